Source: an optimization exercise on an open RTL-to-GDS flow (aim: small area and a short achievable clock period). Production flows keep margins and buffers that such runs may drop. Where RTL was checked, it was by simulation tests only, not by an equivalence proof against the original. Order is by start time. A run may have started before the one above it ended, and the first run may already hold edits. Some runs may be left out. An edit can pass the tests and still lose a function that they never use. The RTL of runs 4 to 6 and 10 was laid out without a check of its function. The clock cells of runs 8 and 10 come from the design's own scripts or RTL, not from TritonCTS. The flow treats the clock pin as an ideal source. Dropping or thinning the clock tree relies on that and would not hold on a real chip.

==> design.v <==
`default_nettype	none
module rxuart(i_clk, i_reset, i_uart_rx, o_wr, o_data);
	parameter  [15:0]	CLOCKS_PER_BAUD = 868;
	localparam	[3:0]	IDLE      = 4'h0;
	localparam	[3:0]	BIT_ZERO  = 4'h1;
	localparam	[3:0]	STOP_BIT  = 4'h9;
	input	wire		i_clk;
	input	wire		i_reset;
	input	wire		i_uart_rx;
	output	reg		o_wr;
	output	reg	[7:0]	o_data;
	reg	[3:0]		state;
	reg	[15:0]		baud_counter;
	reg			zero_baud_counter;
	reg		ck_uart;
	reg		q_uart;
	always @(posedge i_clk)
	if (i_reset)
		{ ck_uart, q_uart } <= -1;
	else
		{ ck_uart, q_uart } <= { q_uart, i_uart_rx };
	always @(posedge i_clk)
	if (i_reset)
	begin
		state <= IDLE;
		baud_counter <= 0;
	end else if (state == IDLE)
	begin
		state <= IDLE;
		baud_counter <= 0;
		if (!ck_uart)
		begin
			state <= BIT_ZERO;
			baud_counter <= CLOCKS_PER_BAUD+CLOCKS_PER_BAUD/2-1'b1;
		end
	end else if (zero_baud_counter)
	begin
		state <= state + 1;
		baud_counter <= CLOCKS_PER_BAUD-1'b1;
		if (state == STOP_BIT)
		begin
			state <= IDLE;
			baud_counter <= 0;
		end
	end else
		baud_counter <= baud_counter - 1'b1;
	always @(*)
		zero_baud_counter = (baud_counter == 0);
	always @(posedge i_clk)
	if ((zero_baud_counter)&&(state != STOP_BIT))
		o_data <= { ck_uart, o_data[7:1] };
	always @(posedge i_clk)
	if (i_reset)
		o_wr <= 1'b0;
	else
		o_wr <= ((zero_baud_counter)&&(state == STOP_BIT));
endmodule
`default_nettype	none
module sfifo(i_clk, i_reset, i_wr, i_data, o_full, o_fill, i_rd, o_data, o_empty);
	parameter	BW=8;	 
	parameter 	LGFLEN=4;
	input	wire			i_clk;
	input	wire			i_reset;
	input	wire			i_wr;
	input	wire [(BW-1):0]	i_data;
	output	reg 			o_full;
	output	reg [LGFLEN:0]	o_fill;
	input	wire			i_rd;
	output	reg [(BW-1):0]	o_data;
	output	reg				o_empty;	 
	reg	[(BW-1):0]		fifo_mem[0:(1<<LGFLEN)-1];
	reg	[LGFLEN:0]		wr_addr, rd_addr;
	reg	[LGFLEN-1:0]	rd_next;
	wire	w_wr = (i_wr && !o_full);
	wire	w_rd = (i_rd && !o_empty);
	always @(posedge i_clk)
	if (i_reset)
		wr_addr <= 0;
	else if (w_wr)
		wr_addr <= wr_addr + 1'b1;
	always @(posedge i_clk)
	if (w_wr)
		fifo_mem[wr_addr[(LGFLEN-1):0]] <= i_data;
	always @(posedge i_clk)
	if (i_reset)
		rd_addr <= 0;
	else if (w_rd)
		rd_addr <= rd_addr + 1;
	always @(*)
		o_data = fifo_mem[rd_addr[LGFLEN-1:0]];
	always @(*)
		o_fill = wr_addr - rd_addr;	 
	always @(*)
		o_full = o_fill == { 1'b1, {(LGFLEN){1'b0}} };	 
	always @(*)
		o_empty = (o_fill  == 0);	 
	always @(*)
		rd_next = rd_addr[LGFLEN-1:0] + 1;
	/*verilator lint_off UNUSED*/
	wire	[LGFLEN-1:0]	unused;
	assign	unused = rd_next;
	/*verilator lint_on UNUSED*/
endmodule
`default_nettype	none
module txuart(i_clk, i_reset, i_wr, i_data, o_uart_tx, o_busy);
	parameter	[15:0]	CLOCKS_PER_BAUD = 16'd868;
	input	wire		i_clk;
	input	wire		i_reset;
	input	wire		i_wr;
	input	wire	[7:0]	i_data;
	output	wire		o_uart_tx;
	output	reg		o_busy;
	localparam [3:0] START	= 4'h0,
		BIT_ZERO	= 4'h1,
		BIT_ONE		= 4'h2,
		BIT_TWO		= 4'h3,
		BIT_THREE	= 4'h4,
		BIT_FOUR	= 4'h5,
		BIT_FIVE	= 4'h6,
		BIT_SIX		= 4'h7,
		BIT_SEVEN	= 4'h8,
		LAST		= 4'h8,
		IDLE		= 4'hf;
	reg	[15:0]	counter;
	reg	[3:0]	state;
	reg	[8:0]	lcl_data;
	reg		baud_stb;
	always @(posedge i_clk)
	if (i_reset)
		{ o_busy, state } <= { 1'b0, IDLE };
	else if ((i_wr)&&(!o_busy))
		{ o_busy, state } <= { 1'b1, START };
	else if (baud_stb)
	begin
		if (state == IDLE)  
			{ o_busy, state } <= { 1'b0, IDLE };
		else if (state < LAST) begin
			o_busy <= 1'b1;
			state <= state + 1'b1;
		end else  
			{ o_busy, state } <= { 1'b1, IDLE };
	end
	always @(posedge i_clk)
	if (i_reset)
		lcl_data <= 9'h1ff;
	else if ((i_wr)&&(!o_busy))
		lcl_data <= { i_data, 1'b0 };
	else if (baud_stb)
		lcl_data <= { 1'b1, lcl_data[8:1] };
	assign	o_uart_tx = lcl_data[0];
	always @(posedge i_clk)
	if (i_reset)
	begin
		counter  <= 0;
		baud_stb <= 1'b1;
	end else if ((i_wr)&&(!o_busy))
	begin
		counter  <= CLOCKS_PER_BAUD - 1'b1;
		baud_stb <= 1'b0;
	end else if (!baud_stb)
	begin
		baud_stb <= (counter == 1);
		counter  <= counter - 1'b1;
	end else if (state != IDLE)
	begin
		counter <= CLOCKS_PER_BAUD - 1;
		baud_stb <= 1'b0;
	end
endmodule
`default_nettype	none
module	linetest(i_clk, i_reset, i_uart_rx, o_uart_tx);
	parameter 		CLOCKS_PER_BAUD = 24;
	input	wire		i_clk;
	input	wire		i_reset;
	input	wire		i_uart_rx;
	output	wire		o_uart_tx;
	wire		rx_stb, tx_busy, fifo_empty, fifo_valid,
			fifo_full;
	wire	[7:0]	rx_data, tx_data;
	wire	[8:0]	fifo_fill;
	reg	[7:0]	line_count;
	reg		run_tx, tx_stb, fifo_rd;
	rxuart	#(.CLOCKS_PER_BAUD(CLOCKS_PER_BAUD))
		receiver(i_clk, i_reset, i_uart_rx, rx_stb, rx_data);
	sfifo	#(.BW(8), .LGFLEN(8))
		fifo(i_clk, i_reset, rx_stb, rx_data, fifo_full, fifo_fill,
			fifo_rd, tx_data, fifo_empty);
	assign	fifo_valid = !fifo_empty;
	always @(posedge i_clk)
	if (i_reset)
	begin
		run_tx <= 1'b0;
		line_count <= 0;
	end else if (rx_stb && (rx_data == 8'ha || rx_data == 8'hd))
	begin
		run_tx <= 1'b1;
		line_count <= fifo_fill[7:0];
	end else if (!run_tx)
	begin
		if (fifo_fill >= 9'd80)
		begin
			run_tx <= 1'b1;
			line_count <= 80;
		end else if (fifo_valid && (tx_data == 8'ha || tx_data == 8'hd))
		begin
			run_tx <= 1'b1;
			line_count <= 1;
		end
	end else if (!fifo_empty && !tx_busy) begin  
		line_count <= line_count - 1;
		if (line_count == 1)
			run_tx <= 0;
	end
	always @(*)
		fifo_rd = (tx_stb && !tx_busy);
	always @(*)
		tx_stb = (run_tx && fifo_valid);
	txuart	#(.CLOCKS_PER_BAUD(CLOCKS_PER_BAUD))
		transmitter(i_clk, i_reset, tx_stb, tx_data, o_uart_tx, tx_busy);
	/*verilator lint_off UNUSED*/
	wire	unused;
	assign	unused = fifo_full;
	/*verilator lint_on UNUSED*/
endmodule
==> run.sh <==
#!/bin/bash
# synth_recipe.tcl (not shown) runs the flow's synth.tcl, then flattens the netlist and writes it again
# the make line also repeats each setting of config.mk as NAME=value (left out here)
make -C /OpenROAD-flow-scripts/flow DESIGN_CONFIG=/design/flow/config.mk WORK_HOME=/design/flow/orfs CLKGATE_MAP_FILE= SYNTH_SCRIPT=/design/flow/synth_recipe.tcl finish
==> config.mk <==
export PLATFORM = sky130hd
export DESIGN_NAME = linetest
export DESIGN_NICKNAME = linetest
export VERILOG_FILES = /design/flow/design.v
export SDC_FILE = /design/flow/constraint.sdc
export NUM_CORES = 4
export LEC_CHECK = 0
export CAP_MARGIN = 20
export CORE_MARGIN = 2
export CORE_UTILIZATION = 40
export SLEW_MARGIN = 20
==> constraint.sdc <==
create_clock -name core_clock -period 5.0 [get_ports {i_clk}]
set_input_delay 1.0000 -clock core_clock [delete_from_list [all_inputs] [get_ports {i_clk}]]
set_output_delay 1.0000 -clock core_clock [all_outputs]
set_load 0.01 [all_outputs]
==> flow_metrics.env, run 1 <==
export IMPL_cts_root_buf="clkbuf_16"
export IMPL_cts_tree="done"
export IMPL_start_kind="flop"
export IMPL_rows=168
export IMPL_num_vias=43900
export IMPL_ant_nets=0
export IMPL_syn_num_nets=4350
export IMPL_critPathArrivalTime_ns=5.42
export IMPL_synth_top_area_share_pct=72.9
export IMPL_setup_slack_ns=0.315
export IMPL_drive_above_1_share_pct=23.9
export IMPL_wl_per_cell_um=28.7
export IMPL_dp_slack_ns=0.410
export IMPL_yosys_most_used_dff="edfxtp_1"
export IMPL_netlist_area_sq_um=84700
export IMPL_tns_ns=0
export IMPL_cpMaxStageDelayCell="nor3_1"
export IMPL_dieArea_sq_um=215000
export IMPL_hold_viol_final=0
export IMPL_dr_first_iter_drc_count=5610
export IMPL_insertion_delay_ns=0.86
export IMPL_cp_cell_sequence="buf_12 -> buf_4 -> buf_4 -> mux4_2 -> a221oi_1 -> o22ai_1 -> nor3_1 -> nor3_1 -> and3_1 -> o2111ai_2 -> a221oi_2 -> a31o_1"
export IMPL_clockBufferDepth=3
export IMPL_portBuffers=3
export IMPL_period_minus_slack_ns=4.68
export IMPL_outcome="finished clean"
export IMPL_setup_viol=0
export IMPL_die_w_um=464
export IMPL_nFillCells=17500
export IMPL_netlist_instances=4323
export IMPL_fp_dieH_um=464
export IMPL_holdPathStages=1
export IMPL_criticalPathCategory="reg -> reg"
export IMPL_drt_total_wl_um=218000
export IMPL_final_min_period_over_clock_period_pct=93.7
export IMPL_io_pins=4
export IMPL_cts_sinks=2145
export IMPL_place_area_sq_um=89700
export IMPL_fin_area_sq_um=96400
export IMPL_worstMarginPinSlew_ns=1.21
export IMPL_htree_levels=4
export IMPL_drc=0
export IMPL_r2r_slack_ns=0.32
export IMPL_clk_pin_slew_ns=0.07
export IMPL_relSlewSlack_pct=19.2
export IMPL_avgViaCountPerCell=5.78
export IMPL_drt_pass1_iter_count=5
export IMPL_async_flop_share_pct=0
export IMPL_clock_skew_ns=0.0519
export IMPL_yosys_top_cells_area="edfxtp_1 73%, mux4_2 12%, mux2i_1 2.4%"
export IMPL_syn2layout_area_growth_pct=13.9
export IMPL_hold_class="reg -> reg"
export IMPL_clock_fmax_ghz=0.213
export IMPL_synth_edf_count=2056
export IMPL_crit_fanout=28
export IMPL_max_stage_delay_ns=0.65
export IMPL_ctsResizeCount=0
export IMPL_cap_viol_max_count=0
export IMPL_dpl_hpwl_um=137000
export IMPL_initial_core_util_pct=40.3
export IMPL_place_congestion=0.866
export IMPL_yosys_warnings=4
export IMPL_antenna_found_initial=2
export IMPL_grt_pass1_vias=43200
export IMPL_worst_ep_required_time_ns=5.74
export IMPL_syn_area_per_cell_sq_um=19.6
export IMPL_cp_end_kind="flop"
export IMPL_r2r_cells=12
export IMPL_track_usage_pct=20.1
export IMPL_rsz0062_at_grt="no"
export IMPL_core_area_sq_um=210000
export IMPL_synth_largest_area_cell="edfxtp_1"
export IMPL_ys_seq_area_share_pct=75.0
export IMPL_ys_types=91
export IMPL_nets=4645
export IMPL_finalMaxSlewViolations=0
export IMPL_cts_hold_buffers=0
export IMPL_whs_ns=0.422
export IMPL_grt_max_degree=206
export IMPL_synth_seq_cells=2145
export IMPL_cts_buffers=209
export IMPL_grt_pass1_wl_um=315000
export IMPL_overflow=0
export IMPL_cts_setup_buffers=0
## cell families after synthesis
| group | Yosys count | share of synthesized area [%] |
|---|---|---|
| AOI/OAI and AO/OA | 419 | 3.44 |
| xor gates and xnor gates | 34 | 0.352 |
| adders and majority gates | 24 | 0.363 |
| buffers and inverters | 273 | 1.95 |
| DFF | 2145 | 75.0 |
| muxes | 677 | 14.7 |
| and+or+nand+nor | 751 | 4.21 |
## synthesized netlist by cell type (19+ instances only)
cell and instances:
edfxtp_1 2056, mux4_2 439, nor2_1 349, mux2i_1 207, nand2_1 115, a22oi_1 105, dfxtp_1 89, clkbuf_1 88
a21oi_1 80, nand3_1 78, buf_2 73, o22ai_1 45, o21ai_0 38, buf_6 32, buf_4 31, nor2b_1 30
nor3_1 30, inv_1 29, ha_1 23, nand4_1 23, mux2_2 22, a221oi_1 19
## worst max-delay path, delay by kind of cell (launching register included)
kind,cells,cell delay (ns)
AOI/OAI and AO/OA,5,1.54
and+or+nand+nor,3,1.11
buffers and inverters,3,0.94
muxes,1,0.51
DFF,1,0.42
## state kept, by name (all words and copies together) (netlist names), 4 cells and up, named ones only
signal,count
receiver.state,4
transmitter.state,4
transmitter.lcl_data,9
line_count,8
fifo.wr_addr,9
receiver.baud_counter,16
transmitter.counter,16
receiver.o_data,8
fifo.fifo_mem,2048
fifo.rd_addr,9
## area by class of cell
class,instances,area [sq um],share of cell area [%]
repair buffers,327,2870,2.98
clock inverters,135,1380,1.43
inverters,30,115,0.119
diodes,1,2.50,0.00259
well taps,2805,3510,3.64
flip-flops and latches,2145,63500,65.9
multi-input cells,1905,19600,20.4
clock buffers,249,5390,5.59
## metal layers
metal  global-route usage, %  wire length [um]  up-vias
li1                        -                 -    18300
met1                    29.6             93600    23300
met2                    30.6            100000     1956
met3                    3.56             18200      317
met4                    5.83              6040        0
met5                       0                 0        -
## metrics by stage
stage | cells | util (%)
final | 7597 | 45.9
after global routing | 7596 | 45.9
after CTS | 7595 | 45.9
after detailed placement | 7211 | 42.7
after global placement | 7211 | 42.7
after floorplan | 4323 | -
## worst paths after layout
kind,from,end
setup / recovery,flop,line_count[3]
hold / removal,receiver.q_uart,receiver.ck_uart
setup reg to reg,flop,line_count[3]
hold reg to reg,receiver.q_uart,receiver.ck_uart
## placed cells by master, fill, tap and decap left out, types with 30 or more instances in the layout
cell type     n
o22ai_1      45
edfxtp_1   2056
mux4_2      439
nand2_1     115
clkbuf_16   209
nor3_1       30
clkinv_1     43
a21oi_1      80
buf_12       33
nand3_1      63
nor2_1      348
a22oi_1     105
mux2i_1     207
dfxtp_1      83
buf_4       291
clkbuf_1     39
clkinv_2     40
o21ai_0      38
Power of run 1 is not shown: the default activity estimate is doubtful for this run.
==> run 2: changes to the inputs <==
==> design.v (replaced) <==
`default_nettype	none
module rxuart(i_clk, i_reset, i_uart_rx, o_wr, o_data);
	parameter	CLOCKS_PER_BAUD = 24;
	localparam	CW = 6;	 
	localparam	[3:0]	IDLE      = 4'h0;
	localparam	[3:0]	BIT_ZERO  = 4'h1;
	localparam	[3:0]	STOP_BIT  = 4'h9;
	input	wire		i_clk;
	input	wire		i_reset;
	input	wire		i_uart_rx;
	output	reg		o_wr;
	output	reg	[7:0]	o_data;
	reg	[3:0]		state;
	reg	[CW-1:0]	baud_counter;
	wire			zero_baud_counter = (baud_counter == 0);
	reg		ck_uart, q_uart;
	always @(posedge i_clk)
	if (i_reset)
		{ ck_uart, q_uart } <= 2'b11;
	else
		{ ck_uart, q_uart } <= { q_uart, i_uart_rx };
	always @(posedge i_clk)
	if (i_reset)
	begin
		state <= IDLE;
		baud_counter <= 0;
	end else if (state == IDLE)
	begin
		if (!ck_uart)
		begin
			state <= BIT_ZERO;
			baud_counter <= CLOCKS_PER_BAUD+CLOCKS_PER_BAUD/2-1;
		end
	end else if (zero_baud_counter)
	begin
		if (state == STOP_BIT)
			state <= IDLE;
		else begin
			state <= state + 1'b1;
			baud_counter <= CLOCKS_PER_BAUD-1;
		end
	end else
		baud_counter <= baud_counter - 1'b1;
	always @(posedge i_clk)
	if (zero_baud_counter && state != STOP_BIT)
		o_data <= { ck_uart, o_data[7:1] };
	always @(posedge i_clk)
	if (i_reset)
		o_wr <= 1'b0;
	else
		o_wr <= (zero_baud_counter && state == STOP_BIT);
endmodule
`default_nettype	none
module sfifo(i_clk, i_reset, i_wr, i_data, o_fill, i_rd, o_data, o_empty);
	input	wire		i_clk;
	input	wire		i_reset;
	input	wire		i_wr;
	input	wire	[7:0]	i_data;
	output	wire	[8:0]	o_fill;
	input	wire		i_rd;
	output	wire	[7:0]	o_data;
	output	wire		o_empty;
	reg	[8:0]	wr_addr, rd_addr;
	assign	o_fill  = wr_addr - rd_addr;
	assign	o_empty = (o_fill == 0);
	wire	full = o_fill[8];
	wire	w_wr = i_wr && !full;
	wire	w_rd = i_rd && !o_empty;
	always @(posedge i_clk)
	if (i_reset)
		wr_addr <= 0;
	else if (w_wr)
		wr_addr <= wr_addr + 1'b1;
	always @(posedge i_clk)
	if (i_reset)
		rd_addr <= 0;
	else if (w_rd)
		rd_addr <= rd_addr + 1'b1;
	reg	[6:0]	pos;
	always @(posedge i_clk)
		pos <= pos + 1'b1;
	reg		pend_v;
	reg	[7:0]	pend_d;
	wire		commit = pend_v && (pos == wr_addr[7:1]);
	wire		commit0 = commit &&  wr_addr[0];
	wire		commit1 = commit && !wr_addr[0];
	always @(posedge i_clk)
	if (i_reset)
		pend_v <= 1'b0;
	else if (w_wr)
		pend_v <= 1'b1;
	else if (commit)
		pend_v <= 1'b0;
	always @(posedge i_clk)
	if (w_wr)
		pend_d <= i_data;
	reg	[1023:0]	ring0, ring1;
	wire	[7:0]	port0 = commit0 ? pend_d : ring0[1023:1016];
	wire	[7:0]	port1 = commit1 ? pend_d : ring1[1023:1016];
	always @(posedge i_clk)
	begin
		ring0 <= { ring0[1015:0], port0 };
		ring1 <= { ring1[1015:0], port1 };
	end
	reg	[7:0]	head, nxt;
	reg		nxt_v;
	wire	[8:0]	rd_plus = { 1'b0, rd_addr[7:1] } + 1'b1;
	wire		fetch = !nxt_v && (pos == rd_plus[6:0]);
	wire	[7:0]	fetch_d = rd_addr[0] ? port0 : port1;
	wire		wr_head = w_wr && (w_rd ? (o_fill == 1) : (o_fill == 0));
	wire		wr_nxt  = w_wr && (w_rd ? (o_fill == 2) : (o_fill == 1));
	always @(posedge i_clk)
	if (wr_head)
		head <= i_data;
	else if (w_rd)
		head <= nxt;
	always @(posedge i_clk)
	if (wr_nxt)
		nxt <= i_data;
	else if (fetch)
		nxt <= fetch_d;
	always @(posedge i_clk)
	if (i_reset)
		nxt_v <= 1'b0;
	else if (wr_nxt)
		nxt_v <= 1'b1;
	else if (w_rd)
		nxt_v <= 1'b0;
	else if (fetch)
		nxt_v <= 1'b1;
	assign	o_data = head;
endmodule
`default_nettype	none
module txuart(i_clk, i_reset, i_wr, i_data, o_uart_tx, o_busy);
	parameter	CLOCKS_PER_BAUD = 24;
	localparam	CW = 5;	 
	input	wire		i_clk;
	input	wire		i_reset;
	input	wire		i_wr;
	input	wire	[7:0]	i_data;
	output	wire		o_uart_tx;
	output	reg		o_busy;
	localparam [3:0] START	= 4'h0,
		LAST		= 4'h8,
		IDLE		= 4'hf;
	reg	[CW-1:0]	counter;
	reg	[3:0]	state;
	reg	[8:0]	lcl_data;
	reg		baud_stb;
	wire	start = i_wr && !o_busy;
	always @(posedge i_clk)
	if (i_reset)
		{ o_busy, state } <= { 1'b0, IDLE };
	else if (start)
		{ o_busy, state } <= { 1'b1, START };
	else if (baud_stb)
	begin
		if (state == IDLE)
			o_busy <= 1'b0;
		else if (state < LAST)
			state <= state + 1'b1;
		else
			state <= IDLE;
	end
	always @(posedge i_clk)
	if (i_reset)
		lcl_data <= 9'h1ff;
	else if (start)
		lcl_data <= { i_data, 1'b0 };
	else if (baud_stb)
		lcl_data <= { 1'b1, lcl_data[8:1] };
	assign	o_uart_tx = lcl_data[0];
	always @(posedge i_clk)
	if (i_reset)
	begin
		counter  <= 0;
		baud_stb <= 1'b1;
	end else if (start)
	begin
		counter  <= CLOCKS_PER_BAUD - 1;
		baud_stb <= 1'b0;
	end else if (!baud_stb)
	begin
		baud_stb <= (counter == 1);
		counter  <= counter - 1'b1;
	end else if (state != IDLE)
	begin
		counter <= CLOCKS_PER_BAUD - 1;
		baud_stb <= 1'b0;
	end
endmodule
`default_nettype	none
module	linetest(i_clk, i_reset, i_uart_rx, o_uart_tx);
	parameter 		CLOCKS_PER_BAUD = 24;
	input	wire		i_clk;
	input	wire		i_reset;
	input	wire		i_uart_rx;
	output	wire		o_uart_tx;
	wire		rx_stb, tx_busy, fifo_empty;
	wire	[7:0]	rx_data, tx_data;
	wire	[8:0]	fifo_fill;
	reg	[7:0]	line_count;
	reg		run_tx;
	rxuart	#(.CLOCKS_PER_BAUD(CLOCKS_PER_BAUD))
		receiver(i_clk, i_reset, i_uart_rx, rx_stb, rx_data);
	wire	tx_stb  = run_tx && !fifo_empty;
	wire	fifo_rd = tx_stb && !tx_busy;
	sfifo	fifo(i_clk, i_reset, rx_stb, rx_data, fifo_fill,
			fifo_rd, tx_data, fifo_empty);
	always @(posedge i_clk)
	if (i_reset)
	begin
		run_tx <= 1'b0;
		line_count <= 0;
	end else if (rx_stb && (rx_data == 8'ha || rx_data == 8'hd))
	begin
		run_tx <= 1'b1;
		line_count <= fifo_fill[7:0];
	end else if (!run_tx)
	begin
		if (fifo_fill >= 9'd80)
		begin
			run_tx <= 1'b1;
			line_count <= 80;
		end else if (!fifo_empty && (tx_data == 8'ha || tx_data == 8'hd))
		begin
			run_tx <= 1'b1;
			line_count <= 1;
		end
	end else if (!fifo_empty && !tx_busy) begin
		line_count <= line_count - 1'b1;
		if (line_count == 1)
			run_tx <= 0;
	end
	txuart	#(.CLOCKS_PER_BAUD(CLOCKS_PER_BAUD))
		transmitter(i_clk, i_reset, tx_stb, tx_data, o_uart_tx, tx_busy);
endmodule
==> run 2 against run 1 <==
- global-route usage fell by 11 points
- cell area shrank 43%
- setup slack better by 0.58 ns
- fmax grew 14%
- critical endpoint is now fifo.nxt[7]
- largest cell class unchanged
==> flow_metrics.env, run 2 <==
export IMPL_max_stage_delay_ns=0.49
export IMPL_avgViaCountPerCell=3.85
export IMPL_worstMarginPinSlew_ns=0.841
export IMPL_initial_core_util_pct=40.3
export IMPL_r2r_end="fifo.nxt[7]"
export IMPL_synth_edf_count=32
export IMPL_synth_top_area_share_pct=90.6
export IMPL_dieArea_sq_um=120000
export IMPL_dr_first_iter_drc_count=821
export IMPL_netlist_area_sq_um=46800
export IMPL_clock_fmax_ghz=0.244
export IMPL_drt_total_wl_um=52400
export IMPL_synth_most_common_cell="dfxtp_1"
export IMPL_clock_skew_ns=0.0391
export IMPL_drt_pass1_iter_count=4
export IMPL_portBuffers=3
export IMPL_hold_start="fifo.ring1[680]"
export IMPL_r2r_start="fifo.wr_addr[0]"
export IMPL_worst_path_buf_inv=2
export IMPL_rows=125
export IMPL_ys_types=73
export IMPL_critPathArrivalTime_ns=4.49
export IMPL_cts_buffers=187
export IMPL_hold_path_end="fifo.ring1[688]"
export IMPL_cp_cell_sequence="inv_1 -> ha_1 -> fa_1 -> nand2b_1 -> a211oi_1 -> o21ai_0 -> nand2_1 -> nand2_1 -> inv_2 -> nand4_2 -> or2_1 -> o21ai_1"
export IMPL_cp_end_kind="flop"
export IMPL_dpl_hpwl_um=26000
export IMPL_grt_pass1_vias=17600
export IMPL_place_congestion=0.759
export IMPL_yosys_top_cells_area="dfxtp_1 91%, edfxtp_1 2.1%, mux2_2 0.63%"
export IMPL_dp_slack_ns=0.858
export IMPL_ctsResizeCount=0
export IMPL_cap_viol_max_count=0
export IMPL_grt_pass1_wl_um=89400
export IMPL_cts_root_buf="clkbuf_16"
export IMPL_relSlewSlack_pct=43.8
export IMPL_synth_seq_cells=2149
export IMPL_clockBufferDepth=3
export IMPL_final_common_cell="dfxtp_1"
export IMPL_rsz0062_at_grt="no"
export IMPL_syn2layout_area_growth_pct=18.0
export IMPL_whs_ns=0.293
export IMPL_yosys_warnings=4
export IMPL_overflow=0
export IMPL_grt_max_degree=38
export IMPL_drc=0
export IMPL_finalMaxSlewViolations=0
export IMPL_antenna_found_initial=3
export IMPL_cts_sinks=2149
export IMPL_synthTopCellsByCount="2,117 x dfxtp_1, 68 x nor2_1, 37 x nand2_1, 36 x inv_1, 32 x edfxtp_1"
export IMPL_r2r_cells=12
export IMPL_nets=2858
export IMPL_drive_above_1_share_pct=12.1
export IMPL_fin_util_pct=47.5
export IMPL_hold_viol_final=0
export IMPL_ys_seq_area_share_pct=92.7
export IMPL_cts_hold_buffers=0
export IMPL_insertion_delay_ns=0.75
export IMPL_clk_pin_slew_ns=0.06
export IMPL_crit_fanout=16
export IMPL_core_area_sq_um=116000
export IMPL_outcome="finished clean"
export IMPL_syn_area_per_cell_sq_um=17.6
export IMPL_num_vias=17400
export IMPL_fp_dieH_um=346
export IMPL_mostFrequentLayoutCells="2,117 x dfxtp_1, 189 x clkbuf_16, 68 x nor2_1, 48 x clkbuf_8"
export IMPL_period_minus_slack_ns=4.11
export IMPL_worst_ep_required_time_ns=5.38
export IMPL_start_kind="flop"
export IMPL_hold_class="reg -> reg"
export IMPL_worst_path_most_repeated_cell="nand2_1"
export IMPL_yosys_most_used_dff="dfxtp_1"
export IMPL_async_flop_share_pct=0
export IMPL_wl_per_cell_um=11.6
export IMPL_cts_tree="done"
export IMPL_holdPathStages=0
export IMPL_syn_num_nets=2685
export IMPL_cpMaxStageDelayCell="o21ai_1"
export IMPL_setup_viol=0
export IMPL_criticalPathCategory="reg -> reg"
export IMPL_cts_setup_buffers=0
export IMPL_r2r_slack_ns=0.89
export IMPL_synth_largest_area_cell="dfxtp_1"
export IMPL_crit_family="simple AND/OR/NAND/NOR gates"
export IMPL_netlist_instances=2658
export IMPL_htree_levels=4
export IMPL_track_usage_pct=9.08
export IMPL_setup_slack_ns=0.893
export IMPL_io_pins=4
export IMPL_tns_ns=0
export IMPL_ant_nets=0
export IMPL_die_w_um=346
export IMPL_final_min_period_over_clock_period_pct=82.1
==> run 2: worst max path at each step <==
stage	startpoint	endpoint	slack (ns)	cells after the start
final	fifo.wr_addr[0]	fifo.nxt[7]	0.89	12
after global routing	fifo.wr_addr[0]	fifo.nxt[1]	0.55	12
after CTS	fifo.wr_addr[0]	fifo.nxt[4]	0.83	12
after detailed placement	fifo.wr_addr[0]	fifo.nxt[6]	0.86	12
after global placement	fifo.wr_addr[0]	fifo.nxt[4]	0.89	12
after floorplan	fifo.wr_addr[0]	fifo.nxt[0]	1.60	13
==> run 2: cell families (layout without fill, tap and decap cells) <==
family	count (synthesis)	in the layout	share of synthesized area [%]
flip-flops	2149	2149	92.7
AND/OR/NAND/NOR	217	217	2.44
AO/OA/AOI/OAI	115	115	1.68
buffers and inverters	59	386	0.554
XOR/XNOR	48	48	0.899
multiplexers	46	46	1.08
adder cells (fa/ha/maj)	24	24	0.658
other	0	1	0
==> run 2: area by class of cell <==
type / count / area, sq um
well taps: 1524 / 1910
repair buffers: 6 / 65.1
fillers: 9746 / 60900
clock buffers: 274 / 5530
clock inverters: 69 / 1020
multi-input cells: 450 / 3160
flip-flops and latches: 2149 / 43300
diodes: 1 / 2.50
inverters: 37 / 139
==> run 2: worst register-to-register path, stage by stage (launching register included) <==
cell and delay [ns]:
dfxtp_1 0.46, inv_1 0.13, ha_1 0.21, fa_1 0.40, nand2b_1 0.23, a211oi_1 0.30, o21ai_0 0.25, nand2_1 0.19
nand2_1 0.13, inv_2 0.30, nand4_2 0.19, or2_1 0.46, o21ai_1 0.49
==> run 2: routing by layer <==
layer / vias to the layer above / routed length, um / GRT usage (%)
li1: 8875 / - / -
met1: 8121 / 29100 / 13.6
met2: 234 / 19300 / 11.6
met3: 128 / 2350 / 2.73
met4: 0 / 1560 / 4.68
met5: - / 0 / 0
==> run 2: through the flow <==
| stage | area, sq um | std cells |
|---|---|---|
| 2_1_floorplan | 46800 | 2658 |
| 3_3_place_gp | 48600 | 4166 |
| 3_5_place_dp | 48600 | 4166 |
| 4_1_cts | 55200 | 4509 |
| 5_1_grt | 55200 | 4509 |
| 6_report | 55200 | 4510 |
Power of run 2 is not shown: the default activity estimate is doubtful for this run.
==> run 3: changes to the inputs <==
--- a/config.mk
+++ b/config.mk
@@ -8,4 +8,5 @@
 export CAP_MARGIN = 20
 export CORE_MARGIN = 2
-export CORE_UTILIZATION = 40
+export CORE_UTILIZATION = 70
+export PLACE_DENSITY = 0.8
 export SLEW_MARGIN = 20
==> run 3 against run 2 <==
- still clean
- sequential share of layout area rose by 2.2 points
- global-route usage rose by 18 points
- register-to-register slack got worse by 0.38 ns
- synthesized cell count did not move
- non-clock buffer count rose by 1
- via count rose by 11%
- clock skew rose by 0.012 ns
- fmax fell by 8.4%
- count of clock-buffer cells in the layout fell by 23
- highest routed layer is now met5
==> flow_metrics.env, run 3 <==
export IMPL_outcome="finished clean"
export IMPL_synth_largest_area_cell="dfxtp_1"
export IMPL_fp_dieH_um=262
export IMPL_initial_core_util_pct=70.9
export IMPL_ys_types=73
export IMPL_relSlewSlack_pct=28.2
export IMPL_syn_area_per_cell_sq_um=17.6
export IMPL_portBuffers=3
export IMPL_syn_num_nets=2685
export IMPL_rows=94
export IMPL_holdPathStages=0
export IMPL_grt_pass1_wl_um=139000
export IMPL_finalMaxSlewViolations=0
export IMPL_clock_fmax_ghz=0.223
export IMPL_cts_hold_buffers=0
export IMPL_antenna_found_initial=4
export IMPL_synth_edf_count=32
export IMPL_ctsResizeCount=0
export IMPL_start_kind="flop"
export IMPL_clockBufferDepth=3
export IMPL_place_congestion=0.749
export IMPL_setup_viol=0
export IMPL_nets=2847
export IMPL_crit_fanout=16
export IMPL_final_common_cell="dfxtp_1"
export IMPL_r2r_cells=12
export IMPL_dr_first_iter_drc_count=1386
export IMPL_syn2layout_area_growth_pct=14.8
export IMPL_die_w_um=262
export IMPL_insertion_delay_ns=0.77
export IMPL_avgViaCountPerCell=5.05
export IMPL_critPathArrivalTime_ns=4.85
export IMPL_drc=0
export IMPL_worstMarginPinSlew_ns=1.08
export IMPL_htree_levels=4
export IMPL_cts_root_buf="clkbuf_16"
export IMPL_synth_most_common_cell="dfxtp_1"
export IMPL_netlist_instances=2658
export IMPL_yosys_top_cells_area="dfxtp_1 91%, edfxtp_1 2.1%, mux2_2 0.63%"
export IMPL_grt_pass1_vias=21800
export IMPL_dpl_hpwl_um=37100
export IMPL_dieArea_sq_um=68900
export IMPL_clock_skew_ns=0.0508
export IMPL_worst_ep_required_time_ns=5.37
export IMPL_synth_top_area_share_pct=90.6
export IMPL_core_area_sq_um=66000
export IMPL_cts_buffers=175
export IMPL_cts_setup_buffers=0
export IMPL_yosys_warnings=4
export IMPL_hold_viol_final=0
export IMPL_r2r_slack_ns=0.52
export IMPL_cap_viol_max_count=0
export IMPL_io_pins=4
export IMPL_period_minus_slack_ns=4.48
export IMPL_ant_nets=0
export IMPL_drt_pass1_iter_count=5
export IMPL_synthTopCellsByCount="2,117 x dfxtp_1, 68 x nor2_1, 37 x nand2_1, 36 x inv_1, 32 x edfxtp_1"
export IMPL_hold_path_end="fifo.ring1[898]"
export IMPL_mostFrequentLayoutCells="2,117 x dfxtp_1, 176 x clkbuf_16, 68 x nor2_1, 38 x clkbuf_8"
export IMPL_drive_above_1_share_pct=11.1
export IMPL_ys_seq_area_share_pct=92.7
export IMPL_wl_per_cell_um=23.8
export IMPL_cp_end_kind="flop"
export IMPL_cts_tree="done"
export IMPL_clk_pin_slew_ns=0.07
export IMPL_yosys_most_used_dff="dfxtp_1"
export IMPL_r2r_start="fifo.wr_addr[0]"
export IMPL_drt_total_wl_um=90700
export IMPL_tns_ns=0
export IMPL_r2r_end="fifo.nxt[7]"
export IMPL_final_min_period_over_clock_period_pct=89.7
export IMPL_grt_max_degree=26
export IMPL_async_flop_share_pct=0
export IMPL_netlist_area_sq_um=46800
export IMPL_track_usage_pct=27.3
export IMPL_num_vias=19300
export IMPL_hold_start="fifo.ring1[890]"
export IMPL_hold_class="reg -> reg"
export IMPL_fin_util_pct=81.3
export IMPL_cts_sinks=2149
export IMPL_synth_seq_cells=2149
export IMPL_criticalPathCategory="reg -> reg"
export IMPL_rsz0062_at_grt="no"
export IMPL_overflow=0
==> run 3: cell count changes in the layout (fill, tap and decap cells not counted), sizes merged <==
cell and change:
buf +1, bufinv -6, clkbuf -23, clkinv -3, clkinvlp -1, diode +1, inv -1
==> run 3: layer usage <==
| layer | wire, um | global-route usage [%] |
|---|---|---|
| met4 | 4840 | 14.7 |
| met3 | 4480 | 5.14 |
| met1 | 33800 | 31.2 |
| met5 | 27 | 0 |
| met2 | 47600 | 48.8 |
==> run 3: kinds of logic (layout without fill, tap and decap cells) <==
group	Yosys count	count (layout)	share of synthesized area (%)
other	0	2	0
flip-flops	2149	2149	92.7
AND/OR/NAND/NOR	217	217	2.44
AO/OA/AOI/OAI	115	115	1.68
buffers and inverters	59	353	0.554
multiplexers	46	46	1.08
adder cells (fa/ha/maj)	24	24	0.658
XOR/XNOR	48	48	0.899
==> run 3: final cells by class <==
cell class / count / area [sq um]
Clock buffer: 251 / 5070
Multi-Input combinational cell: 450 / 3160
Clock inverter: 58 / 817
Tap cell: 864 / 1080
Timing Repair Buffer: 7 / 60.1
Sequential cell: 2149 / 43300
Inverter: 37 / 139
Antenna cell: 2 / 5.00
Fill cell: 2713 / 12300
==> run 3: worst max-delay path, stage by stage (launching register included) <==
cell      delay [ns]
dfxtp_1         0.46
inv_1           0.14
ha_1            0.22
fa_1            0.40
nand2b_1        0.25
a211oi_1        0.31
o21ai_0         0.29
nand2_1         0.23
nand2_1         0.20
inv_2           0.37
nand4_2         0.22
or2_1           0.50
o21ai_1         0.52
==> run 3: metrics by stage <==
step | hold slack (ns) | setup slack (ns) | instances | area [sq um]
5_1_grt | 0.302 | 0.317 | 3816 | 53700
6_report | 0.294 | 0.516 | 3818 | 53700
4_1_cts | 0.297 | 0.504 | 3816 | 53700
3_5_place_dp | 0.312 | 0.668 | 3507 | 47800
3_3_place_gp | 0.310 | 0.844 | 3507 | 47800
2_1_floorplan | 0.310 | 1.60 | 2658 | 46800
==> run 3: worst max-delay path by stage <==
stage	startpoint	to	slack [ns]	depth (start not counted)
global placement	fifo.wr_addr[0]	fifo.nxt[3]	0.84	12
CTS	fifo.wr_addr[0]	fifo.nxt[0]	0.50	12
floorplan	fifo.wr_addr[0]	fifo.nxt[0]	1.60	13
finish	fifo.wr_addr[0]	fifo.nxt[7]	0.52	12
detailed placement	fifo.wr_addr[0]	fifo.nxt[3]	0.67	12
global route	fifo.wr_addr[0]	fifo.nxt[4]	0.32	12
Power of run 3 is not shown: the default activity estimate is doubtful for this run.
==> run 4: changes to the inputs <==
--- a/design.v
+++ b/design.v
@@ -1,4 +1,4 @@
 `default_nettype	none
-module rxuart(i_clk, i_reset, i_uart_rx, o_wr, o_data);
+module rxuart(i_clk, i_reset, i_uart_rx, o_wr, o_data, o_nl);
 	parameter	CLOCKS_PER_BAUD = 24;
 	localparam	CW = 6;	 
@@ -11,4 +11,5 @@
 	output	reg		o_wr;
 	output	reg	[7:0]	o_data;
+	output	reg		o_nl;	 
 	reg	[3:0]		state;
 	reg	[CW-1:0]	baud_counter;
@@ -46,4 +47,6 @@
 		o_data <= { ck_uart, o_data[7:1] };
 	always @(posedge i_clk)
+		o_nl <= (o_data == 8'h0a) || (o_data == 8'h0d);
+	always @(posedge i_clk)
 	if (i_reset)
 		o_wr <= 1'b0;
@@ -52,29 +55,47 @@
 endmodule
 `default_nettype	none
-module sfifo(i_clk, i_reset, i_wr, i_data, o_fill, i_rd, o_data, o_empty);
-	input	wire		i_clk;
-	input	wire		i_reset;
-	input	wire		i_wr;
+module sfifo(i_clk, i_reset, i_wr, i_data, i_nl, o_fill, o_ne, o_full,
+		i_rd, o_data, o_nl);
+	input	wire		i_clk;
+	input	wire		i_reset;
+	input	wire		i_wr;	 
 	input	wire	[7:0]	i_data;
-	output	wire	[8:0]	o_fill;
-	input	wire		i_rd;
-	output	wire	[7:0]	o_data;
-	output	wire		o_empty;
-	reg	[8:0]	wr_addr, rd_addr;
-	assign	o_fill  = wr_addr - rd_addr;
-	assign	o_empty = (o_fill == 0);
-	wire	full = o_fill[8];
-	wire	w_wr = i_wr && !full;
-	wire	w_rd = i_rd && !o_empty;
-	always @(posedge i_clk)
-	if (i_reset)
-		wr_addr <= 0;
-	else if (w_wr)
-		wr_addr <= wr_addr + 1'b1;
-	always @(posedge i_clk)
-	if (i_reset)
-		rd_addr <= 0;
-	else if (w_rd)
-		rd_addr <= rd_addr + 1'b1;
+	input	wire		i_nl;	 
+	output	reg	[8:0]	o_fill;
+	output	reg		o_ne;	 
+	output	wire		o_full;
+	input	wire		i_rd;	 
+	output	reg	[7:0]	o_data;
+	output	reg		o_nl;	 
+	assign	o_full = o_fill[8];
+	wire	fill_is1 = (o_fill == 9'd1);
+	wire	fill_is0 = !o_ne;
+	wire	[8:0]	fill_inc = o_fill + 1'b1;
+	wire	[8:0]	fill_dec = o_fill - 1'b1;
+	always @(posedge i_clk)
+	if (i_reset)
+		o_fill <= 0;
+	else if (i_wr && !i_rd)
+		o_fill <= fill_inc;
+	else if (!i_wr && i_rd)
+		o_fill <= fill_dec;
+	always @(posedge i_clk)
+	if (i_reset)
+		o_ne <= 1'b0;
+	else if (i_wr)
+		o_ne <= 1'b1;
+	else if (i_rd && fill_is1)
+		o_ne <= 1'b0;
+	reg	[7:0]	wl, tg;
+	always @(posedge i_clk)
+	if (i_reset)
+		wl <= 8'hff;
+	else if (i_wr)
+		wl <= wl + 1'b1;
+	always @(posedge i_clk)
+	if (i_reset)
+		tg <= 8'h01;
+	else if (i_rd)
+		tg <= tg + 1'b1;
 	reg	[6:0]	pos;
 	always @(posedge i_clk)
@@ -82,16 +103,16 @@
 	reg		pend_v;
 	reg	[7:0]	pend_d;
-	wire		commit = pend_v && (pos == wr_addr[7:1]);
-	wire		commit0 = commit &&  wr_addr[0];
-	wire		commit1 = commit && !wr_addr[0];
+	wire		commit  = pend_v && (pos == wl[7:1]);
+	wire		commit0 = commit && !wl[0];
+	wire		commit1 = commit &&  wl[0];
 	always @(posedge i_clk)
 	if (i_reset)
 		pend_v <= 1'b0;
-	else if (w_wr)
+	else if (i_wr)
 		pend_v <= 1'b1;
 	else if (commit)
 		pend_v <= 1'b0;
 	always @(posedge i_clk)
-	if (w_wr)
+	if (i_wr)
 		pend_d <= i_data;
 	reg	[1023:0]	ring0, ring1;
@@ -103,21 +124,21 @@
 		ring1 <= { ring1[1015:0], port1 };
 	end
-	reg	[7:0]	head, nxt;
-	reg		nxt_v;
-	wire	[8:0]	rd_plus = { 1'b0, rd_addr[7:1] } + 1'b1;
-	wire		fetch = !nxt_v && (pos == rd_plus[6:0]);
-	wire	[7:0]	fetch_d = rd_addr[0] ? port0 : port1;
-	wire		wr_head = w_wr && (w_rd ? (o_fill == 1) : (o_fill == 0));
-	wire		wr_nxt  = w_wr && (w_rd ? (o_fill == 2) : (o_fill == 1));
+	reg	[7:0]	nxt;
+	reg		nxt_nl, nxt_v;
+	wire		fetch = !nxt_v && (pos == tg[7:1]);
+	wire	[7:0]	fetch_d = tg[0] ? port1 : port0;
+	wire		wr_head = i_wr && (i_rd ? fill_is1 : fill_is0);
+	wire		wr_nxt  = i_wr && !i_rd && fill_is1;
 	always @(posedge i_clk)
 	if (wr_head)
-		head <= i_data;
-	else if (w_rd)
-		head <= nxt;
+		{ o_nl, o_data } <= { i_nl, i_data };
+	else if (i_rd)
+		{ o_nl, o_data } <= { nxt_nl, nxt };
 	always @(posedge i_clk)
 	if (wr_nxt)
-		nxt <= i_data;
+		{ nxt_nl, nxt } <= { i_nl, i_data };
 	else if (fetch)
-		nxt <= fetch_d;
+		{ nxt_nl, nxt } <= { (fetch_d == 8'h0a) || (fetch_d == 8'h0d),
+					fetch_d };
 	always @(posedge i_clk)
 	if (i_reset)
@@ -125,9 +146,8 @@
 	else if (wr_nxt)
 		nxt_v <= 1'b1;
-	else if (w_rd)
+	else if (i_rd)
 		nxt_v <= 1'b0;
 	else if (fetch)
 		nxt_v <= 1'b1;
-	assign	o_data = head;
 endmodule
 `default_nettype	none
@@ -197,5 +217,5 @@
 	input	wire		i_uart_rx;
 	output	wire		o_uart_tx;
-	wire		rx_stb, tx_busy, fifo_empty;
+	wire		rx_stb, rx_nl, tx_busy, fifo_ne, fifo_full, head_nl;
 	wire	[7:0]	rx_data, tx_data;
 	wire	[8:0]	fifo_fill;
@@ -203,9 +223,13 @@
 	reg		run_tx;
 	rxuart	#(.CLOCKS_PER_BAUD(CLOCKS_PER_BAUD))
-		receiver(i_clk, i_reset, i_uart_rx, rx_stb, rx_data);
-	wire	tx_stb  = run_tx && !fifo_empty;
+		receiver(i_clk, i_reset, i_uart_rx, rx_stb, rx_data, rx_nl);
+	wire	tx_stb  = run_tx && fifo_ne;
 	wire	fifo_rd = tx_stb && !tx_busy;
-	sfifo	fifo(i_clk, i_reset, rx_stb, rx_data, fifo_fill,
-			fifo_rd, tx_data, fifo_empty);
+	wire	fifo_wr = rx_stb && !fifo_full;
+	sfifo	fifo(i_clk, i_reset, fifo_wr, rx_data, rx_nl, fifo_fill,
+			fifo_ne, fifo_full, fifo_rd, tx_data, head_nl);
+	wire		fill_ge80 = fifo_fill >= 9'd80;
+	wire	[7:0]	count_dec = line_count - 1'b1;
+	wire		count_is1 = (line_count == 8'd1);
 	always @(posedge i_clk)
 	if (i_reset)
@@ -213,5 +237,5 @@
 		run_tx <= 1'b0;
 		line_count <= 0;
-	end else if (rx_stb && (rx_data == 8'ha || rx_data == 8'hd))
+	end else if (rx_stb && rx_nl)
 	begin
 		run_tx <= 1'b1;
@@ -219,16 +243,16 @@
 	end else if (!run_tx)
 	begin
-		if (fifo_fill >= 9'd80)
+		if (fill_ge80)
 		begin
 			run_tx <= 1'b1;
 			line_count <= 80;
-		end else if (!fifo_empty && (tx_data == 8'ha || tx_data == 8'hd))
+		end else if (fifo_ne && head_nl)
 		begin
 			run_tx <= 1'b1;
 			line_count <= 1;
 		end
-	end else if (!fifo_empty && !tx_busy) begin
-		line_count <= line_count - 1'b1;
-		if (line_count == 1)
+	end else if (fifo_rd) begin
+		line_count <= count_dec;
+		if (count_is1)
 			run_tx <= 0;
 	end
--- a/config.mk
+++ b/config.mk
@@ -9,4 +9,6 @@
 export CORE_MARGIN = 2
 export CORE_UTILIZATION = 70
+export CTS_CLUSTER_DIAMETER = 60
+export CTS_CLUSTER_SIZE = 30
 export PLACE_DENSITY = 0.8
 export SLEW_MARGIN = 20
==> run 4 against run 3 <==
- hold slack better by 0.025 ns
- fmax up 43%
- critical path depth down 6
==> flow_metrics.env, run 4 <==
export IMPL_cts_sinks=2160
export IMPL_dr_first_iter_drc_count=950
export IMPL_critPathArrivalTime_ns=3.42
export IMPL_synth_fa_ha_area_share_pct=0.483
export IMPL_syn_num_nets=2650
export IMPL_relSlewSlack_pct=35.3
export IMPL_dp_slack_ns=1.95
export IMPL_synth_seq_cells=2160
export IMPL_antenna_found_initial=3
export IMPL_num_vias=16700
export IMPL_syn2layout_area_growth_pct=7.62
export IMPL_netlist_instances=2629
export IMPL_cts_setup_buffers=0
export IMPL_hold_class="reg -> reg"
export IMPL_fp_dieH_um=262
export IMPL_netlist_area_sq_um=46600
export IMPL_synth_xor_area_share_pct=0.846
export IMPL_start_kind="flop"
export IMPL_clock_fmax_ghz=0.319
export IMPL_period_minus_slack_ns=3.13
export IMPL_num_antenna_cells=0
export IMPL_io_pins=4
export IMPL_syn_area_per_cell_sq_um=17.7
export IMPL_final_min_period_over_clock_period_pct=62.7
export IMPL_tns_ns=0
export IMPL_portBuffers=3
export IMPL_ant_nets=0
export IMPL_grt_pass1_wl_um=106000
export IMPL_rsz0062_at_grt="no"
export IMPL_track_usage_pct=20.6
export IMPL_cts_buffers=86
export IMPL_cpMaxStageDelayCell="inv_1"
export IMPL_avgViaCountPerCell=4.67
export IMPL_yosys_warnings=4
export IMPL_synthSimpleGateAreaFrac_pct=2.59
export IMPL_crit_family="buffers and inverters"
export IMPL_mostFrequentLayoutCells="2,126 x dfxtp_1, 87 x clkbuf_16, 62 x nand2_1, 50 x nor2_1, 34 x edfxtp_1"
export IMPL_ys_seq_area_share_pct=93.5
export IMPL_synth_top_area_share_pct=91.3
export IMPL_initial_core_util_pct=70.7
export IMPL_nets=2718
export IMPL_synth_edf_count=34
export IMPL_drt_total_wl_um=68700
export IMPL_core_area_sq_um=65900
export IMPL_cts_hold_buffers=0
export IMPL_worst_ep_required_time_ns=5.28
export IMPL_worst_path_buf_inv=1
export IMPL_final_common_cell="dfxtp_1"
export IMPL_cp_cell_sequence="nand2_1 -> nor2_1 -> inv_1 -> ha_1 -> nand2_1 -> o21ai_1"
export IMPL_hold_viol_final=0
export IMPL_cp_end_kind="flop"
export IMPL_place_congestion=0.716
export IMPL_ys_types=57
export IMPL_yosys_most_used_dff="dfxtp_1"
export IMPL_synthTopCellsByCount="2,126 x dfxtp_1, 62 x nand2_1, 50 x nor2_1, 34 x edfxtp_1, 28 x a21oi_1"
export IMPL_insertion_delay_ns=0.67
export IMPL_die_w_um=262
export IMPL_dpl_hpwl_um=33700
export IMPL_synth_compound_area_share_pct=1.17
export IMPL_htree_levels=3
export IMPL_max_stage_delay_ns=0.70
export IMPL_rows=94
export IMPL_clk_pin_slew_ns=0.11
export IMPL_dieArea_sq_um=68600
export IMPL_outcome="finished clean"
export IMPL_synth_top_family_by_area="simple AND/OR/NAND/NOR gates"
export IMPL_finalMaxSlewViolations=0
export IMPL_async_flop_share_pct=0
export IMPL_drive_above_1_share_pct=5.56
export IMPL_wl_per_cell_um=19.2
export IMPL_cts_root_buf="clkbuf_16"
export IMPL_drc=0
export IMPL_worst_path_most_repeated_cell="nand2_1"
export IMPL_crit_fanout=29
export IMPL_setup_slack_ns=1.87
export IMPL_synth_largest_area_cell="dfxtp_1"
export IMPL_criticalPathCategory="reg -> reg"
export IMPL_worstMarginPinSlew_ns=0.969
export IMPL_clockBufferDepth=3
export IMPL_cts_tree="done"
export IMPL_ctsResizeCount=0
export IMPL_clock_skew_ns=0.0274
export IMPL_overflow=0
export IMPL_grt_pass1_vias=18200
export IMPL_synth_most_common_cell="dfxtp_1"
export IMPL_cap_viol_max_count=0
export IMPL_fin_util_pct=76.1
export IMPL_grt_max_degree=41
export IMPL_setup_viol=0
export IMPL_yosys_top_cells_area="dfxtp_1 91%, edfxtp_1 2.2%, xor2_1 0.51%"
export IMPL_synth_mux_area_share_pct=0.972
export IMPL_drt_pass1_iter_count=5
[run 4: worst paths after layout]
kind,cells past startpoint,from,slack [ns],endpoint
min,0,fifo.ring1[294],0.32,fifo.ring1[302]
max reg2reg,6,run_tx,1.87,fifo.nxt[1]
min reg2reg,0,fifo.ring1[294],0.32,fifo.ring1[302]
max,6,run_tx,1.87,fifo.nxt[1]
[run 4: metal layers]
metal  wire length, um  up-vias  share of wire [%]  global-route usage [%]
met5                13        -              0.019                       0
met4              1520        2                2.2                    5.54
met3              1880      117                2.7                    3.33
met2             35100      222                 51                    36.6
met1             30200     8033                 44                    26.6
li1                  -     8361                  -                       -
[run 4: kinds of logic (layout without fill, tap and decap cells)]
logic type               count (synthesis)  after routing
flip-flops                            2160           2160
multiplexers                            41             41
buffers and inverters                   50            139
XOR/XNOR                                45             45
AND/OR/NAND/NOR                        227            227
AO/OA/AOI/OAI                           88             88
adder cells (fa/ha/maj)                 18             18
[run 4: area by class of cell]
cell class,count,area (sq um)
Tap cell,864,1080
Timing Repair Buffer,6,47.5
Clock inverter,15,282
Inverter,24,90.1
Sequential cell,2160,43600
Clock buffer,94,2230
Fill cell,3342,15700
Multi-Input combinational cell,419,2830
[run 4: worst register-to-register path, cell delays in order, from the launching register on]
cell and delay, ns:
dfxtp_1 0.40, nand2_1 0.10, nor2_1 0.05, inv_1 0.70, ha_1 0.57, nand2_1 0.37, o21ai_1 0.57
[run 4: per-stage QoR]
stage / hold slack [ns] / area [sq um] / std cells
after floorplan: 0.310 / 46600 / 2629
after global placement: 0.311 / 47600 / 3473
after detailed placement: 0.312 / 47600 / 3473
after CTS: 0.325 / 50100 / 3582
after global routing: 0.325 / 50100 / 3582
final: 0.320 / 50100 / 3582
Power of run 4 is not shown: the default activity estimate is doubtful for this run.
==> run 5: changes to the inputs <==
--- a/config.mk
+++ b/config.mk
@@ -12,3 +12,4 @@
 export CTS_CLUSTER_SIZE = 30
 export PLACE_DENSITY = 0.8
+export SETUP_SLACK_MARGIN = 2.5
 export SLEW_MARGIN = 20
==> run 5 against run 4 <==
- fmax rose by 28%
- sequential cell count did not move
- register-to-register slack improved by 0.69 ns
- area after synthesis did not move
- critical path depth rose by 2
- count of clock-buffer cells in the layout fell by 6
- synthesized cell count did not move
- hold slack improved by 0.0045 ns
- clock skew fell by 0.0047 ns
- global-route usage fell by 0.38 points
- final cell count rose by 0.36%
- highest routed layer is now met4
==> flow_metrics.env, run 5 <==
export IMPL_synth_edf_count=34
export IMPL_track_usage_pct=20.3
export IMPL_initial_core_util_pct=70.7
export IMPL_setup_viol=0
export IMPL_overflow=0
export IMPL_path_depth=8
export IMPL_rsz0062_at_grt="yes"
export IMPL_tns_ns=0
export IMPL_syn_area_per_cell_sq_um=17.7
export IMPL_yosys_most_used_dff="dfxtp_1"
export IMPL_mostFrequentLayoutCells="2,118 x dfxtp_1, 87 x clkbuf_16, 61 x nand2_1, 49 x nor2_1, 34 x edfxtp_1"
export IMPL_outcome="finished clean"
export IMPL_cp_end_kind="flop"
export IMPL_syn_num_nets=2650
export IMPL_yosys_warnings=4
export IMPL_htree_levels=3
export IMPL_netlist_instances=2629
export IMPL_antenna_found_initial=2
export IMPL_synth_most_common_cell="dfxtp_1"
export IMPL_grt_pass1_wl_um=105000
export IMPL_period_minus_slack_ns=2.45
export IMPL_cts_sinks=2160
export IMPL_num_vias=16800
export IMPL_cap_viol_max_count=0
export IMPL_fp_dieH_um=262
export IMPL_holdPathStages=0
export IMPL_cts_buffers=86
export IMPL_clk_pin_slew_ns=0.11
export IMPL_critPathArrivalTime_ns=2.86
export IMPL_ant_nets=0
export IMPL_worst_ep_required_time_ns=5.41
export IMPL_dr_first_iter_drc_count=1072
export IMPL_drc=0
export IMPL_wl_per_cell_um=18.8
export IMPL_synth_seq_cells=2160
export IMPL_worstMarginPinSlew_ns=0.846
export IMPL_rows=94
export IMPL_grt_pass1_vias=18000
export IMPL_nets=2727
export IMPL_nFillCells=3366
export IMPL_r2r_cells=8
export IMPL_finalMaxSlewViolations=0
export IMPL_yosys_top_cells_area="dfxtp_1 91%, edfxtp_1 2.2%, xor2_1 0.51%"
export IMPL_setup_slack_ns=2.55
export IMPL_ys_seq_area_share_pct=93.5
export IMPL_relSlewSlack_pct=43.6
export IMPL_dp_slack_ns=1.96
export IMPL_dpl_hpwl_um=32800
export IMPL_hold_viol_final=0
export IMPL_die_w_um=262
export IMPL_place_congestion=0.767
export IMPL_hold_class="reg -> reg"
export IMPL_max_stage_delay_ns=0.39
export IMPL_clock_skew_ns=0.0227
export IMPL_ys_types=57
export IMPL_cp_cell_sequence="xor2_4 -> nor4b_4 -> nand3_4 -> mux2i_4 -> mux2i_1 -> and2b_1 -> a21o_1 -> a32o_1"
export IMPL_cts_hold_buffers=0
export IMPL_synth_largest_area_cell="dfxtp_1"
export IMPL_cts_root_buf="clkbuf_16"
export IMPL_criticalPathCategory="reg -> reg"
export IMPL_portBuffers=3
export IMPL_insertion_delay_ns=0.66
export IMPL_cpMaxStageDelayCell="dfxtp_4"
export IMPL_synthTopCellsByCount="2,126 x dfxtp_1, 62 x nand2_1, 50 x nor2_1, 34 x edfxtp_1, 28 x a21oi_1"
export IMPL_start_kind="flop"
export IMPL_drt_total_wl_um=67600
export IMPL_worst_path_buf_inv=0
export IMPL_clockBufferDepth=3
export IMPL_cts_tree="done"
export IMPL_io_pins=4
export IMPL_drt_pass1_iter_count=5
export IMPL_syn2layout_area_growth_pct=7.95
export IMPL_final_common_cell="dfxtp_1"
export IMPL_crit_fanout=8
export IMPL_avgViaCountPerCell=4.68
export IMPL_clock_fmax_ghz=0.409
export IMPL_grt_max_degree=39
export IMPL_num_antenna_cells=0
export IMPL_synth_top_area_share_pct=91.3
export IMPL_netlist_area_sq_um=46600
export IMPL_core_area_sq_um=65900
export IMPL_dieArea_sq_um=68600
export IMPL_crit_family="simple AND/OR/NAND/NOR gates"
export IMPL_final_min_period_over_clock_period_pct=48.9
export IMPL_async_flop_share_pct=0
export IMPL_drive_above_1_share_pct=6.77
==> run 5: cell counts after synthesis <==
Identical to the previous run, type by type.
==> run 5: through the flow <==
step	util [%]	std cells	hold slack, ns	area, sq um
after floorplan	-	2629	0.310	46600
after global placement	72.3	3473	0.310	47600
after detailed placement	72.3	3473	0.312	47600
after CTS	76.2	3587	0.319	50200
after global routing	76.4	3595	0.319	50300
final	76.4	3595	0.324	50300
==> run 5: cell families after synthesis <==
logic type | Yosys count | share of synthesized area (%)
fa+ha+maj | 18 | 0.483
xor+xnor | 45 | 0.846
compound gates | 88 | 1.17
buf+inv | 50 | 0.411
simple gates | 227 | 2.59
mux | 41 | 0.972
flops | 2160 | 93.5
==> run 5: layout make-up <==
cell class / count / area, sq um / share of cell area [%]
Clock buffer: 88 / 2180 / 4.34
Clock inverter: 25 / 344 / 0.684
Tap cell: 864 / 1080 / 2.15
Sequential cell: 2160 / 43600 / 86.7
Timing Repair Buffer: 15 / 114 / 0.226
Inverter: 24 / 91.3 / 0.182
Multi-Input combinational cell: 419 / 2890 / 5.75
==> run 5: worst reg2reg max path, stage by stage, from the launching register on <==
cell and delay [ns]:
dfxtp_4 0.39, xor2_4 0.20, nor4b_4 0.34, nand3_4 0.22, mux2i_4 0.25, mux2i_1 0.22, and2b_1 0.21, a21o_1 0.17
a32o_1 0.21
==> run 5: worst paths after layout <==
check | startpoint | to | slack, ns
setup / recovery | fifo.wl[3] | fifo.nxt_nl | 2.55
setup reg to reg | fifo.wl[3] | fifo.nxt_nl | 2.55
hold / removal | fifo.ring0[248] | fifo.ring0[256] | 0.32
hold reg to reg | fifo.ring0[248] | fifo.ring0[256] | 0.32
==> run 5: metal layers <==
metal	wire [um]	GRT usage [%]	up-vias
met3	1650	3.01	104
met4	1560	5.23	0
met1	30800	27.3	8102
li1	-	-	8413
met2	33700	34.8	206
met5	0	0	-
==> run 5: what timing repair did <==
action / CTS / global route
cloned: 0 / 0
gates resized for setup: 5 / 17
pin swaps: 1 / 4
setup buffers: 1 / 8
setup endpoints to repair: 38 / 19
Power of run 5 is not shown: the default activity estimate is doubtful for this run.
==> run 6: changes to the inputs <==
--- a/config.mk
+++ b/config.mk
@@ -12,4 +12,4 @@
 export CTS_CLUSTER_SIZE = 30
 export PLACE_DENSITY = 0.8
-export SETUP_SLACK_MARGIN = 2.5
+export SETUP_SLACK_MARGIN = 3.0
 export SLEW_MARGIN = 20
==> run 6 against run 5 <==
- sequential cell count is the same
- sequential share of layout area shrank 0.85 points
- highest routed layer unchanged
- still clean on timing, DRC and antenna
- critical path type unchanged
- critical endpoint unchanged
- via count grew 3.2%
- setup slack gained 0.017 ns
- count of clock-buffer cells in the layout grew 4
- final cell count grew 0.56%
- area after synthesis is the same
- synthesized cell count is the same
- first-iteration DRC count grew 15%
- register-to-register slack gained 0.02 ns
- global-route usage grew 2.1 points
- non-clock buffer count grew 17
==> flow_metrics.env, run 6 <==
export IMPL_highest_layer="met4"
export IMPL_nets=2749
export IMPL_synthTopCellsByCount="2,126 x dfxtp_1, 62 x nand2_1, 50 x nor2_1, 34 x edfxtp_1, 28 x a21oi_1"
export IMPL_clockBufferDepth=3
export IMPL_holdPathStages=0
export IMPL_start_kind="flop"
export IMPL_htree_levels=3
export IMPL_synth_edf_count=34
export IMPL_grt_pass1_vias=19100
export IMPL_r2r_start="fifo.pos[1]"
export IMPL_cts_sinks=2160
export IMPL_clk_pin_slew_ns=0.11
export IMPL_die_w_um=262
export IMPL_route_met2_wl_um=38400
export IMPL_dp_slack_ns=2.49
export IMPL_synth_largest_area_cell="dfxtp_1"
export IMPL_dr_first_iter_drc_count=1230
export IMPL_fp_dieH_um=262
export IMPL_yosys_most_used_dff="dfxtp_1"
export IMPL_ys_seq_area_share_pct=93.5
export IMPL_insertion_delay_ns=0.67
export IMPL_final_common_cell="dfxtp_1"
export IMPL_netlist_instances=2629
export IMPL_worst_ep_required_time_ns=5.43
export IMPL_crit_fanout=8
export IMPL_cts_tree="done"
export IMPL_hold_start="fifo.ring1[48]"
export IMPL_drive_above_1_share_pct=9.01
export IMPL_setup_viol=0
export IMPL_ant_nets=0
export IMPL_ys_types=57
export IMPL_dpl_hpwl_um=33900
export IMPL_num_vias=17400
export IMPL_cts_buffers=88
export IMPL_worstMarginPinSlew_ns=0.844
export IMPL_syn_num_nets=2650
export IMPL_mostFrequentLayoutCells="2,105 x dfxtp_1, 89 x clkbuf_16, 56 x nand2_1, 46 x nor2_1, 34 x edfxtp_1"
export IMPL_hold_path_end="fifo.ring1[56]"
export IMPL_max_stage_delay_ns=0.38
export IMPL_async_flop_share_pct=0
export IMPL_r2r_end="fifo.nxt_nl"
export IMPL_drt_met1_wl_um=32000
export IMPL_synth_seq_cells=2160
export IMPL_synth_most_common_cell="dfxtp_1"
export IMPL_antenna_found_initial=1
export IMPL_initial_core_util_pct=70.7
export IMPL_worst_path_most_repeated_cell="mux2_4"
export IMPL_io_pins=4
export IMPL_drc=0
export IMPL_cpMaxStageDelayCell="dfxtp_4"
export IMPL_cts_root_buf="clkbuf_16"
export IMPL_avgViaCountPerCell=4.80
export IMPL_relSlewSlack_pct=43.7
export IMPL_cap_viol_max_count=0
export IMPL_final_min_period_over_clock_period_pct=48.6
export IMPL_rsz0062_at_grt="yes"
export IMPL_num_antenna_cells=0
export IMPL_hold_viol_final=0
export IMPL_cp_end_kind="flop"
export IMPL_wl_per_cell_um=20.7
export IMPL_finalMaxSlewViolations=0
export IMPL_outcome="finished clean"
export IMPL_dieArea_sq_um=68600
export IMPL_synth_top_area_share_pct=91.3
export IMPL_clock_skew_ns=0.0336
export IMPL_period_minus_slack_ns=2.43
export IMPL_syn2layout_area_growth_pct=9.11
export IMPL_grt_pass1_wl_um=115000
export IMPL_cp_cell_sequence="xor2_4 -> nor4_4 -> nand3_4 -> mux2_4 -> mux2_4 -> nor4b_4 -> a32o_1"
export IMPL_setup_slack_ns=2.57
export IMPL_cts_hold_buffers=0
export IMPL_rows=94
export IMPL_hold_class="reg -> reg"
export IMPL_core_area_sq_um=65900
export IMPL_drt_pass1_iter_count=5
export IMPL_netlist_area_sq_um=46600
export IMPL_r2r_slack_ns=2.57
export IMPL_drt_total_wl_um=74800
export IMPL_syn_area_per_cell_sq_um=17.7
export IMPL_yosys_top_cells_area="dfxtp_1 91%, edfxtp_1 2.2%, xor2_1 0.51%"
export IMPL_yosys_warnings=4
export IMPL_met3WireLength_um=2130
export IMPL_tns_ns=0
export IMPL_overflow=0
export IMPL_portBuffers=3
export IMPL_criticalPathCategory="reg -> reg"
export IMPL_clock_fmax_ghz=0.412
export IMPL_critPathArrivalTime_ns=2.86
export IMPL_r2r_cells=7
export IMPL_grt_max_degree=41
export IMPL_track_usage_pct=22.3
export IMPL_place_congestion=0.734
## run 6: cell types whose count changed in the layout (fill, tap and decap cells not counted), moves of 5 or more
cell,previous run,this run
mux2_2,18,13
a21oi_1,28,23
mux2_4,4,9
clkinv_2,6,0
dfxtp_2,7,13
a21oi_2,0,5
dfxtp_1,2118,2105
buf_4,12,26
nand2_1,61,56
dfxtp_4,1,8
## run 6: how the worst max path moves through the flow
stage	start	to	cells past startpoint
CTS	fifo.wl[1]	fifo.nxt_nl	7
global route	fifo.pos[1]	fifo.nxt_nl	8
global placement	fifo.pos[0]	fifo.nxt_nl	7
detailed placement	fifo.pos[0]	fifo.nxt_nl	8
floorplan	fifo.pos[1]	fifo.nxt_nl	7
finish	fifo.pos[1]	fifo.nxt_nl	7
## run 6: kinds of logic (layout without fill, tap and decap cells)
family / count (synthesis) / in the layout / synth area share [%]
buffers and inverters: 50 / 170 / 0.411
flip-flops: 2160 / 2160 / 93.5
XOR/XNOR: 45 / 45 / 0.846
AO/OA/AOI/OAI: 88 / 88 / 1.17
AND/OR/NAND/NOR: 227 / 229 / 2.59
multiplexers: 41 / 41 / 0.972
adder cells (fa/ha/maj): 18 / 18 / 0.483
## run 6: area by class of cell
cell class / count / area (sq um)
Clock buffer: 92 / 2240
Clock inverter: 21 / 370
Fill cell: 3203 / 15000
Inverter: 24 / 108
Multi-Input combinational cell: 421 / 3130
Sequential cell: 2160 / 43600
Tap cell: 864 / 1080
Timing Repair Buffer: 32 / 273
Timing Repair inverter: 1 / 8.76
## run 6: layer usage
metal,global-route usage [%],vias to the layer above
met5,0,-
met4,6.36,0
met3,3.10,156
met1,28.7,8413
met2,39.8,356
li1,-,8432
## run 6: critical path: cells and delay by family (launching register included)
family	cells	cell delay [ns]
XOR/XNOR	1	0.20
flip-flops	1	0.38
AO/OA/AOI/OAI	1	0.25
multiplexers	2	0.65
AND/OR/NAND/NOR	3	0.72
## run 6: repair_timing
action                                  4_1_cts  5_1_grt
gates cloned                                  0        3
setup buffers                                12       15
pin swaps                                    10       11
endpoints found under the setup margin       65       46
resized for setup                            45       37
## run 6: per-stage QoR
stage | hold slack (ns) | util, % | cell area, sq um | instances
floorplan | 0.310 | - | 46700 | 2629
finish | 0.324 | 77.2 | 50800 | 3615
detailed placement | 0.312 | 72.4 | 47700 | 3472
CTS | 0.322 | 76.8 | 50600 | 3597
global placement | 0.310 | 72.4 | 47700 | 3472
global route | 0.325 | 77.2 | 50800 | 3615
Power of run 6 is not shown: the default activity estimate is doubtful for this run.
==> run 7: changes to the inputs <==
--- a/design.v
+++ b/design.v
@@ -99,11 +99,22 @@
 		tg <= tg + 1'b1;
 	reg	[6:0]	pos;
-	always @(posedge i_clk)
-		pos <= pos + 1'b1;
+	wire	[6:0]	pos_inc = pos + 1'b1;
+	always @(posedge i_clk)
+		pos <= pos_inc;
 	reg		pend_v;
 	reg	[7:0]	pend_d;
-	wire		commit  = pend_v && (pos == wl[7:1]);
-	wire		commit0 = commit && !wl[0];
-	wire		commit1 = commit &&  wl[0];
+	reg		pend_nl;
+	reg		commit0, commit1;
+	wire		commit = commit0 || commit1;
+	wire		wmatch = !i_wr && pend_v && (pos_inc == wl[7:1]);
+	always @(posedge i_clk)
+	if (i_reset)
+	begin
+		commit0 <= 1'b0;
+		commit1 <= 1'b0;
+	end else begin
+		commit0 <= wmatch && !wl[0];
+		commit1 <= wmatch &&  wl[0];
+	end
 	always @(posedge i_clk)
 	if (i_reset)
@@ -115,5 +126,5 @@
 	always @(posedge i_clk)
 	if (i_wr)
-		pend_d <= i_data;
+		{ pend_nl, pend_d } <= { i_nl, i_data };
 	reg	[1023:0]	ring0, ring1;
 	wire	[7:0]	port0 = commit0 ? pend_d : ring0[1023:1016];
@@ -124,8 +135,17 @@
 		ring1 <= { ring1[1015:0], port1 };
 	end
+	reg		ring0_nl, ring1_nl;
+	always @(posedge i_clk)
+	begin
+		ring0_nl <= (ring0[1015:1008] == 8'h0a) || (ring0[1015:1008] == 8'h0d);
+		ring1_nl <= (ring1[1015:1008] == 8'h0a) || (ring1[1015:1008] == 8'h0d);
+	end
+	wire	port0_nl = commit0 ? pend_nl : ring0_nl;
+	wire	port1_nl = commit1 ? pend_nl : ring1_nl;
 	reg	[7:0]	nxt;
 	reg		nxt_nl, nxt_v;
-	wire		fetch = !nxt_v && (pos == tg[7:1]);
-	wire	[7:0]	fetch_d = tg[0] ? port1 : port0;
+	reg		fetch;
+	wire	[7:0]	fetch_d  = tg[0] ? port1 : port0;
+	wire		fetch_nl = tg[0] ? port1_nl : port0_nl;
 	wire		wr_head = i_wr && (i_rd ? fill_is1 : fill_is0);
 	wire		wr_nxt  = i_wr && !i_rd && fill_is1;
@@ -139,6 +159,11 @@
 		{ nxt_nl, nxt } <= { i_nl, i_data };
 	else if (fetch)
-		{ nxt_nl, nxt } <= { (fetch_d == 8'h0a) || (fetch_d == 8'h0d),
-					fetch_d };
+		{ nxt_nl, nxt } <= { fetch_nl, fetch_d };
+	always @(posedge i_clk)
+	if (i_reset)
+		fetch <= 1'b0;
+	else
+		fetch <= !i_rd && !wr_nxt && !fetch && !nxt_v
+				&& (pos_inc == tg[7:1]);
 	always @(posedge i_clk)
 	if (i_reset)
==> run 7 against run 6 <==
- still clean
- global-route usage is 0.68 points lower
- register-to-register slack better by 0.43 ns
- sequential cell count increased by 6
- count of clock-buffer cells in the layout grew 1
- via count is 1.3% higher
- non-clock buffer count shrank 1
- clock skew shrank 0.0062 ns
- hold slack better by 0.00079 ns
- cell area is essentially flat
- area after synthesis grew 0.80%
- synthesized cell count increased by 1.1%
==> flow_metrics.env, run 7 <==
export IMPL_drt_total_wl_um=72900
export IMPL_synth_seq_cells=2166
export IMPL_avgViaCountPerCell=4.84
export IMPL_overflow=0
export IMPL_crit_family="flip-flops"
export IMPL_final_common_cell="dfxtp_1"
export IMPL_cts_buffers=87
export IMPL_hold_viol_final=0
export IMPL_ant_nets=0
export IMPL_num_antenna_cells=0
export IMPL_crit_fanout=2
export IMPL_clockBufferDepth=3
export IMPL_initial_core_util_pct=71.1
export IMPL_synth_top_area_share_pct=90.8
export IMPL_ys_seq_area_share_pct=93.1
export IMPL_netlist_area_sq_um=47000
export IMPL_path_depth=1
export IMPL_die_w_um=263
export IMPL_synth_largest_area_cell="dfxtp_1"
export IMPL_worstMarginPinSlew_ns=0.830
export IMPL_grt_use_met3_pct=3.26
export IMPL_core_area_sq_um=66100
export IMPL_worst_path_buf_inv=1
export IMPL_synth_most_common_cell="dfxtp_1"
export IMPL_final_min_period_over_clock_period_pct=41.8
export IMPL_worstSetupStartpoint="transmitter.lcl_data[0]"
export IMPL_mostFrequentLayoutCells="2,121 x dfxtp_1, 89 x clkbuf_16, 48 x nor2_1, 43 x nand2_1, 35 x edfxtp_1"
export IMPL_htree_levels=3
export IMPL_synthTopCellsByCount="2,131 x dfxtp_1, 49 x nor2_1, 44 x nand2_1, 35 x edfxtp_1"
export IMPL_grt_pass1_wl_um=114000
export IMPL_yosys_warnings=4
export IMPL_yosys_most_used_dff="dfxtp_1"
export IMPL_setup_viol=0
export IMPL_crit_path_end="o_uart_tx"
export IMPL_syn2layout_area_growth_pct=8.32
export IMPL_nets=2768
export IMPL_r2r_start="fifo.o_ne"
export IMPL_drive_above_1_share_pct=7.36
export IMPL_dr_first_iter_drc_count=1025
export IMPL_netlist_instances=2658
export IMPL_max_stage_delay_ns=0.33
export IMPL_synth_edf_count=35
export IMPL_io_pins=4
export IMPL_r2r_cells=8
export IMPL_cap_viol_max_count=0
export IMPL_r2r_end="fifo.o_fill[6]"
export IMPL_grt_use_met2_pct=38.7
export IMPL_syn_num_nets=2679
export IMPL_cts_sinks=2166
export IMPL_drc=0
export IMPL_r2r_slack_ns=3.00
export IMPL_outcome="finished clean"
export IMPL_dieArea_sq_um=69200
export IMPL_worst_ep_required_time_ns=4.00
export IMPL_cp_end_kind="output port"
export IMPL_critPathArrivalTime_ns=1.09
export IMPL_clock_skew_ns=0.0274
export IMPL_grt_pass1_vias=19500
export IMPL_tns_ns=0
export IMPL_async_flop_share_pct=0
export IMPL_criticalPathCategory="reg -> out"
export IMPL_wl_per_cell_um=20.0
export IMPL_rsz0062_at_grt="yes"
export IMPL_period_minus_slack_ns=2.09
export IMPL_dpl_hpwl_um=36200
export IMPL_finalMaxSlewViolations=0
export IMPL_nFillCells=3341
export IMPL_portBuffers=3
export IMPL_track_usage_pct=21.7
export IMPL_cp_cell_sequence="buf_6"
export IMPL_ys_types=67
export IMPL_insertion_delay_ns=0.68
export IMPL_antenna_found_initial=4
export IMPL_syn_area_per_cell_sq_um=17.7
export IMPL_fp_dieH_um=263
export IMPL_grt_busiest_layer="met2"
export IMPL_yosys_top_cells_area="dfxtp_1 91%, edfxtp_1 2.2%, xor2_1 0.52%"
export IMPL_cpMaxStageDelayCell="dfxtp_2"
export IMPL_start_kind="flop"
export IMPL_rows=94
export IMPL_drt_pass1_iter_count=5
export IMPL_cts_root_buf="clkbuf_16"
export IMPL_num_vias=17600
export IMPL_hold_class="reg -> reg"
export IMPL_grt_max_degree=71
export IMPL_clock_fmax_ghz=0.479
export IMPL_cts_tree="done"
export IMPL_grt_met1_usage_pct=27.2
export IMPL_clk_pin_slew_ns=0.11
export IMPL_place_congestion=0.748
export IMPL_relSlewSlack_pct=44.7
## run 7: cell count changes after synthesis, sizes merged, moves of 5 or more
cell | before | now
nand2 | 62 | 45
buf | 4 | 20
clkbuf | 22 | 13
o21a | 3 | 12
dfxtp | 2126 | 2131
nand2b | 14 | 19
## run 7: repair_timing
item / CTS / global route
endpoints found under the setup margin: 46 / 19
setup buffers: 23 / 1
pin swaps: 5 / 9
gates cloned: 3 / 0
gates resized for setup: 24 / 22
hold buffers: 0 / 0
## run 7: how the worst min path moves through the flow
stage	from	end	slack, ns	cells after the start
5_1_grt	fifo.ring1[899]	fifo.ring1[907]	0.33	0
3_5_place_dp	fifo.ring0[142]	fifo.ring0[150]	0.31	0
3_3_place_gp	fifo.ring0[313]	fifo.ring0[321]	0.31	0
2_1_floorplan	fifo.ring0[992]	fifo.ring0[1000]	0.31	0
4_1_cts	fifo.ring0[896]	fifo.ring0[904]	0.33	0
6_report	fifo.ring0[360]	fifo.ring0[368]	0.32	0
## run 7: cell type report
| cell class | instances | area, sq um | area share, % |
|---|---|---|---|
| timing repair buffer | 31 | 256 | 0.504 |
| sequential | 2166 | 43700 | 85.9 |
| timing repair inverter | 1 | 6.26 | 0.0123 |
| tap | 864 | 1080 | 2.12 |
| clock inverter | 21 | 304 | 0.598 |
| multi-input combinational | 440 | 3150 | 6.18 |
| clock buffer | 93 | 2270 | 4.47 |
| inverter | 20 | 82.6 | 0.162 |
## run 7: cells by family (layout without fill, tap and decap cells)
family / Yosys count / after routing / synth area share (%)
xor gates and xnor gates: 47 / 47 / 0.935
adders and majority gates: 18 / 18 / 0.479
DFF: 2166 / 2166 / 93.1
buffers and inverters: 53 / 166 / 0.498
AOI/OAI and AO/OA: 112 / 112 / 1.55
and+or+nand+nor: 217 / 218 / 2.45
muxes: 45 / 45 / 1.03
## run 7: per-layer routing
layer	vias up	routed length, um	share of wire, %
met1	8500	30400	42
met4	0	2220	3.0
met3	162	2520	3.5
met5	-	0	0
met2	360	37800	52
li1	8560	-	-
## run 7: through the flow
stage | cell area, sq um | instances | setup slack [ns] | hold WS (ns) | utilization, %
after global routing | 50900 | 3636 | 2.86 | 0.327 | 77.0
after floorplan | 47000 | 2658 | 2.75 | 0.310 | -
after CTS | 50800 | 3635 | 2.87 | 0.326 | 76.8
after detailed placement | 48000 | 3495 | 2.31 | 0.312 | 72.6
after global placement | 48000 | 3495 | 2.41 | 0.310 | 72.6
final | 50900 | 3636 | 2.91 | 0.324 | 77.0
Power of run 7 is not shown: the default activity estimate is doubtful for this run.
==> run 8: changes to the inputs <==
==> flow/run.sh (new file) <==
#!/bin/bash
# The standard layout (standard.sh), except for the clock tree: in
# place of TritonCTS, flow/pre_cts.tcl builds a two-level tree of
# clkbuf_16s (four roots on the clock port, each driving the leaf buffers
# of its quarter; each leaf drives a compact cluster of at most 30
# flip-flops). The rest of the CTS step (legalisation, timing repair) and
# every other step are ORFS's own.
set -euo pipefail
export PRE_CTS_TCL="$PWD/flow/pre_cts.tcl"
bash standard.sh > standard.log 2>&1
==> flow/pre_cts.tcl (new file) <==
# Sourced by ORFS's cts.tcl (PRE_CTS_TCL) just before clock_tree_synthesis.
# Build a two-level clock tree by hand: leaf clkbuf_16s driving compact
# clusters of flip-flops, and NROOT root clkbuf_16s on the clock port.
proc mt_split {items k} {
  # items: list of {name x y}; split into k spatially compact groups
  if {$k <= 1} { return [list $items] }
  set xs [lmap i $items {lindex $i 1}]
  set ys [lmap i $items {lindex $i 2}]
  set w [expr {[tcl::mathfunc::max {*}$xs] - [tcl::mathfunc::min {*}$xs]}]
  set h [expr {[tcl::mathfunc::max {*}$ys] - [tcl::mathfunc::min {*}$ys]}]
  set idx [expr {$w >= $h ? 1 : 2}]
  set s [lsort -integer -index $idx $items]
  set k1 [expr {$k / 2}]
  set n1 [expr {int(round(double([llength $s]) * $k1 / $k))}]
  return [concat [mt_split [lrange $s 0 [expr {$n1 - 1}]] $k1] \
                 [mt_split [lrange $s $n1 end] [expr {$k - $k1}]]]
}
proc mt_centroid {items} {
  set sx 0; set sy 0
  foreach i $items { set sx [expr {$sx + [lindex $i 1]}]; set sy [expr {$sy + [lindex $i 2]}] }
  set n [llength $items]
  return [list [expr {$sx / $n}] [expr {$sy / $n}]]
}
proc mt_build {clkport leafsize nroot bufcell rootcell} {
  set db [ord::get_db]
  set block [ord::get_db_block]
  set bmaster [$db findMaster $bufcell]
  set rmaster [$db findMaster $rootcell]
  set bterm [$block findBTerm $clkport]
  set clknet [$bterm getNet]
  set sinks {}
  foreach it [$clknet getITerms] {
    set inst [$it getInst]
    set bb [$inst getBBox]
    lappend sinks [list $it [expr {([$bb xMin] + [$bb xMax]) / 2}] [expr {([$bb yMin] + [$bb yMax]) / 2}]]
  }
  set n [llength $sinks]
  set k [expr {int(ceil(double($n) / $leafsize))}]
  puts "MYTREE sinks $n leaves $k roots $nroot"
  set leaves {}
  set li 0
  foreach grp [mt_split $sinks $k] {
    lassign [mt_centroid $grp] cx cy
    set inst [odb::dbInst_create $block $bmaster "clkleaf_$li"]
    $inst setLocation [expr {int($cx)}] [expr {int($cy)}]
    $inst setPlacementStatus PLACED
    set net [odb::dbNet_create $block "clknet_leaf_$li"]
    $net setSigType CLOCK
    [$inst findITerm X] connect $net
    foreach s $grp {
      set it [lindex $s 0]
      $it disconnect
      $it connect $net
    }
    lappend leaves [list $inst $cx $cy]
    incr li
  }
  set ri 0
  foreach grp [mt_split $leaves $nroot] {
    lassign [mt_centroid $grp] cx cy
    set inst [odb::dbInst_create $block $rmaster "clkroot_$ri"]
    $inst setLocation [expr {int($cx)}] [expr {int($cy)}]
    $inst setPlacementStatus PLACED
    set net [odb::dbNet_create $block "clknet_root_$ri"]
    $net setSigType CLOCK
    [$inst findITerm X] connect $net
    foreach s $grp { [[lindex $s 0] findITerm A] connect $net }
    [$inst findITerm A] connect $clknet
    incr ri
  }
  $clknet setSigType CLOCK
}

mt_build i_clk 30 4 sky130_fd_sc_hd__clkbuf_16 sky130_fd_sc_hd__clkbuf_16

# The tree is built: cts.tcl's clock_tree_synthesis call only has to
# switch the timer to propagated clocks.
rename clock_tree_synthesis ""
proc clock_tree_synthesis {args} {
  set_propagated_clock [all_clocks]
}
==> standard.sh (new file) <==
#!/bin/bash
# synth_recipe.tcl (not shown) runs the flow's synth.tcl, then flattens the netlist and writes it again
# the make line also repeats each setting of config.mk as NAME=value (left out here)
make -C /OpenROAD-flow-scripts/flow DESIGN_CONFIG=/design/flow/config.mk WORK_HOME=/design/flow/orfs CLKGATE_MAP_FILE= SYNTH_SCRIPT=/design/flow/synth_recipe.tcl "${@:-finish}"
removed: run.sh
==> run 8 against run 7 <==
- first-iteration DRC count increased by 6.5%
- fmax increased by 4.4%
- critical path type is now reg -> reg
- wire length decreased by 3.6%
- via count decreased by 1.5%
==> flow_metrics.env, run 8 <==
export IMPL_outcome="finished clean"
export IMPL_syn_num_nets=2679
export IMPL_core_area_sq_um=66100
export IMPL_insertion_delay_ns=0.53
export IMPL_synth_edf_count=35
export IMPL_finalMaxSlewViolations=0
export IMPL_track_usage_pct=20.3
export IMPL_ant_nets=0
export IMPL_layout_area_seq_sq_um=43700
export IMPL_io_pins=4
export IMPL_cap_viol_max_count=0
export IMPL_dr_first_iter_drc_count=1092
export IMPL_synth_seq_cells=2166
export IMPL_rows=94
export IMPL_fp_dieH_um=263
export IMPL_worst_ep_required_time_ns=5.40
export IMPL_period_minus_slack_ns=2.00
export IMPL_drt_pass1_iter_count=5
export IMPL_clock_fmax_ghz=0.500
export IMPL_multi_input_area_sq_um=3090
export IMPL_nets=2748
export IMPL_start_kind="flop"
export IMPL_hold_class="reg -> reg"
export IMPL_drt_total_wl_um=70200
export IMPL_grt_pass1_vias=18700
export IMPL_async_flop_share_pct=0
export IMPL_cp_end_kind="flop"
export IMPL_initial_core_util_pct=71.1
export IMPL_syn_area_per_cell_sq_um=17.7
export IMPL_criticalPathCategory="reg -> reg"
export IMPL_antenna_found_initial=2
export IMPL_setup_viol=0
export IMPL_clk_pin_slew_ns=0.12
export IMPL_grt_max_degree=71
export IMPL_worstMarginPinSlew_ns=0.822
export IMPL_synth_top_area_share_pct=90.8
export IMPL_ys_seq_area_share_pct=93.1
export IMPL_final_min_period_over_clock_period_pct=40.0
export IMPL_place_congestion=0.748
export IMPL_cts_hold_buffers=0
export IMPL_critPathArrivalTime_ns=2.40
export IMPL_dpl_hpwl_um=36200
export IMPL_num_vias=17300
export IMPL_rsz0062_at_grt="yes"
export IMPL_synth_most_common_cell="dfxtp_1"
export IMPL_netlist_instances=2658
export IMPL_nFillCells=3414
export IMPL_die_w_um=263
export IMPL_yosys_warnings=4
export IMPL_final_common_cell="dfxtp_1"
export IMPL_drc=0
export IMPL_tns_ns=0
export IMPL_overflow=0
export IMPL_drive_above_1_share_pct=5.50
export IMPL_clock_skew_ns=0.0471
export IMPL_wl_per_cell_um=19.6
export IMPL_hold_viol_final=0
export IMPL_fin_util_pct=75.8
export IMPL_ys_types=67
export IMPL_netlist_area_sq_um=47000
export IMPL_relSlewSlack_pct=45.2
export IMPL_yosys_top_cells_area="dfxtp_1 91%, edfxtp_1 2.2%, xor2_1 0.52%"
export IMPL_syn2layout_area_growth_pct=6.63
export IMPL_yosys_most_used_dff="dfxtp_1"
export IMPL_dieArea_sq_um=69200
export IMPL_avgViaCountPerCell=4.83
export IMPL_grt_pass1_wl_um=110000
export IMPL_crit_fanout=5
export IMPL_num_antenna_cells=0
export IMPL_portBuffers=3
export IMPL_synth_largest_area_cell="dfxtp_1"
export IMPL_mostFrequentLayoutCells="2,122 x dfxtp_1, 77 x clkbuf_16, 48 x nor2_1, 43 x nand2_1, 35 x edfxtp_1"
export IMPL_synthTopCellsByCount="2,131 x dfxtp_1, 49 x nor2_1, 44 x nand2_1, 35 x edfxtp_1"
==> run 8: layer usage <==
metal / routed length (um) / part of all wire [%] / GRT usage, % / up-vias
li1: - / - / - / 8495
met1: 29100 / 41 / 25.7 / 8374
met2: 36900 / 53 / 37.5 / 320
met3: 2410 / 3.4 / 2.24 / 130
met4: 1800 / 2.6 / 4.49 / 2
met5: 13 / 0.019 / 0 / -
==> run 8: path summary, 6_finish.rpt <==
check,start,endpoint,slack [ns],depth (start not counted)
max,transmitter.o_busy,fifo.o_fill[6],3.00,8
min,fifo.ring1[122],fifo.ring1[130],0.29,0
max reg2reg,transmitter.o_busy,fifo.o_fill[6],3.00,8
min reg2reg,fifo.ring1[122],fifo.ring1[130],0.29,0
==> run 8: logic make-up (layout without fill, tap and decap cells) <==
family,Yosys count,after routing,synth area share [%]
flops,2166,2166,93.1
simple gates,217,218,2.45
compound gates,112,112,1.55
buf+inv,53,119,0.498
xor+xnor,47,47,0.935
mux,45,45,1.03
fa+ha+maj,18,18,0.479
==> run 8: through the flow <==
step | std cells | worst slack (ns) | instance area [sq um] | hold WS (ns)
3_5_place_dp | 3495 | 2.31 | 48000 | 0.312
4_1_cts | 3585 | 2.97 | 50000 | 0.303
3_3_place_gp | 3495 | 2.41 | 48000 | 0.310
6_report | 3589 | 3.00 | 50100 | 0.294
5_1_grt | 3589 | 2.91 | 50100 | 0.306
2_1_floorplan | 2658 | 2.75 | 47000 | 0.310
==> run 8: area by class of cell <==
| type | count | share of cell area [%] |
|---|---|---|
| Tap cell | 864 | 2.16 |
| Sequential cell | 2166 | 87.3 |
| Timing Repair inverter | 1 | 0.0125 |
| Timing Repair Buffer | 21 | 0.332 |
| Inverter | 20 | 0.165 |
| Buffer | 77 | 3.85 |
| Multi-Input combinational cell | 440 | 6.18 |
==> run 8: repair_timing <==
| item | CTS | global route |
|---|---|---|
| setup buffers | 11 | 3 |
| gates resized for setup | 19 | 12 |
| hold endpoints to repair | 0 | 0 |
| pin swaps | 3 | 4 |
| endpoints found under the setup margin | 45 | 38 |
| cloned | 2 | 1 |
==> run 8: worst max-delay path, cell delays in order (launching register included) <==
cell	delay (ns)
dfxtp_2	0.34
and3b_2	0.30
inv_8	0.05
ha_4	0.17
or4b_4	0.53
a21oi_4	0.21
o21ai_2	0.08
xor2_1	0.14
nor2_1	0.05
Power of run 8 is not shown: the default activity estimate is doubtful for this run.
==> run 9: changes to the inputs <==
==> run.sh (new file) <==
#!/bin/bash
# synth_recipe.tcl (not shown) runs the flow's synth.tcl, then flattens the netlist and writes it again
# the make line also repeats each setting of config.mk as NAME=value (left out here)
make -C /OpenROAD-flow-scripts/flow DESIGN_CONFIG=/design/flow/config.mk WORK_HOME=/design/flow/orfs CLKGATE_MAP_FILE= SYNTH_SCRIPT=/design/flow/synth_recipe.tcl finish
--- a/config.mk
+++ b/config.mk
@@ -6,4 +6,5 @@
 export NUM_CORES = 4
 export LEC_CHECK = 0
+export ABC_AREA = 1
 export CAP_MARGIN = 20
 export CORE_MARGIN = 2
removed: flow/run.sh
removed: flow/pre_cts.tcl
removed: standard.sh
==> run 9 against run 8 <==
- still clean
- hold slack better by 0.027 ns
- global-route usage increased by 2.1 points
- via count rose by 6.9%
- setup slack worse by 0.12 ns
- sequential cell count unchanged
- synthesized cell count is 6.9% higher
==> flow_metrics.env, run 9 <==
export IMPL_outcome="finished clean"
export IMPL_syn_area_per_cell_sq_um=16.6
export IMPL_wl_per_cell_um=19.6
export IMPL_num_antenna_cells=0
export IMPL_dr_first_iter_drc_count=1193
export IMPL_io_pins=4
export IMPL_hold_viol_final=0
export IMPL_final_min_period_over_clock_period_pct=42.4
export IMPL_clk_pin_slew_ns=0.11
export IMPL_critPathArrivalTime_ns=1.12
export IMPL_multi_input_area_sq_um=2830
export IMPL_track_usage_pct=22.4
export IMPL_overflow=0
export IMPL_die_w_um=263
export IMPL_grt_max_degree=40
export IMPL_yosys_top_cells_area="dfxtp_1 91%, edfxtp_1 2.2%, nand2_1 1.4%"
export IMPL_place_inst=3697
export IMPL_yosys_most_used_dff="dfxtp_1"
export IMPL_ant_nets=0
export IMPL_synth_edf_count=35
export IMPL_worst_path_buf_inv=1
export IMPL_yosys_warnings=4
export IMPL_netlist_instances=2842
export IMPL_insertion_delay_ns=0.67
export IMPL_synth_most_common_cell="dfxtp_1"
export IMPL_finalMaxSlewViolations=0
export IMPL_crit_fanout=2
export IMPL_drt_total_wl_um=75000
export IMPL_synth_largest_area_cell="dfxtp_1"
export IMPL_num_vias=18500
export IMPL_crit_family="flip-flops"
export IMPL_final_common_cell="dfxtp_1"
export IMPL_cap_viol_max_count=0
export IMPL_async_flop_share_pct=0
export IMPL_instances_no_fill=3825
export IMPL_clockBufferDepth=3
export IMPL_drt_pass1_iter_count=7
export IMPL_cp_cell_sequence="buf_6"
export IMPL_portBuffers=3
export IMPL_htree_levels=3
export IMPL_drive_above_1_share_pct=6.23
export IMPL_antenna_found_initial=2
export IMPL_netlist_area_sq_um=47000
export IMPL_syn2layout_area_growth_pct=8.24
export IMPL_clock_skew_ns=0.0236
export IMPL_max_stage_delay_ns=0.36
export IMPL_place_congestion=0.840
export IMPL_syn_num_nets=2863
export IMPL_grt_pass1_vias=20000
export IMPL_ys_seq_area_share_pct=92.9
export IMPL_rsz0062_at_grt="yes"
export IMPL_clock_fmax_ghz=0.472
export IMPL_fin_util_pct=76.2
export IMPL_setup_viol=0
export IMPL_cts_buffers=89
export IMPL_avgViaCountPerCell=4.84
export IMPL_worst_ep_required_time_ns=4.00
export IMPL_synthTopCellsByCount="2,131 x dfxtp_1, 178 x nand2_1, 110 x inv_1, 64 x nand3_1, 56 x nor2_1"
export IMPL_criticalPathCategory="reg -> out"
export IMPL_initial_core_util_pct=70.4
export IMPL_place_area_sq_um=48100
export IMPL_core_area_sq_um=66800
export IMPL_rows=95
export IMPL_relSlewSlack_pct=46.4
export IMPL_layout_area_seq_sq_um=43700
export IMPL_drc=0
export IMPL_hold_class="reg -> reg"
export IMPL_fp_dieH_um=263
export IMPL_nFillCells=3415
export IMPL_mostFrequentLayoutCells="2,128 x dfxtp_1, 175 x nand2_1, 110 x inv_1, 93 x clkbuf_16, 63 x nand3_1"
export IMPL_worstMarginPinSlew_ns=0.803
export IMPL_nets=2946
export IMPL_dieArea_sq_um=69300
export IMPL_cts_sinks=2166
export IMPL_dpl_hpwl_um=36400
export IMPL_cpMaxStageDelayCell="dfxtp_2"
export IMPL_cts_tree="done"
export IMPL_cts_hold_buffers=0
export IMPL_ys_types=42
export IMPL_cp_end_kind="output port"
export IMPL_synth_seq_cells=2166
export IMPL_synth_top_area_share_pct=90.7
export IMPL_period_minus_slack_ns=2.12
export IMPL_fin_area_sq_um=50900
export IMPL_tns_ns=0
export IMPL_start_kind="flop"
export IMPL_cts_root_buf="clkbuf_16"
export IMPL_grt_pass1_wl_um=119000
-- run 9: final cells by class --
cell class                      instances  area share (%)
Clock buffer                           98            4.63
Clock inverter                         20           0.671
Inverter                              123           0.912
Multi-Input combinational cell        532            5.56
Sequential cell                      2166            85.9
Tap cell                              873            2.15
Timing Repair Buffer                   13           0.224
-- run 9: metal layers --
metal  part of all wire (%)  up-vias  GRT usage [%]
met2                     50      501           38.8
met3                    4.2      238           3.73
met4                    3.9        4           8.02
li1                       -     8988              -
met1                     42     8778           28.5
met5                  0.033        -              0
-- run 9: repair_timing --
action                                  in CTS  in global routing
endpoints found under the hold margin        0                  0
pin swaps                                    2                  3
cloned                                       1                  1
gates resized for setup                     14                 11
buffers inserted                             2                  6
endpoints found under the setup margin      40                 51
-- run 9: final timing paths --
check	cells past startpoint	slack [ns]	end	start
hold reg to reg	0	0.32	fifo.ring1[446]	fifo.ring1[438]
hold / removal	0	0.32	fifo.ring1[446]	fifo.ring1[438]
setup reg to reg	4	3.00	fifo.nxt[0]	fifo.commit0
setup / recovery	1	2.88	o_uart_tx	transmitter.lcl_data[0]
-- run 9: kinds of logic (layout without fill, tap and decap cells) --
family,count (synthesis),after routing,synth area share [%]
adders and majority gates,18,18,0.479
xor gates and xnor gates,11,11,0.205
and+or+nand+nor,346,348,3.26
AOI/OAI and AO/OA,155,155,1.90
DFF,2166,2166,92.9
buffers and inverters,146,254,1.24
-- run 9: through the flow --
| step | hold WS [ns] | setup slack [ns] |
|---|---|---|
| 6_report | 0.321 | 2.88 |
| 4_1_cts | 0.320 | 2.85 |
| 2_1_floorplan | 0.310 | 3.09 |
| 3_3_place_gp | 0.310 | 2.23 |
| 3_5_place_dp | 0.312 | 2.02 |
| 5_1_grt | 0.324 | 2.84 |
Power of run 9 is not shown: the default activity estimate is doubtful for this run.
==> run 10: changes to the inputs <==
--- a/design.v
+++ b/design.v
@@ -1,4 +1,4 @@
 `default_nettype	none
-module rxuart(i_clk, i_reset, i_uart_rx, o_wr, o_data, o_nl);
+module rxuart(i_clk, i_reset, i_uart_rx, o_wr, o_data, o_nl, o_wr_next);
 	parameter	CLOCKS_PER_BAUD = 24;
 	localparam	CW = 6;	 
@@ -11,4 +11,5 @@
 	output	reg		o_wr;
 	output	reg	[7:0]	o_data;
+	output	wire		o_wr_next;	 
 	output	reg		o_nl;	 
 	reg	[3:0]		state;
@@ -52,5 +53,6 @@
 		o_wr <= 1'b0;
 	else
-		o_wr <= (zero_baud_counter && state == STOP_BIT);
+		o_wr <= o_wr_next;
+	assign	o_wr_next = zero_baud_counter && (state == STOP_BIT);
 endmodule
 `default_nettype	none
@@ -177,13 +179,14 @@
 endmodule
 `default_nettype	none
-module txuart(i_clk, i_reset, i_wr, i_data, o_uart_tx, o_busy);
+module txuart(i_clk, i_reset, i_start, i_data, o_uart_tx, o_busy, o_done);
 	parameter	CLOCKS_PER_BAUD = 24;
 	localparam	CW = 5;	 
 	input	wire		i_clk;
 	input	wire		i_reset;
-	input	wire		i_wr;
+	input	wire		i_start;	 
 	input	wire	[7:0]	i_data;
 	output	wire		o_uart_tx;
 	output	reg		o_busy;
+	output	wire		o_done;	 
 	localparam [3:0] START	= 4'h0,
 		LAST		= 4'h8,
@@ -193,5 +196,6 @@
 	reg	[8:0]	lcl_data;
 	reg		baud_stb;
-	wire	start = i_wr && !o_busy;
+	wire	start = i_start;
+	assign	o_done = baud_stb && (state == IDLE);
 	always @(posedge i_clk)
 	if (i_reset)
@@ -242,5 +246,6 @@
 	input	wire		i_uart_rx;
 	output	wire		o_uart_tx;
-	wire		rx_stb, rx_nl, tx_busy, fifo_ne, fifo_full, head_nl;
+	wire		rx_stb, rx_nl, rx_stb_next, tx_busy, tx_done,
+			fifo_ne, fifo_full, head_nl;
 	wire	[7:0]	rx_data, tx_data;
 	wire	[8:0]	fifo_fill;
@@ -248,13 +253,25 @@
 	reg		run_tx;
 	rxuart	#(.CLOCKS_PER_BAUD(CLOCKS_PER_BAUD))
-		receiver(i_clk, i_reset, i_uart_rx, rx_stb, rx_data, rx_nl);
-	wire	tx_stb  = run_tx && fifo_ne;
-	wire	fifo_rd = tx_stb && !tx_busy;
-	wire	fifo_wr = rx_stb && !fifo_full;
-	sfifo	fifo(i_clk, i_reset, fifo_wr, rx_data, rx_nl, fifo_fill,
-			fifo_ne, fifo_full, fifo_rd, tx_data, head_nl);
+		receiver(i_clk, i_reset, i_uart_rx, rx_stb, rx_data, rx_nl,
+			rx_stb_next);
 	wire		fill_ge80 = fifo_fill >= 9'd80;
 	wire	[7:0]	count_dec = line_count - 1'b1;
 	wire		count_is1 = (line_count == 8'd1);
+	reg	fifo_rd, fifo_wr;
+	always @(posedge i_clk)
+	if (i_reset)
+	begin
+		fifo_rd <= 1'b0;
+		fifo_wr <= 1'b0;
+	end else begin
+		fifo_rd <= !fifo_rd
+			&& ((rx_stb && rx_nl) || run_tx || fill_ge80
+				|| (fifo_ne && head_nl))
+			&& (fifo_wr || fifo_ne)
+			&& !(tx_busy && !tx_done);
+		fifo_wr <= rx_stb_next && !(fifo_full && !fifo_rd);
+	end
+	sfifo	fifo(i_clk, i_reset, fifo_wr, rx_data, rx_nl, fifo_fill,
+			fifo_ne, fifo_full, fifo_rd, tx_data, head_nl);
 	always @(posedge i_clk)
 	if (i_reset)
@@ -283,4 +300,5 @@
 	end
 	txuart	#(.CLOCKS_PER_BAUD(CLOCKS_PER_BAUD))
-		transmitter(i_clk, i_reset, tx_stb, tx_data, o_uart_tx, tx_busy);
+		transmitter(i_clk, i_reset, fifo_rd, tx_data, o_uart_tx, tx_busy,
+			tx_done);
 endmodule
==> flow/run.sh (new file) <==
#!/bin/bash
# The standard layout (standard.sh), except for the clock tree: in
# place of TritonCTS, flow/pre_cts.tcl builds a two-level tree of
# clkbuf_16s (four roots on the clock port, each driving the leaf buffers
# of its quarter; each leaf drives a compact cluster of at most 30
# flip-flops). The rest of the CTS step (legalisation, timing repair) and
# every other step are ORFS's own.
set -euo pipefail
export PRE_CTS_TCL="$PWD/flow/pre_cts.tcl"
bash standard.sh > standard.log 2>&1
==> flow/pre_cts.tcl: back to that of run 8 <==
==> standard.sh (new file) <==
#!/bin/bash
# synth_recipe.tcl (not shown) runs the flow's synth.tcl, then flattens the netlist and writes it again
# the make line also repeats each setting of config.mk as NAME=value (left out here)
make -C /OpenROAD-flow-scripts/flow DESIGN_CONFIG=/design/flow/config.mk WORK_HOME=/design/flow/orfs CLKGATE_MAP_FILE= SYNTH_SCRIPT=/design/flow/synth_recipe.tcl "${@:-finish}"
--- a/config.mk
+++ b/config.mk
@@ -6,5 +6,4 @@
 export NUM_CORES = 4
 export LEC_CHECK = 0
-export ABC_AREA = 1
 export CAP_MARGIN = 20
 export CORE_MARGIN = 2
removed: run.sh
==> run 10 against run 9 <==
- critical endpoint unchanged
- utilization is 0.50 points lower
- die area is 0.17% lower
- sequential share of layout area is 1.6 points higher
==> flow_metrics.env, run 10 <==
export IMPL_crit_family="flip-flops"
export IMPL_clk_pin_slew_ns=0.11
export IMPL_fin_area_sq_um=50000
export IMPL_outcome="finished clean"
export IMPL_rsz0062_at_grt="yes"
export IMPL_avgViaCountPerCell=4.75
export IMPL_grt_pass1_vias=18500
export IMPL_synth_most_common_cell="dfxtp_1"
export IMPL_core_area_sq_um=66100
export IMPL_syn_area_per_cell_sq_um=17.7
export IMPL_antenna_found_initial=0
export IMPL_io_pins=4
export IMPL_dp_slack_ns=2.06
export IMPL_yosys_top_cells_area="dfxtp_1 91%, edfxtp_1 2.2%, mux2_2 1.0%"
export IMPL_start_kind="flop"
export IMPL_place_inst=3492
export IMPL_dpl_hpwl_um=32900
export IMPL_overflow=0
export IMPL_place_area_sq_um=47900
export IMPL_setup_slack_ns=2.98
export IMPL_synth_edf_count=35
export IMPL_track_usage_pct=19.4
export IMPL_num_vias=17000
export IMPL_crit_fanout=2
export IMPL_r2r_end="fifo.o_data[2]"
export IMPL_r2r_start="fifo.o_fill[8]"
export IMPL_insertion_delay_ns=0.52
export IMPL_finalMaxSlewViolations=0
export IMPL_ys_types=73
export IMPL_drive_above_1_share_pct=6.48
export IMPL_yosys_warnings=4
export IMPL_syn2layout_area_growth_pct=6.58
export IMPL_cp_cell_sequence="clkbuf_2"
export IMPL_synth_top_area_share_pct=90.9
export IMPL_criticalPathCategory="reg -> out"
export IMPL_clock_fmax_ghz=0.494
export IMPL_critPathArrivalTime_ns=1.02
export IMPL_synthTopCellsByCount="2,133 x dfxtp_1, 58 x nand2_1, 50 x nor2_1, 42 x mux2_2, 35 x edfxtp_1"
export IMPL_r2r_cells=6
export IMPL_initial_core_util_pct=71.0
export IMPL_yosys_most_used_dff="dfxtp_1"
export IMPL_final_min_period_over_clock_period_pct=40.5
export IMPL_grt_pass1_wl_um=107000
export IMPL_instances_no_fill=3580
export IMPL_worst_path_buf_inv=1
export IMPL_clock_skew_ns=0.0277
export IMPL_tns_ns=0
export IMPL_setup_viol=0
export IMPL_place_congestion=0.759
export IMPL_drt_total_wl_um=66700
export IMPL_ys_seq_area_share_pct=93.2
export IMPL_final_common_cell="dfxtp_1"
export IMPL_ant_nets=0
export IMPL_nets=2738
export IMPL_cap_viol_max_count=0
export IMPL_fp_dieH_um=263
export IMPL_layout_area_seq_sq_um=43800
export IMPL_dieArea_sq_um=69200
export IMPL_hold_class="reg -> reg"
export IMPL_synth_seq_cells=2168
export IMPL_hold_start="fifo.ring1[455]"
export IMPL_cp_end_kind="output port"
export IMPL_portBuffers=3
export IMPL_relSlewSlack_pct=63.6
export IMPL_worst_ep_required_time_ns=4.00
export IMPL_r2r_slack_ns=3.05
export IMPL_grt_max_degree=48
export IMPL_nFillCells=3425
export IMPL_wl_per_cell_um=18.6
export IMPL_rows=94
export IMPL_worstSetupStartpoint="transmitter.lcl_data[0]"
export IMPL_netlist_instances=2658
export IMPL_netlist_area_sq_um=47000
export IMPL_worstMarginPinSlew_ns=0.545
export IMPL_hold_path_end="fifo.ring1[463]"
export IMPL_cpMaxStageDelayCell="dfxtp_2"
export IMPL_mostFrequentLayoutCells="2,121 x dfxtp_1, 77 x clkbuf_16, 56 x nand2_1, 49 x nor2_1, 42 x mux2_2"
export IMPL_period_minus_slack_ns=2.02
export IMPL_holdPathStages=0
export IMPL_drt_pass1_iter_count=5
export IMPL_max_stage_delay_ns=0.36
export IMPL_dr_first_iter_drc_count=1139
export IMPL_die_w_um=263
export IMPL_hold_viol_final=0
export IMPL_synth_largest_area_cell="dfxtp_1"
export IMPL_syn_num_nets=2679
export IMPL_multi_input_area_sq_um=3060
export IMPL_drc=0
export IMPL_async_flop_share_pct=0
run 10: cell types whose count changed in the layout (fill, tap and decap cells not counted), moves of 16 or more:
cell / previous run / this run
o21ai_0: 54 / 33
clkbuf_16: 93 / 77
nand2_1: 175 / 56
mux2_2: 0 / 42
inv_1: 110 / 17
nand3_1: 63 / 12
run 10: kinds of logic (layout without fill, tap and decap cells):
group | after synthesis | in the layout | synth area share, %
flip-flops | 2168 | 2168 | 93.2
AND/OR/NAND/NOR | 210 | 210 | 2.29
AO/OA/AOI/OAI | 118 | 118 | 1.62
multiplexers | 55 | 55 | 1.28
buffers and inverters | 53 | 110 | 0.480
XOR/XNOR | 36 | 36 | 0.671
adder cells (fa/ha/maj) | 18 | 18 | 0.480
other | 0 | 1 | 0
run 10: area by class of cell:
cell class	count	area share [%]
sequential	2168	87.5
multi-input combinational	437	6.12
buffer	77	3.85
tap	864	2.16
timing repair buffer	14	0.255
inverter	19	0.150
antenna	1	0.00500
run 10: how the worst max path moves through the flow:
stage                               end  slack, ns  depth (start not counted)
6_report                      o_uart_tx       2.98                          1
4_1_cts                       o_uart_tx       2.77                          1
2_1_floorplan            fifo.o_fill[6]       2.99                          9
3_5_place_dp   receiver.baud_counter[4]       2.06                          3
5_1_grt                       o_uart_tx       2.94                          1
3_3_place_gp   receiver.baud_counter[4]       2.11                          3
run 10: layer usage:
metal  track usage (%)  wire [um]  part of all wire (%)
met1              26.0      29400                    44
met2              35.0      34000                    51
met3              1.70       1870                   2.8
met4              3.95       1460                   2.2
met5                 0          0                     0
run 10: what timing repair did:
action / CTS / global route
hold buffers: 0 / 0
gates cloned: 0 / 0
resized for setup: 12 / 20
buffers inserted: 3 / 7
setup endpoints to repair: 86 / 32
pin swaps: 1 / 3
run 10: stage by stage:
stage,util [%],hold slack (ns)
floorplan,-,0.310
global placement,72.5,0.311
detailed placement,72.5,0.312
CTS,75.6,0.322
global route,75.7,0.322
finish,75.7,0.325
Power of run 10 is not shown: the default activity estimate is doubtful for this run.

==> port drivers added, routing unchanged <==
How much do the figures lean on ideal ports? The routed layouts below were timed once more, with nothing changed but the port constraints. Step 1 (the two cells are an assumption about what drives the block):
set clk [get_ports {i_clk}]
set_driving_cell -lib_cell sky130_fd_sc_hd__clkbuf_16 $clk
set_driving_cell -lib_cell sky130_fd_sc_hd__buf_2 [delete_from_list [all_inputs] $clk]
Step 2, shift: input delay + t, output delay - t, t = (earliest + latest rising clock arrival at the registers) / 2. This alone moves slack from input paths to output paths. a / b / c = no drivers / after step 1 / after step 2; a / b = the first two.
run | t, ns | setup slack, ns | worst hold slack (ns)
run 1 | 0.930 | 0.315 / 0.315 / 0.315 | 0.422 / 0.422 / 0.422
run 2 | 0.798 | 0.893 / 0.893 / 0.893 | 0.293 / 0.293 / 0.293
run 3 | 0.816 | 0.516 / 0.516 / 0.516 | 0.294 / 0.294 / 0.294
run 4 | 0.724 | 1.865 / 1.865 / 1.865 | 0.320 / 0.320 / 0.320
run 5 | 0.714 | 2.553 / 2.553 / 2.532 | 0.324 / 0.324 / 0.324
run 6 | 0.720 | 2.570 / 2.570 / 2.498 | 0.324 / 0.324 / 0.324
run 7 | 0.730 | 2.910 / 2.847 / 2.673 | 0.324 / 0.324 / 0.324
run 8 | 0.639 | 2.999 / 2.882 / 2.711 | 0.294 / 0.294 / 0.294
run 9 | 0.724 | 2.879 / 2.812 / 2.426 | 0.321 / 0.321 / 0.321
run 10 | 0.641 | 2.977 / 2.844 / 2.467 | 0.325 / 0.325 / 0.325
After both steps every run listed still meets setup and hold. The setup slack of run 10, which loses most, moves by -0.133 ns with the drivers and by -0.510 ns with both steps.
